Context: an optimization exercise on an open-source flow, tuned for small area and a short achievable clock period. The choices shown serve that exercise and are no tape-out recipe. Only simulation tests tie the RTL to the original design; equivalence was not proved. Runs are listed by start time; runs that overlapped did not see each other's results, and the first one shown may already differ from the original design. Not every run is shown, and edits may drop behaviour that the tests do not exercise. Power is estimated from default activity; no workload was simulated.

==> flow/design.v <==
module Mux2 (
	input 			selector,
	input 	[31:0] 	input0,
	input 	[31:0] 	input1,
	output 	[31:0] 	data
);
assign data = (selector == 0 ? input0 : input1);
endmodule  
module Mux4 (
	input 	[1:0]	selector,
	input 	[31:0]	input0,
	input 	[31:0]	input1,
	input 	[31:0]	input2,
	input 	[31:0]	input3,
	output 	[31:0]	data
);
assign data = (selector[1] == 0)
				? (selector[0] == 0 ? input0 : input1)
				: (selector[0] == 0 ? input2 : input3);
endmodule  
module Adder (
	input 			[31:0]	dataa,
	input 			[31:0] 	datab,
	input 					add_or_sub,
	output 	reg 	[31:0] 	result,
	output 	reg 			CF,
	output 	reg 			OF,
	output 	reg 			ZF,
	output 	reg 			SF
);
reg [31:0] datab_xor, datab_xor_tmp;
reg carry_n, carry_n_1;
always @(*) begin
	datab_xor = {32{add_or_sub}} ^ datab[31:0];
	datab_xor_tmp = {32{add_or_sub}} ^ datab[31:0] + add_or_sub;
	{carry_n, result} = dataa[31:0] + datab_xor[31:0] + add_or_sub;
	CF = carry_n ^ add_or_sub;
	OF = (dataa[31] == datab_xor[31]) && (dataa[31] != result[31]);
	ZF = ~(|result[31:0]);
	SF = result[31];
end
endmodule  
module Shifter (
	input 			[31:0]	dataa,
	input 			[31:0] 	datab,
	input 					l_or_r,
	input 					a_or_h,
	output 	reg 	[31:0] 	result
);
always @(*) begin
	casex ({a_or_h, l_or_r})
		2'bx0: begin
			result = dataa << datab[4:0];
		end
		2'b01: begin
			result = (dataa >> datab[4:0]) | ({32{dataa[31]}} << (32 - datab[4:0]));
		end
		2'b11: begin
			result = dataa >> datab[4:0];
		end
		default: begin
			result = 32'bx;
		end	
	endcase
end
endmodule  
module ALU (
	input 		[31:0] 	dataa,
	input 		[31:0] 	datab,
	input 		[3:0]  	ALUctr,
	output 	reg			less,
	output 	reg			zero,
	output 	reg	[31:0] 	aluresult
);
wire [31:0] result_tmp[1:0];
wire CF, OF, ZF, SF;
Adder adder(
	.dataa(dataa),
	.datab(datab),
	.add_or_sub(ALUctr[1] | ALUctr[3]),  
	.result(result_tmp[0]),
	.CF(CF),
	.OF(OF),
	.ZF(ZF),
	.SF(SF)
);
Shifter shifter(
	.dataa(dataa),
	.datab(datab),
	.l_or_r(ALUctr[2]),  
	.a_or_h(~ALUctr[3]),  
	.result(result_tmp[1])
);
always @(*) begin
	casex (ALUctr)
		4'bx00x: begin
			aluresult = result_tmp[ALUctr[0]];
			zero = |aluresult;
			less = 1'b0;
		end
		4'b0010: begin
			zero = ZF;
			less = (SF ^ OF) & ~ZF;
			aluresult = less;
		end
		4'b1010: begin
			zero = ZF;
			less = CF & ~ZF;
			aluresult = less;
		end
		4'bx011: begin
			aluresult = datab;
			zero = |aluresult;
			less = 1'b0;
		end
		4'bx100: begin
			aluresult = dataa ^ datab;
			zero = |aluresult;
			less = 1'b0;
		end
		4'bx101: begin
			aluresult = result_tmp[ALUctr[0]];
			zero = |aluresult;
			less = 1'b0;
		end
		4'bx110: begin
			aluresult = dataa | datab;
			zero = |aluresult;
			less = 1'b0;
		end
		4'bx111: begin
			aluresult = dataa & datab;
			zero = |aluresult;
			less = 1'b0;
		end
		default: begin
			aluresult = 32'bx;
			zero = 1'bx;
			less = 1'bx;
		end
	endcase
end
endmodule  
module BranchCond (
	input 			[2:0] 	branch, 
	input 					zero, 
	input 					less, 
	output 	wire 			pcAsrc, 
	output 	wire 			pcBsrc
);
assign pcAsrc = (~branch[2] & (branch[1] ^ branch[0])) 
				| (branch[2] & ~branch[1] & (branch[0] ^ zero)) 
				| (branch[2] & branch[1] & (branch[0] ^ less));
assign pcBsrc = ~branch[2] & branch[1] & ~branch[0];
endmodule  
module ContrGen (
	input 			[6:0] 	op,
	input 			[2:0] 	func3,
	input 			[6:0] 	func7,
	output 	wire 	[2:0] 	extop,
	output 	wire 			regwr,
	output 	wire 			ALUAsrc,
	output 	wire 	[1:0] 	ALUBsrc,
	output 	wire 	[3:0] 	ALUctr,
	output 	wire 	[2:0] 	branch,
	output 	wire 			mem2reg,
	output 	wire 			memwr,
	output 	wire 	[2:0] 	memop
);
assign extop[2] = (&op[6:5]) & ~op[4] & (&op[3:2]);
assign extop[1] = op[5] & (&(~op[4:2]));
assign extop[0] = (~op[6] & op[4] & ~op[3] & op[2]) | ((&op[6:5]) & (&(~op[4:2])));
assign regwr = ~(op[5] & (&(~op[4:2])));
assign ALUAsrc = (~op[6] & ~op[5] & op[4] & ~op[3] & op[2]) | (op[6] & op[5] & ~op[4] & op[2]);
assign ALUBsrc[1] = op[6] & op[5] & ~op[4] & op[2];
assign ALUBsrc[0] = (~op[6] & (~op[5] | ~op[4]) & ~op[3] & ~op[2]) | (~op[6] & op[4] & ~op[3] & op[2]);
assign ALUctr = (op[4] & ~op[3] & op[2])
					? (op[5] ? 4'b0011 : 4'b0000)
					: ((~op[6] & ~op[5] & op[4] & ~op[3] & ~op[2])	
						? (~(|func3[2:0])
							? 4'b0000
							: ((~func3[2] & func3[1])
								? {func3[0], 3'b010}
								: {func7[5], func3[2:0]}))
						: ((~op[6] & op[5] & op[4] & ~op[3] & ~op[2])
							? ((~func3[2] & func3[1])
								? {func3[0], 3'b010}
								: {func7[5], func3[2:0]})
							: ((&op[6:5])
								? (op[2]
									? 4'b0000
									: {&func3[2:1], 3'b010})
								: 4'b0000)));						
assign branch[2] = op[6] & op[5] & (&(~op[4:2]));
assign branch[1] = op[6] & op[5] & ((~op[3] & op[2]) | ((&(~op[4:2])) & func3[2]));
assign branch[0] = op[6] & op[5] & (op[3] | func3[0]);
assign mem2reg = &(~op[6:2]);
assign memwr = ~op[6] & op[5] & ~op[4] & ~op[3] & ~op[2];
assign memop = func3[2:0];
endmodule  
module ImmGen (
	input 			[24:0] 	instr_31_7, 
	input 			[2:0] 	extop, 
	output 	wire 	[31:0] 	imm
);
wire [31:0] immI;
wire [31:0] immU;
wire [31:0] immS;
wire [31:0] immB;
wire [31:0] immJ;
assign immI = {{20{instr_31_7[24]}}, instr_31_7[24:13]};
assign immU = {instr_31_7[24:5], 12'b0};
assign immS = {{20{instr_31_7[24]}}, instr_31_7[24:18], instr_31_7[4:0]};
assign immB = {{20{instr_31_7[24]}}, instr_31_7[0], instr_31_7[23:18], instr_31_7[4:1], 1'b0};
assign immJ = {{12{instr_31_7[24]}}, instr_31_7[12:5], instr_31_7[13], instr_31_7[23:14], 1'b0};
assign imm = (extop == 3'b000)
				? immI
				: ((extop == 3'b001)
					? immU
					: ((extop == 3'b010)
						? immS
						: ((extop == 3'b011)
							? immB
							: immJ)));
endmodule  
module RegFile (
	input 					clk, 
	input 					regwr, 
	input 			[4:0] 	ra, 
	input 			[4:0] 	rb, 
	input 			[4:0] 	rw, 
	input 			[31:0] 	busW, 
	output 	wire 	[31:0] 	busA, 
	output 	wire 	[31:0] 	busB
);
reg [31:0] regs[31:0];
assign busA = regs[ra];
assign busB = regs[rb];
always @(posedge clk) begin
	regs[0] <= 0;
	if(regwr && rw != 0) begin
		regs[rw] <= busW;		
	end
end
endmodule  
module rv32is(
	input 			clock,
	input 			reset,
	output 	[31:0] 	imemaddr,
	input  	[31:0] 	imemdataout,
	output 	[31:0] 	dmemaddr,
	input  	[31:0] 	dmemdataout,
	output 	[31:0] 	dmemdatain,
	output 	[2:0]	dmemop,
	output			dmemwe,
	output 	[31:0] 	dbgdata
);
reg 	[31:0] 	pc;
wire 	[31:0]	pcA, pcB, nxtpc;
wire 	[31:0] 	instr;
wire 	[6:0] 	op;
wire 	[2:0] 	func3;
wire 	[6:0] 	func7;
wire 	[4:0] 	ra, rb, rw;
wire 	[31:0] 	busW, busA, busB;
wire 	[2:0] 	extop;
wire 			regwr;
wire 			ALUAsrc;
wire 	[1:0] 	ALUBsrc;
wire 	[3:0] 	ALUctr;
wire 	[2:0] 	branch;
wire 			mem2reg;
wire 			memwr;
wire 	[2:0] 	memop;
wire 			pcAsrc, pcBsrc;
wire 	[31:0] 	imm;
wire 	[31:0] 	alua, alub, aluresult;
wire 			less, zero;
assign instr = imemdataout;
assign op = instr[6:0];
assign func3 = instr[14:12];
assign func7 = instr[31:25];
assign ra = instr[19:15];
assign rb = instr[24:20];
assign rw = instr[11:7];
ImmGen immgen(
	.instr_31_7(instr[31:7]), 
	.extop(extop), 
	.imm(imm)
);
ContrGen contrgen(
	.op(op),
	.func3(func3),
	.func7(func7),
	.extop(extop),
	.regwr(regwr),
	.ALUAsrc(ALUAsrc),
	.ALUBsrc(ALUBsrc),
	.ALUctr(ALUctr),
	.branch(branch),
	.mem2reg(mem2reg),
	.memwr(memwr),
	.memop(memop)
);
RegFile myregfile(
	.clk(clock), 
	.regwr(regwr), 
	.ra(ra), 
	.rb(rb), 
	.rw(rw), 
	.busW(busW), 
	.busA(busA), 
	.busB(busB)
);
Mux2 mux2_ALUAsrc(
	.selector(ALUAsrc),
	.input0(busA),
	.input1(pc),
	.data(alua)
);
Mux4 mux4_ALUBsrc(
	.selector(ALUBsrc),
	.input0(busB),
	.input1(imm),
	.input2(32'd4),
	.input3(32'd0),
	.data(alub)
);
ALU alu(
	.dataa(alua),
	.datab(alub),
	.ALUctr(ALUctr),
	.less(less),
	.zero(zero),
	.aluresult(aluresult)
);
BranchCond branchcond(
	.branch(branch), 
	.zero(zero), 
	.less(less), 
	.pcAsrc(pcAsrc),
	.pcBsrc(pcBsrc)
);
Mux2 mux2_pcAsrc(
	.selector(pcAsrc),
	.input0(32'd4),
	.input1(imm),
	.data(pcA)
);
Mux2 mux2_pcBsrc(
	.selector(pcBsrc),
	.input0(pc),
	.input1(busA),
	.data(pcB)
);
assign nxtpc = reset ? 32'b0 : ((pcA + pcB) & {31'h7fffffff, ~pcBsrc});
assign imemaddr = nxtpc;
assign dmemaddr = aluresult;
assign dmemdatain = busB;
assign dmemop = memop;
assign dmemwe = memwr;
Mux2 mux2_regwr(
	.selector(mem2reg),
	.input0(aluresult),
	.input1(dmemdataout),
	.data(busW)
);
assign dbgdata = pc;
always @(posedge clock) begin
	if(reset) begin
		pc <= 0;
	end
	else begin
		pc <= nxtpc;
	end
end
endmodule  
==> flow/run.sh <==
#!/bin/bash
# synth_recipe.tcl (not shown) runs the flow's synth.tcl, then flattens the netlist and writes it again
# the make line also repeats each setting of config.mk as NAME=value (left out here)
make -C /OpenROAD-flow-scripts/flow DESIGN_CONFIG=/design/flow/config.mk WORK_HOME=/design/flow/orfs CLKGATE_MAP_FILE= SYNTH_SCRIPT=/design/flow/synth_recipe.tcl finish
==> flow/config.mk <==
export PLATFORM = sky130hd
export DESIGN_NAME = rv32is
export DESIGN_NICKNAME = rv32is
export VERILOG_FILES = /design/flow/design.v
export SDC_FILE = /design/flow/constraint.sdc
export NUM_CORES = 4
export LEC_CHECK = 0
export CAP_MARGIN = 20
export CORE_MARGIN = 2
export CORE_UTILIZATION = 40
export SETUP_SLACK_MARGIN = 0.5
export SLEW_MARGIN = 20
export SYNTH_MEMORY_MAX_BITS = 2048
==> flow/constraint.sdc <==
create_clock -name core_clock -period 17.0 [get_ports {clock}]
set_input_delay 3.4000 -clock core_clock [delete_from_list [all_inputs] [get_ports {clock}]]
set_output_delay 3.4000 -clock core_clock [all_outputs]
set_load 0.01 [all_outputs]
==> report_table.html, run 1 <==
<table>
<tr><th>Metric</th><th>Value</th></tr>
<tr><th colspan="2">Outcome</th></tr>
<tr><td>Run status</td><td>no timing/DRC/antenna violations</td></tr>
<tr><th colspan="2">Setup path</th></tr>
<tr><td>Most Frequent Cell on Critical Path</td><td>sky130_fd_sc_hd__buf_4</td></tr>
<tr><td>Critical path class</td><td>in -&gt; out</td></tr>
<tr><td>R2R depth</td><td>~50</td></tr>
<tr><td>Highest net fanout along the worst path</td><td>7</td></tr>
<tr><td>CP Data Required Time</td><td>13.60 ns</td></tr>
<tr><td>Slowest cell on the critical path</td><td>sky130_fd_sc_hd__mux4_2</td></tr>
<tr><td>Register-to-Register Setup Slack</td><td>6.66 ns</td></tr>
<tr><td>Delay of the slowest cell on the worst path</td><td>between 0.5 and 0.6 ns</td></tr>
<tr><td>Capturing element type of the critical path</td><td>output port</td></tr>
<tr><td>Critical Path Source Type</td><td>primary input</td></tr>
<tr><td>RR Startpoint</td><td>myregfile.regs[12][1]$_DFFE_PP_</td></tr>
<tr><td>Worst reg2reg path endpoint</td><td>pc[28]$_SDFF_PP0_</td></tr>
<tr><td>Arr. time, crit path</td><td>12.86 ns</td></tr>
<tr><th colspan="2">Placed design</th></tr>
<tr><td>DP HPWL</td><td>148,000 um</td></tr>
<tr><td>Count of buffers inserted at the top-level ports</td><td>195</td></tr>
<tr><td>Minimum setup slack after placement</td><td>-0.710 ns</td></tr>
<tr><td>Weighted congestion at the end of routability-driven global placement</td><td>0.986</td></tr>
<tr><th colspan="2">GRT</th></tr>
<tr><td>Number of global-route vias before repair</td><td>roughly 41,000</td></tr>
<tr><td>First-pass GRT wire length</td><td>approximately 300,000 um</td></tr>
<tr><td>Number of antenna violations at the first check in global routing</td><td>7</td></tr>
<tr><td>Overall routing resource usage</td><td>27.7%</td></tr>
<tr><td>Largest net degree at the start of global routing</td><td>59</td></tr>
<tr><td>Overflow after GRT</td><td>0</td></tr>
<tr><th colspan="2">Timing</th></tr>
<tr><td>Final-report max-slew violation count</td><td>0</td></tr>
<tr><td>Clock period minus final worst setup slack</td><td>around 16 ns</td></tr>
<tr><td>Total of endpoints with negative setup slack in the final report</td><td>0</td></tr>
<tr><td>Final worst setup slack</td><td>0.737 ns</td></tr>
<tr><td>Worst clock skew on the final layout</td><td>0.0466 ns</td></tr>
<tr><td>Highest achievable clock rate</td><td>61.5 MHz</td></tr>
<tr><td>Final critical-path share of the clock period</td><td>95.7%</td></tr>
<tr><td>Setup repair after global routing missed its margin</td><td>true</td></tr>
<tr><td>Setup TNS</td><td>0 ns</td></tr>
<tr><td>Worst Tran Pin Value</td><td>1.22 ns</td></tr>
<tr><td>Endpoints failing hold</td><td>0</td></tr>
<tr><td>Max transition margin</td><td>18.0%</td></tr>
<tr><th colspan="2">Clock network</th></tr>
<tr><td>Root Buffer</td><td>sky130_fd_sc_hd__clkbuf_16</td></tr>
<tr><td>Total number of clock tree sinks</td><td>1,056</td></tr>
<tr><td>Later-pin clock latency in the skew report</td><td>0.74 ns</td></tr>
<tr><td>TritonCTS buffer count</td><td>110</td></tr>
<tr><td>Buffer levels on the longest clock path</td><td>3</td></tr>
<tr><td>Clock-pin slew on the worst setup and hold paths</td><td>0.06 ns</td></tr>
<tr><td>Clock tree from TritonCTS</td><td>yes</td></tr>
<tr><td>Depth of the CTS H-tree</td><td>3</td></tr>
<tr><th colspan="2">Route</th></tr>
<tr><td>Number of search-and-repair iterations in the first detailed-routing pass</td><td>6</td></tr>
<tr><td>Via count normalized by instance count</td><td>approximately 6.3</td></tr>
<tr><td>Detailed Route Iter0 Violations</td><td>between 4,000 and 5,000</td></tr>
<tr><td>Drt total wl</td><td>214,000 um</td></tr>
<tr><td>Routed wire per std cell</td><td>32.1 um</td></tr>
<tr><td>DRC violation count after routing</td><td>0</td></tr>
<tr><td>Overall via count from detail_route</td><td>41,900</td></tr>
<tr><td>Number of antenna-violating nets in the routed design</td><td>0</td></tr>
<tr><th colspan="2">Logic synthesis</th></tr>
<tr><td>Post-synthesis cell count</td><td>3,894</td></tr>
<tr><td>Top post-synthesis cells by area</td><td>sky130_fd_sc_hd__edfxtp_1, sky130_fd_sc_hd__mux4_2, sky130_fd_sc_hd__mux2i_1, sky130_fd_sc_hd__ha_1, sky130_fd_sc_hd__dfxtp_1</td></tr>
<tr><td>Number of flops mapped to enable cells by yosys</td><td>a little under 1,000</td></tr>
<tr><td>Largest area contributor in the netlist</td><td>sky130_fd_sc_hd__edfxtp_1</td></tr>
<tr><td>Async set or reset register ratio after synthesis</td><td>0%</td></tr>
<tr><td>Number of unique standard cell types used by synthesis</td><td>107</td></tr>
<tr><td>Count of synthesis-stage warnings from yosys</td><td>5</td></tr>
<tr><td>Fraction of post-synthesis cell area in the top cell type by area</td><td>49.9%</td></tr>
<tr><td>Total standard cell area after synthesis</td><td>59,800 um2</td></tr>
<tr><td>Avg Cell Area, Syn</td><td>15.3 um2</td></tr>
<tr><td>Flip-flop and latch count after synthesis</td><td>1,056</td></tr>
<tr><td>Prevailing post-synth register cell</td><td>sky130_fd_sc_hd__edfxtp_1</td></tr>
<tr><td>Sequential cell area fraction in the yosys report</td><td>52.0%</td></tr>
<tr><th colspan="2">Min path</th></tr>
<tr><td>Class of the most critical hold timing path</td><td>reg -&gt; reg</td></tr>
<tr><td>Worst Hold Launch</td><td>pc[1]$_SDFF_PP0_</td></tr>
<tr><td>Hold depth</td><td>3</td></tr>
<tr><td>Terminating pin of the worst hold path</td><td>pc[1]$_SDFF_PP0_</td></tr>
<tr><th colspan="2">Final layout</th></tr>
<tr><td>Count of filler cells inserted in the layout</td><td>~12,000</td></tr>
<tr><td>Total Nets Final</td><td>4,843</td></tr>
<tr><td>Area growth, synth to finish</td><td>23.6%</td></tr>
<tr><td>Fraction of layout cells with a size suffix above 1</td><td>a little under two fifths</td></tr>
<tr><th colspan="2">Die</th></tr>
<tr><td>Floorplan core area</td><td>between 100,000 and 150,000 um2</td></tr>
<tr><td>Area enclosed by the die boundary</td><td>152,000 um2</td></tr>
<tr><td>Site row count</td><td>141</td></tr>
<tr><td>Number of top-level pins</td><td>198</td></tr>
<tr><td>Die width</td><td>just under 400 um</td></tr>
<tr><td>Floorplan die height</td><td>between 300 and 400 um</td></tr>
<tr><td>Initial standard-cell utilization of the core</td><td>roughly 40%</td></tr>
<tr><th colspan="2">Power</th></tr>
<tr><td>Power per cell area</td><td>118 nW/um2</td></tr>
<tr><td>Static leakage</td><td>26.4 nW</td></tr>
<tr><td>Peak supply drop</td><td>0.0000771 V</td></tr>
<tr><th colspan="2">Run</th></tr>
<tr><td>Max Cap Violations</td><td>0</td></tr>
</table>
==> power breakdown <==
group	total (W)	switching (W)	internal (W)
Clock	0.00252	0.00105	0.00147
Combinational	0.00281	0.00170	0.00112
Sequential	0.00335	0.0000422	0.00330
Total	0.00868	0.00279	0.00589
==> registers in the layout, summed over array words and instances, names as in the netlist <==
signal          cells
pc                 32
myregfile.regs   1024
==> per-layer routing <==
metal | track usage, % | vias up | part of all wire (%) | routed length [um]
li1 | - | 17500 | - | -
met1 | 38.6 | 21800 | 40 | 85800
met2 | 42.9 | 2210 | 46 | 97700
met3 | 5.62 | 392 | 10 | 21600
met4 | 10.5 | 16 | 4.3 | 9180
met5 | 0 | - | 0.050 | 108
==> Yosys cell counts (all sizes together) (8+ instances only) <==
cell type and count:
edfxtp 992, mux4 620, nor2 274, a21oi 195
mux2i 181, buf 158, o21ai 155, inv 130
ha 128, nand2 124, clkbuf 123, mux2 112
dfxtp 64, xnor2 45, nor3 44, nand3 38
a221oi 35, o211ai 33, xor2 32, a211oi 28
a21o 25, nand2b 25, a31oi 21, nor2b 21
o22ai 21, a22oi 19, and2 17, o21a 17
or3 16, a211o 14, o21bai 14, nand4 13
o31ai 12, a22o 10, and3 10, o221ai 10
nor4 9, or2 9, a21boi 8
==> per-stage QoR <==
stage | power [W] | area [um2] | util (%) | hold slack (ns) | instances
3_5_place_dp | 0.00606 | 68300 | 46.1 | 0.885 | 6368
6_report | 0.00868 | 73900 | 49.9 | 0.926 | 6673
2_1_floorplan | 0.00478 | 60000 | - | 0.855 | 3925
4_1_cts | 0.00860 | 72700 | 49.1 | 0.898 | 6599
5_1_grt | 0.00899 | 73900 | 49.9 | 0.974 | 6671
3_3_place_gp | 0.00603 | 68300 | 46.1 | 0.870 | 6366
==> area by class of cell <==
| cell class | instances | area (um2) | share of cell area [%] |
|---|---|---|---|
| Antenna cell | 2 | 5.00 | 0.00678 |
| Clock buffer | 132 | 2920 | 3.95 |
| Clock inverter | 74 | 846 | 1.15 |
| Inverter | 131 | 493 | 0.667 |
| Multi-Input combinational cell | 2457 | 28000 | 37.9 |
| Sequential cell | 1056 | 31100 | 42.1 |
| Tap cell | 1930 | 2410 | 3.27 |
| Timing Repair Buffer | 891 | 8120 | 11.0 |
==> layout by cell type (no fill, tap or decap), types with 19 or more instances in the layout <==
cell type                           n
sky130_fd_sc_hd__clkinv_2          25
sky130_fd_sc_hd__a21oi_2           23
sky130_fd_sc_hd__a211oi_1          21
sky130_fd_sc_hd__buf_6             19
sky130_fd_sc_hd__nor2b_1           21
sky130_fd_sc_hd__o21ai_1           39
sky130_fd_sc_hd__o211ai_1          31
sky130_fd_sc_hd__clkdlybuf4s50_1  168
sky130_fd_sc_hd__nor2_4            34
sky130_fd_sc_hd__mux2i_1          162
sky130_fd_sc_hd__buf_4            622
sky130_fd_sc_hd__a221oi_1          33
sky130_fd_sc_hd__conb_1            32
sky130_fd_sc_hd__a21o_1            25
sky130_fd_sc_hd__o22ai_1           19
sky130_fd_sc_hd__xnor2_1           40
sky130_fd_sc_hd__buf_12            36
sky130_fd_sc_hd__inv_1            121
sky130_fd_sc_hd__dfxtp_1           64
sky130_fd_sc_hd__clkbuf_16        117
sky130_fd_sc_hd__mux2_2            92
sky130_fd_sc_hd__mux4_2           620
sky130_fd_sc_hd__xor2_1            30
sky130_fd_sc_hd__a21oi_1          167
sky130_fd_sc_hd__ha_1             121
sky130_fd_sc_hd__nor3_1            32
sky130_fd_sc_hd__nand2b_1          24
sky130_fd_sc_hd__a31oi_1           20
sky130_fd_sc_hd__nor2_1           233
sky130_fd_sc_hd__nand3_1           38
sky130_fd_sc_hd__o21ai_0          110
sky130_fd_sc_hd__edfxtp_1         992
sky130_fd_sc_hd__nand2_1          122
==> kinds of logic after synthesis <==
family,after synthesis,share of synthesized area (%)
DFF,1056,52.0
muxes,913,28.7
AOI/OAI and AO/OA,675,7.39
and+or+nand+nor,630,4.94
buffers and inverters,412,3.12
adders and majority gates,130,2.75
xor gates and xnor gates,77,1.14
other,1,0.00628
==> worst max path at each step <==
stage                         endpoint             from  slack [ns]  cells after the start
after floorplan           imemaddr[30]  imemdataout[23]        0.51                     41
after global placement    imemaddr[31]  imemdataout[20]       -0.73                     46
after detailed placement  imemaddr[31]  imemdataout[20]       -0.71                     45
after CTS                 imemaddr[31]  imemdataout[15]        0.43                     47
after global routing      imemaddr[28]  imemdataout[20]        0.28                     48
final                     imemaddr[30]  imemdataout[20]        0.74                     47
==> critical path, delay by kind of cell <==
kind            cells  cell delay [ns]
compound gates     21             4.04
simple gates        8             1.25
xor+xnor            2             0.29
mux                 4             1.57
buf+inv            10             1.65
fa+ha+maj           2             0.61
==> what timing repair did <==
action                     4_1_cts  5_1_grt
pin swaps                       18       60
cloned                           3        6
buffers inserted                22       65
hold buffers                     0        0
resized for setup               84      137
setup endpoints to repair       21       20
hold endpoints to repair         0        0
==> run 2: changes to the inputs <==
==> flow/design.v (replaced) <==
module Mux2 (
	input 			selector,
	input 	[31:0] 	input0,
	input 	[31:0] 	input1,
	output 	[31:0] 	data
);
assign data = (selector == 0 ? input0 : input1);
endmodule  
module Mux4 (
	input 	[1:0]	selector,
	input 	[31:0]	input0,
	input 	[31:0]	input1,
	input 	[31:0]	input2,
	input 	[31:0]	input3,
	output 	[31:0]	data
);
assign data = (selector[1] == 0)
				? (selector[0] == 0 ? input0 : input1)
				: (selector[0] == 0 ? input2 : input3);
endmodule  
module Adder (
	input 			[31:0]	dataa,
	input 			[31:0] 	datab,
	input 					sub,
	output 	wire 	[31:0] 	result
);
assign result = dataa + (datab ^ {32{sub}}) + {31'b0, sub};
endmodule  
module Shifter (
	input 			[31:0]	dataa,
	input 			[4:0] 	shamt,
	input 					left,
	input 					arith,
	output 	wire 	[31:0] 	result
);
function [31:0] rev32(input [31:0] x);
	integer k;
	for (k = 0; k < 32; k = k + 1) rev32[k] = x[31 - k];
endfunction
wire [31:0] src = left ? rev32(dataa) : dataa;
wire 		fill = arith & dataa[31];
wire [31:0] s0 = shamt[0] ? {{ 1{fill}}, src[31:1]}  : src;
wire [31:0] s1 = shamt[1] ? {{ 2{fill}}, s0[31:2]}  : s0;
wire [31:0] s2 = shamt[2] ? {{ 4{fill}}, s1[31:4]}  : s1;
wire [31:0] s3 = shamt[3] ? {{ 8{fill}}, s2[31:8]}  : s2;
wire [31:0] s4 = shamt[4] ? {{16{fill}}, s3[31:16]} : s3;
assign result = left ? rev32(s4) : s4;
endmodule  
module ALU (
	input 		[31:0] 	dataa,
	input 		[31:0] 	datab,
	input 		[2:0]  	func3,
	input 				sub,
	input 				arith,
	output 	wire [31:0] sum,
	output 	reg  [31:0] aluresult
);
wire [31:0] shres;
Adder adder(
	.dataa(dataa),
	.datab(datab),
	.sub(sub),
	.result(sum)
);
Shifter shifter(
	.dataa(dataa),
	.shamt(datab[4:0]),
	.left(~func3[2]),
	.arith(arith),
	.result(shres)
);
wire 	diffsign = dataa[31] ^ datab[31];
wire 	lts = diffsign ? dataa[31] : sum[31];
wire 	ltu = diffsign ? datab[31] : sum[31];
always @(*) begin
	case (func3)
		3'b000: aluresult = sum;
		3'b001: aluresult = shres;
		3'b010: aluresult = {31'b0, lts};
		3'b011: aluresult = {31'b0, ltu};
		3'b100: aluresult = dataa ^ datab;
		3'b101: aluresult = shres;
		3'b110: aluresult = dataa | datab;
		default: aluresult = dataa & datab;
	endcase
end
endmodule  
module BranchCond (
	input 			[31:0] 	rs1,
	input 			[31:0] 	rs2,
	input 			[2:0] 	func3,
	output 	wire 			taken
);
wire eq  = (rs1 == rs2);
wire ltu = (rs1 < rs2);
wire lt  = (rs1[31] ^ rs2[31]) ? rs1[31] : ltu;
reg c;
always @(*) begin
	case (func3[2:1])
		2'b00: c = eq;
		2'b10: c = lt;
		default: c = ltu;
	endcase
end
assign taken = c ^ func3[0];
endmodule  
module ContrGen (
	input 			[6:0] 	op,
	input 			[2:0] 	func3,
	input 					f7b5,
	output 	wire 			regwr,
	output 	wire 			memwr,
	output 	wire 			mem2reg,
	output 	wire 			jump,
	output 	wire 			jal,
	output 	wire 			jalr,
	output 	wire 			branch,
	output 	wire 			lui,
	output 	wire 			auipc,
	output 	wire 			bsrc_reg,
	output 	wire 			imm_s,
	output 	wire 			sub,
	output 	wire 			arith,
	output 	wire 	[2:0] 	alufunc
);
assign memwr    = ~op[6] & op[5] & ~op[4];
assign mem2reg  = ~op[6] & ~op[5] & ~op[4];
assign regwr    = ~(op[5] & ~op[4] & ~op[2]);
assign jump     = op[6] & op[2];
assign jal      = op[3];
assign jalr     = op[6] & op[2] & ~op[3];
assign branch   = op[6] & ~op[2];
assign lui      = op[4] & op[2] & op[5];
assign auipc    = op[4] & op[2] & ~op[5];
assign bsrc_reg = op[5] & op[4];
assign imm_s    = op[5] & ~op[6];
wire   aluop    = op[4] & ~op[2];
assign alufunc  = aluop ? func3 : 3'b000;
assign sub      = aluop & ((func3 == 3'b000 & op[5] & f7b5) | (func3[2:1] == 2'b01));
assign arith    = f7b5;
endmodule  
module ImmGen (
	input 			[31:7] 	instr,
	input 					imm_s,
	input 					jal,
	input 					upper,
	output 	wire 	[31:0] 	immIS,
	output 	wire 	[31:0] 	immU,
	output 	wire 	[31:0] 	immPC
);
wire [31:0] immB = {{20{instr[31]}}, instr[7], instr[30:25], instr[11:8], 1'b0};
wire [31:0] immJ = {{12{instr[31]}}, instr[19:12], instr[20], instr[30:21], 1'b0};
assign immIS = {{20{instr[31]}}, instr[31:25], imm_s ? instr[11:7] : instr[24:20]};
assign immU  = {instr[31:12], 12'b0};
assign immPC = upper ? immU : (jal ? immJ : immB);
endmodule  
module RegRead (
	input 		[31:1] 	sela,
	input 		[31:1] 	selb,
	input 		[1023:32] regbits,
	output 	reg [31:0] 	busA,
	output 	reg [31:0] 	busB
);
integer i;
always @(*) begin
	busA = 32'b0;
	busB = 32'b0;
	for (i = 1; i < 32; i = i + 1) begin
		busA = busA | ({32{sela[i]}} & regbits[32*i +: 32]);
		busB = busB | ({32{selb[i]}} & regbits[32*i +: 32]);
	end
end
endmodule  
module RegFile (
	input 					clk,
	input 					regwr,
	input 			[4:0] 	ra,
	input 			[4:0] 	rb,
	input 			[4:0] 	rw,
	input 			[31:0] 	busW,
	output 	wire 	[31:0] 	busA,
	output 	wire 	[31:0] 	busB
);
reg  [31:0] regs [1:31];
wire [31:1] sela, selb;
wire [1023:32] regbits;
genvar g;
generate for (g = 1; g < 32; g = g + 1) begin : row
	assign sela[g] = (ra == g);
	assign selb[g] = (rb == g);
	assign regbits[32*g +: 32] = regs[g];
	always @(posedge clk)
		if (regwr && rw == g)
			regs[g] <= busW;
end endgenerate
RegRead rd(
	.sela(sela),
	.selb(selb),
	.regbits(regbits),
	.busA(busA),
	.busB(busB)
);
endmodule  
module rv32is(
	input 			clock,
	input 			reset,
	output 	[31:0] 	imemaddr,
	input  	[31:0] 	imemdataout,
	output 	[31:0] 	dmemaddr,
	input  	[31:0] 	dmemdataout,
	output 	[31:0] 	dmemdatain,
	output 	[2:0]	dmemop,
	output			dmemwe,
	output 	[31:0] 	dbgdata
);
reg 	[31:1] 	pc1;
wire 	[31:0] 	pc = {pc1, 1'b0};
wire 	[31:0] 	instr = imemdataout;
wire 	[2:0] 	func3 = instr[14:12];
wire regwr, memwr, mem2reg, jump, jal, jalr, branch, lui, auipc;
wire bsrc_reg, imm_s, sub, arith;
wire [2:0] alufunc;
ContrGen contrgen(
	.op(instr[6:0]),
	.func3(func3),
	.f7b5(instr[30]),
	.regwr(regwr),
	.memwr(memwr),
	.mem2reg(mem2reg),
	.jump(jump),
	.jal(jal),
	.jalr(jalr),
	.branch(branch),
	.lui(lui),
	.auipc(auipc),
	.bsrc_reg(bsrc_reg),
	.imm_s(imm_s),
	.sub(sub),
	.arith(arith),
	.alufunc(alufunc)
);
wire [31:0] immIS, immU, immPC;
ImmGen immgen(
	.instr(instr[31:7]),
	.imm_s(imm_s),
	.jal(jal),
	.upper(instr[4]),
	.immIS(immIS),
	.immU(immU),
	.immPC(immPC)
);
wire [31:0] busA, busB, busW;
RegFile myregfile(
	.clk(clock),
	.regwr(regwr),
	.ra(instr[19:15]),
	.rb(instr[24:20]),
	.rw(instr[11:7]),
	.busW(busW),
	.busA(busA),
	.busB(busB)
);
wire [31:0] alub;
Mux2 mux2_alub(
	.selector(bsrc_reg),
	.input0(immIS),
	.input1(busB),
	.data(alub)
);
wire [31:0] sum, aluresult;
ALU alu(
	.dataa(busA),
	.datab(alub),
	.func3(alufunc),
	.sub(sub),
	.arith(arith),
	.sum(sum),
	.aluresult(aluresult)
);
wire taken;
BranchCond branchcond(
	.rs1(busA),
	.rs2(busB),
	.func3(func3),
	.taken(taken)
);
wire [31:0] target = pc + immPC;
wire [31:0] pc4 = {pc[31:2] + 30'd1, pc[1:0]};
wire [31:0] wbsel;
Mux4 mux4_wb(
	.selector({lui | jump, auipc | jump}),
	.input0(aluresult),
	.input1(target),
	.input2(immU),
	.input3(pc4),
	.data(wbsel)
);
Mux2 mux2_regwr(
	.selector(mem2reg),
	.input0(wbsel),
	.input1(dmemdataout),
	.data(busW)
);
wire [31:0] seqtgt = (jal | (branch & taken)) ? target : pc4;
wire [31:0] nxtpc = reset ? 32'b0 : (jalr ? {sum[31:1], 1'b0} : seqtgt);
assign imemaddr = nxtpc;
assign dbgdata = pc;
assign dmemaddr = sum;
assign dmemdatain = busB;
assign dmemop = func3;
assign dmemwe = memwr;
always @(posedge clock)
	pc1 <= nxtpc[31:1];
endmodule  
--- a/flow/config.mk
+++ b/flow/config.mk
@@ -9,5 +9,7 @@
 export CORE_MARGIN = 2
-export CORE_UTILIZATION = 40
-export SETUP_SLACK_MARGIN = 0.5
+export CORE_UTILIZATION = 55
+export SETUP_SLACK_MARGIN = 4
 export SLEW_MARGIN = 20
+export SYNTH_HIERARCHICAL = 1
 export SYNTH_MEMORY_MAX_BITS = 2048
+export SYNTH_MINIMUM_KEEP_SIZE = 2000
==> run 2 against run 1 <==
- still clean
- cell count down 8.3%
- first-iteration DRC count up 41%
- clock-buffer cell count is 2 lower
- sequential cell count fell by 33
- worst hold slack got worse by 0.25 ns
- area after synthesis down 9.8%
- critical path depth shrank 25
- sequential share of layout area rose by 6.1 points
- worst setup slack improved by 3.2 ns
- critical path type unchanged
- highest routed layer unchanged
==> report_table.html, run 2 <==
<table>
<tr><th>Metric</th><th>Value</th></tr>
<tr><th colspan="2">Outcome</th></tr>
<tr><td>Run status</td><td>no timing/DRC/antenna violations (unchanged)</td></tr>
<tr><th colspan="2">GRT</th></tr>
<tr><td>Overall routing resource usage</td><td>42.9% (was 27.7%)</td></tr>
<tr><td>Overflow after GRT</td><td>0 (unchanged)</td></tr>
<tr><td>Number of antenna violations at the first check in global routing</td><td>20 (was 7)</td></tr>
<tr><td>Largest net degree at the start of global routing</td><td>45 (was 59)</td></tr>
<tr><td>First-pass GRT wire length</td><td>306,000 um (was 300,000 um)</td></tr>
<tr><td>Number of global-route vias before repair</td><td>42,300 (was 41,100)</td></tr>
<tr><th colspan="2">Route</th></tr>
<tr><td>Number of search-and-repair iterations in the first detailed-routing pass</td><td>9 (was 6)</td></tr>
<tr><td>Detailed Route Iter0 Violations</td><td>6,997 (was 4,966)</td></tr>
<tr><td>Number of antenna-violating nets in the routed design</td><td>0 (unchanged)</td></tr>
<tr><td>Routed wire per std cell</td><td>36.0 um (was 32.1 um)</td></tr>
<tr><td>Via count normalized by instance count</td><td>7.44 (was 6.28)</td></tr>
<tr><td>Overall via count from detail_route</td><td>45,600 (was 41,900)</td></tr>
<tr><td>DRC violation count after routing</td><td>0 (unchanged)</td></tr>
<tr><td>Drt total wl</td><td>220,000 um (was 214,000 um)</td></tr>
<tr><th colspan="2">Setup path</th></tr>
<tr><td>Slowest cell on the critical path</td><td>sky130_fd_sc_hd__or4_4 (was sky130_fd_sc_hd__mux4_2)</td></tr>
<tr><td>Worst reg2reg path endpoint</td><td>myregfile.regs[14][31]$_DFFE_PP_ (was pc[28]$_SDFF_PP0_)</td></tr>
<tr><td>Critical Path Source Type</td><td>primary input (unchanged)</td></tr>
<tr><td>Critical path class</td><td>in -&gt; out (unchanged)</td></tr>
<tr><td>R2R depth</td><td>20 (was 51)</td></tr>
<tr><td>RR Startpoint</td><td>myregfile.regs[6][4]$_DFFE_PP_ (was myregfile.regs[12][1]$_DFFE_PP_)</td></tr>
<tr><td>Arr. time, crit path</td><td>9.63 ns (was 12.86 ns)</td></tr>
<tr><td>CP Data Required Time</td><td>13.60 ns (about the same)</td></tr>
<tr><td>Delay of the slowest cell on the worst path</td><td>0.70 ns (was 0.51 ns)</td></tr>
<tr><td>Critical path cell sequence</td><td>clkdlybuf4s50_1, buf_12, buf_4, nand2_8, nor2_2, buf_12, a22oi_2, nand4_1, or4_4, a32o_1, a21o_1, xnor2_1, ha_2, nand4_1, a2111o_1, buf_4, nand3_1, a21oi_1, xnor2_1, o21ai_0, a31oi_1, clkdlybuf4s50_1</td></tr>
<tr><td>Highest net fanout along the worst path</td><td>31 (was 7)</td></tr>
<tr><td>Register-to-Register Setup Slack</td><td>10.74 ns (was 6.66 ns)</td></tr>
<tr><td>Capturing element type of the critical path</td><td>output port (unchanged)</td></tr>
<tr><th colspan="2">Clock network</th></tr>
<tr><td>Later-pin clock latency in the skew report</td><td>0.72 ns (was 0.74 ns)</td></tr>
<tr><td>TritonCTS buffer count</td><td>104 (was 110)</td></tr>
<tr><td>Clock-pin slew on the worst setup and hold paths</td><td>0.06 ns (about the same)</td></tr>
<tr><td>Clock tree from TritonCTS</td><td>yes (unchanged)</td></tr>
<tr><td>Buffer levels on the longest clock path</td><td>3 (unchanged)</td></tr>
<tr><td>Total number of clock tree sinks</td><td>1,023 (was 1,056)</td></tr>
<tr><td>Total of hold buffers inserted after clock tree synthesis</td><td>0 (unchanged)</td></tr>
<tr><td>Root Buffer</td><td>sky130_fd_sc_hd__clkbuf_16 (unchanged)</td></tr>
<tr><td>Depth of the CTS H-tree</td><td>3 (unchanged)</td></tr>
<tr><th colspan="2">Timing</th></tr>
<tr><td>Setup TNS</td><td>0 ns (unchanged)</td></tr>
<tr><td>Hold Slack</td><td>0.673 ns (was 0.926 ns)</td></tr>
<tr><td>Clock period minus final worst setup slack</td><td>13.03 ns (was 16.26 ns)</td></tr>
<tr><td>Total of endpoints with negative setup slack in the final report</td><td>0 (unchanged)</td></tr>
<tr><td>Endpoints failing hold</td><td>0 (unchanged)</td></tr>
<tr><td>Highest achievable clock rate</td><td>76.7 MHz (was 61.5 MHz)</td></tr>
<tr><td>Final-report max-slew violation count</td><td>0 (unchanged)</td></tr>
<tr><td>Worst Tran Pin Value</td><td>1.24 ns (was 1.22 ns)</td></tr>
<tr><td>Worst clock skew on the final layout</td><td>0.0590 ns (was 0.0466 ns)</td></tr>
<tr><td>Final critical-path share of the clock period</td><td>76.7% (was 95.7%)</td></tr>
<tr><td>Max transition margin</td><td>16.9% (was 18.0%)</td></tr>
<tr><td>Setup repair after global routing missed its margin</td><td>true (unchanged)</td></tr>
<tr><th colspan="2">Die</th></tr>
<tr><td>Die width</td><td>317 um (was 391 um)</td></tr>
<tr><td>Site row count</td><td>114 (was 141)</td></tr>
<tr><td>Number of top-level pins</td><td>198 (unchanged)</td></tr>
<tr><td>Area enclosed by the die boundary</td><td>101,000 um2 (was 152,000 um2)</td></tr>
<tr><td>Floorplan core area</td><td>96,900 um2 (was 148,000 um2)</td></tr>
<tr><td>Floorplan die height</td><td>317 um (was 391 um)</td></tr>
<tr><td>Initial standard-cell utilization of the core</td><td>55.7% (was 40.4%)</td></tr>
<tr><th colspan="2">Min path</th></tr>
<tr><td>Terminating pin of the worst hold path</td><td>pc1[1]$_DFF_P_ (was pc[1]$_SDFF_PP0_)</td></tr>
<tr><td>Worst Hold Launch</td><td>pc1[1]$_DFF_P_ (was pc[1]$_SDFF_PP0_)</td></tr>
<tr><td>Class of the most critical hold timing path</td><td>reg -&gt; reg (unchanged)</td></tr>
<tr><td>Hold depth</td><td>2 (was 3)</td></tr>
<tr><th colspan="2">Power</th></tr>
<tr><td>Static leakage</td><td>21.7 nW (was 26.4 nW)</td></tr>
<tr><td>Peak supply drop</td><td>0.000131 V (was 0.0000771 V)</td></tr>
<tr><td>Power per cell area</td><td>116 nW/um2 (was 118 nW/um2)</td></tr>
<tr><th colspan="2">Logic synthesis</th></tr>
<tr><td>Post-synthesis cell count</td><td>4,508 (was 3,894)</td></tr>
<tr><td>Total standard cell area after synthesis</td><td>53,900 um2 (was 59,800 um2)</td></tr>
<tr><td>Avg Cell Area, Syn</td><td>12.0 um2 (was 15.3 um2)</td></tr>
<tr><td>Count of synthesis-stage warnings from yosys</td><td>13 (was 5)</td></tr>
<tr><td>Largest area contributor in the netlist</td><td>sky130_fd_sc_hd__edfxtp_1 (unchanged)</td></tr>
<tr><td>Ranking of synthesized cells by instance count</td><td>sky130_fd_sc_hd__edfxtp_1, sky130_fd_sc_hd__a22oi_1, sky130_fd_sc_hd__clkbuf_1 (was sky130_fd_sc_hd__edfxtp_1, sky130_fd_sc_hd__mux4_2, sky130_fd_sc_hd__nor2_1)</td></tr>
<tr><td>Prevailing post-synth register cell</td><td>sky130_fd_sc_hd__edfxtp_1 (unchanged)</td></tr>
<tr><td>Async set or reset register ratio after synthesis</td><td>0% (unchanged)</td></tr>
<tr><td>Number of flops mapped to enable cells by yosys</td><td>992 (unchanged)</td></tr>
<tr><td>Fraction of post-synthesis cell area in the top cell type by area</td><td>55.3% (was 49.9%)</td></tr>
<tr><td>Number of unique standard cell types used by synthesis</td><td>93 (was 107)</td></tr>
<tr><td>Top post-synthesis cells by area</td><td>sky130_fd_sc_hd__edfxtp_1, sky130_fd_sc_hd__a22oi_1, sky130_fd_sc_hd__ha_1, sky130_fd_sc_hd__a21oi_1, sky130_fd_sc_hd__nand3_1 (was sky130_fd_sc_hd__edfxtp_1, sky130_fd_sc_hd__mux4_2, sky130_fd_sc_hd__mux2i_1, sky130_fd_sc_hd__ha_1, sky130_fd_sc_hd__dfxtp_1)</td></tr>
<tr><td>Sequential cell area fraction in the yosys report</td><td>56.4% (was 52.0%)</td></tr>
<tr><td>Most common cell in the netlist</td><td>sky130_fd_sc_hd__edfxtp_1 (unchanged)</td></tr>
<tr><td>Flip-flop and latch count after synthesis</td><td>1,023 (was 1,056)</td></tr>
<tr><th colspan="2">Final layout</th></tr>
<tr><td>Largest Register</td><td>myregfile.regs (unchanged)</td></tr>
<tr><td>Count of filler cells inserted in the layout</td><td>7,396 (was 12,400)</td></tr>
<tr><td>Largest registers</td><td>myregfile.regs (992), pc1 (31) (was myregfile.regs (1024), pc (32))</td></tr>
<tr><td>Largest register FFs</td><td>992 (was 1,024)</td></tr>
<tr><td>Area growth, synth to finish</td><td>17.2% (was 23.6%)</td></tr>
<tr><td>Most common library cell in the layout ignoring fill and taps</td><td>sky130_fd_sc_hd__edfxtp_1 (unchanged)</td></tr>
<tr><td>Commonest cells after routing, fill and taps aside</td><td>sky130_fd_sc_hd__edfxtp_1, sky130_fd_sc_hd__a22oi_1, sky130_fd_sc_hd__buf_4 (was sky130_fd_sc_hd__edfxtp_1, sky130_fd_sc_hd__buf_4, sky130_fd_sc_hd__mux4_2)</td></tr>
<tr><td>Total Nets Final</td><td>4,982 (was 4,843)</td></tr>
<tr><td>Fraction of layout cells with a size suffix above 1</td><td>16.3% (was 38.3%)</td></tr>
<tr><th colspan="2">Placed design</th></tr>
<tr><td>Count of buffers inserted at the top-level ports</td><td>193 (was 195)</td></tr>
<tr><td>Weighted congestion at the end of routability-driven global placement</td><td>1.07 (was 0.986)</td></tr>
<tr><td>DP HPWL</td><td>147,000 um (was 148,000 um)</td></tr>
<tr><th colspan="2">Run</th></tr>
<tr><td>Max Cap Violations</td><td>0 (unchanged)</td></tr>
</table>
[run 2: changes by cell type after synthesis, moves of 64 or more]
cell / change
sky130_fd_sc_hd__a222oi_1: +65
sky130_fd_sc_hd__a22oi_1: +752
sky130_fd_sc_hd__clkbuf_1: +126
sky130_fd_sc_hd__or4_1: +65
sky130_fd_sc_hd__a221oi_2: +64
sky130_fd_sc_hd__mux4_2: -620
sky130_fd_sc_hd__mux2i_1: -87
sky130_fd_sc_hd__nand4_1: +127
sky130_fd_sc_hd__nand3_1: +178
sky130_fd_sc_hd__mux2_2: -93
[run 2: logic make-up (layout without fill, tap and decap cells)]
group | after synthesis | after routing | synth area share (%)
compound gates | 1651 | 1651 | 23.2
xor+xnor | 114 | 114 | 1.87
fa+ha+maj | 159 | 159 | 3.72
buf+inv | 458 | 785 | 3.45
flops | 1023 | 1023 | 56.4
mux | 99 | 99 | 1.88
other cells | 1 | 9 | 0.00696
simple gates | 1003 | 1006 | 9.48
[run 2: how the worst max path moves through the flow]
stage / start / end / slack (ns) / cells after the start
2_1_floorplan: imemdataout[23] / imemaddr[21] / 4.60 / 26
3_3_place_gp: imemdataout[22] / imemaddr[21] / 1.81 / 22
3_5_place_dp: imemdataout[22] / imemaddr[21] / 1.83 / 21
4_1_cts: imemdataout[23] / imemaddr[28] / 3.99 / 23
5_1_grt: imemdataout[23] / imemaddr[15] / 3.88 / 23
6_report: imemdataout[23] / imemaddr[15] / 3.97 / 22
[run 2: cell type report]
class	instances	area (um2)	area share [%]
diodes	7	17.5	0.0277
clock buffers	130	2720	4.31
clock inverters	58	653	1.03
inverters	130	492	0.778
multi-input cells	3031	23100	36.6
flip-flops and latches	1023	30400	48.1
well taps	1276	1600	2.53
repair buffers	467	4160	6.58
[run 2: per-stage QoR]
step                      cell area (um2)  util, %  setup WS, ns  cells  power [W]
after floorplan                     53900        -          4.60   4509    0.00408
after global placement              58100     60.0          1.81   5834    0.00489
after detailed placement            58100     60.0          1.83   5835    0.00490
after CTS                           62500     64.5          3.99   6078    0.00723
after global routing                63200     65.2          3.88   6116    0.00755
final                               63200     65.2          3.97   6122    0.00736
[run 2: power by group]
| part | leakage, nW | total [W] | switching [W] | internal [W] |
|---|---|---|---|---|
| clock | 1.63 | 0.00230 | 0.000996 | 0.00130 |
| combinational | 10.8 | 0.00198 | 0.00130 | 0.000677 |
| sequential | 9.26 | 0.00308 | 0.0000493 | 0.00303 |
| total | 21.7 | 0.00736 | 0.00235 | 0.00501 |
[run 2: metal layers]
metal / track usage, % / vias to the layer above / part of all wire (%)
li1: - / 18900 / -
met1: 54.7 / 22400 / 35
met2: 63.8 / 3540 / 44
met3: 14.9 / 672 / 14
met4: 24.9 / 10 / 6.8
met5: 0 / - / 0.027
[run 2: modules after synthesis (local to each module, per instance)]
module / cells / flops+latches
rv32is: 3042 / 1023
RegRead: 1466 / 0
[run 2: critical path, delay by kind of cell]
kind,cells,cell delay (ns)
buffers and inverters,6,1.70
XOR/XNOR,2,0.67
AND/OR/NAND/NOR,6,1.74
AO/OA/AOI/OAI,7,1.70
adder cells (fa/ha/maj),1,0.39
[run 2: what timing repair did]
| action | CTS | global route |
|---|---|---|
| endpoints found under the setup margin | 58 | 39 |
| gates resized for setup | 158 | 88 |
| pin swaps | 36 | 36 |
| setup buffers | 51 | 35 |
| cloned | 4 | 1 |
==> run 3: changes to the inputs <==
==> flow/design.v (replaced) <==
module Aoi222 (
	input 		s0, d0, s1, d1, s2, d2,
	output 	wire 	y
);
assign y = ~((s0 & d0) | (s1 & d1) | (s2 & d2));
endmodule  
module RdBit (
	input 		[31:1] 	sel,
	input 		[31:1] 	d,
	output 	wire 		q
);
wire [10:0] n;
genvar k;
generate for (k = 0; k < 10; k = k + 1) begin : grp
	Aoi222 aoi(
		.s0(sel[3*k+1]), .d0(d[3*k+1]),
		.s1(sel[3*k+2]), .d1(d[3*k+2]),
		.s2(sel[3*k+3]), .d2(d[3*k+3]),
		.y(n[k])
	);
end endgenerate
assign n[10] = ~(sel[31] & d[31]);
assign q = ~&n;
endmodule  
module RegRead (
	input 		[31:1] 	sela,
	input 		[31:1] 	selb,
	input 		[1023:32] regbits,
	output 	wire [31:0] busA,
	output 	wire [31:0] busB
);
genvar b, r;
generate for (b = 0; b < 32; b = b + 1) begin : col
	wire [31:1] colbits;
	for (r = 1; r < 32; r = r + 1) begin : c
		assign colbits[r] = regbits[32*r + b];
	end
	RdBit rda(.sel(sela), .d(colbits), .q(busA[b]));
	RdBit rdb(.sel(selb), .d(colbits), .q(busB[b]));
end endgenerate
endmodule  
module Hold (
	input 		we, wen, d, q,
	output 	wire 	y
);
assign y = (we & d) | (wen & q);
endmodule  
module RegFile (
	input 					clk,
	input 					regwr,
	input 			[4:0] 	ra,
	input 			[4:0] 	rb,
	input 			[4:0] 	rw,
	input 			[31:0] 	busW,
	output 	wire 	[31:0] 	busA,
	output 	wire 	[31:0] 	busB
);
reg  [31:0] regs [1:31];
wire [31:1] sela, selb;
wire [1023:32] regbits;
genvar g, b;
generate for (g = 1; g < 32; g = g + 1) begin : row
	assign sela[g] = (ra == g);
	assign selb[g] = (rb == g);
	assign regbits[32*g +: 32] = regs[g];
	wire we = regwr & (rw == g);
	wire [31:0] nxt;
	for (b = 0; b < 32; b = b + 1) begin : bt
		Hold h(.we(we), .wen(~we), .d(busW[b]), .q(regs[g][b]), .y(nxt[b]));
	end
	always @(posedge clk)
		regs[g] <= nxt;
end endgenerate
RegRead rd(
	.sela(sela),
	.selb(selb),
	.regbits(regbits),
	.busA(busA),
	.busB(busB)
);
endmodule  
module rv32is(
	input 			clock,
	input 			reset,
	output 	[31:0] 	imemaddr,
	input  	[31:0] 	imemdataout,
	output 	[31:0] 	dmemaddr,
	input  	[31:0] 	dmemdataout,
	output 	[31:0] 	dmemdatain,
	output 	[2:0]	dmemop,
	output			dmemwe,
	output 	[31:0] 	dbgdata
);
function [31:0] rev32(input [31:0] x);
	integer k;
	for (k = 0; k < 32; k = k + 1) rev32[k] = x[31 - k];
endfunction
reg 	[31:1] 	pc1;
wire 	[31:0] 	pc = {pc1, 1'b0};
wire 	[31:0] 	instr = imemdataout;
wire 	[6:0] 	op = instr[6:0];
wire 	[2:0] 	func3 = instr[14:12];
wire memwr    = ~op[6] & op[5] & ~op[4];
wire mem2reg  = ~op[6] & ~op[5] & ~op[4];
wire regwr    = ~(op[5] & ~op[4] & ~op[2]);
wire jump     = op[6] & op[2];
wire jal      = op[3];
wire jalr     = op[6] & op[2] & ~op[3];
wire branch   = op[6] & ~op[2];
wire lui      = op[4] & op[2] & op[5];
wire auipc    = op[4] & op[2] & ~op[5];
wire bsrc_reg = op[5] & op[4];
wire imm_s    = op[5] & ~op[6];
wire aluop    = op[4] & ~op[2];
wire [2:0] alufunc = aluop ? func3 : 3'b000;
wire sub      = aluop & ((func3 == 3'b000 & op[5] & instr[30]) | (func3[2:1] == 2'b01));
wire arith    = instr[30];
wire [31:0] immIS = {{20{instr[31]}}, instr[31:25], imm_s ? instr[11:7] : instr[24:20]};
wire [31:0] immU  = {instr[31:12], 12'b0};
wire [31:0] immB  = {{20{instr[31]}}, instr[7], instr[30:25], instr[11:8], 1'b0};
wire [31:0] immJ  = {{12{instr[31]}}, instr[19:12], instr[20], instr[30:21], 1'b0};
wire [31:0] immPC = instr[4] ? immU : (jal ? immJ : immB);
wire [31:0] busA, busB, busW;
RegFile myregfile(
	.clk(clock),
	.regwr(regwr),
	.ra(instr[19:15]),
	.rb(instr[24:20]),
	.rw(instr[11:7]),
	.busW(busW),
	.busA(busA),
	.busB(busB)
);
wire [31:0] alub = bsrc_reg ? busB : immIS;
wire [31:0] sum  = busA + (alub ^ {32{sub}}) + {31'b0, sub};
wire        pcrel = op[6] ? ~op[2] | op[3] : op[2];    
wire [31:0] addr = (pcrel ? pc : busA) + (pcrel ? immPC : immIS);
wire diffsign = busA[31] ^ alub[31];
wire lts = diffsign ? busA[31] : sum[31];
wire ltu = diffsign ? alub[31] : sum[31];
wire [4:0]  shamt = alub[4:0];
wire [31:0] shsrc = ~func3[2] ? rev32(busA) : busA;
wire        fill  = arith & busA[31];
wire [31:0] s0 = shamt[0] ? {{ 1{fill}}, shsrc[31:1]} : shsrc;
wire [31:0] s1 = shamt[1] ? {{ 2{fill}}, s0[31:2]}  : s0;
wire [31:0] s2 = shamt[2] ? {{ 4{fill}}, s1[31:4]}  : s1;
wire [31:0] s3 = shamt[3] ? {{ 8{fill}}, s2[31:8]}  : s2;
wire [31:0] s4 = shamt[4] ? {{16{fill}}, s3[31:16]} : s3;
reg [31:0] aluresult;
always @(*) begin
	case (alufunc)
		3'b000: aluresult = sum;
		3'b001: aluresult = rev32(s4);
		3'b010: aluresult = {31'b0, lts};
		3'b011: aluresult = {31'b0, ltu};
		3'b100: aluresult = busA ^ alub;
		3'b101: aluresult = s4;
		3'b110: aluresult = busA | alub;
		default: aluresult = busA & alub;
	endcase
end
wire beq  = (busA == busB);
wire bltu = (busA < busB);
wire blt  = (busA[31] ^ busB[31]) ? busA[31] : bltu;
reg  bcond;
always @(*) begin
	case (func3[2:1])
		2'b00: bcond = beq;
		2'b10: bcond = blt;
		default: bcond = bltu;
	endcase
end
wire taken = bcond ^ func3[0];
wire [31:0] target = addr;
wire [31:0] pc4 = {pc[31:2] + 30'd1, pc[1:0]};
reg [31:0] wbsel;
always @(*) begin
	case ({lui | jump, auipc | jump})
		2'b00: wbsel = aluresult;
		2'b01: wbsel = target;
		2'b10: wbsel = immU;
		default: wbsel = pc4;
	endcase
end
assign busW = mem2reg ? dmemdataout : wbsel;
wire [31:0] seqtgt = (jal | (branch & taken)) ? target : pc4;
wire [31:0] nxtpc = reset ? 32'b0 : (jalr ? {addr[31:1], 1'b0} : seqtgt);
assign imemaddr = nxtpc;
assign dbgdata = pc;
assign dmemaddr = addr;
assign dmemdatain = busB;
assign dmemop = func3;
assign dmemwe = memwr;
always @(posedge clock)
	pc1 <= nxtpc[31:1];
endmodule  
--- a/flow/config.mk
+++ b/flow/config.mk
@@ -10,3 +10,3 @@
 export CORE_UTILIZATION = 55
-export SETUP_SLACK_MARGIN = 4
+export SETUP_SLACK_MARGIN = 5
 export SLEW_MARGIN = 20
@@ -14,2 +14 @@
 export SYNTH_MEMORY_MAX_BITS = 2048
-export SYNTH_MINIMUM_KEEP_SIZE = 2000
==> run 3 against run 2 <==
- still clean
- non-clock buffer count is 197 higher
- cell count up 12%
- synthesized cell count is 9.5% higher
- die area down 6.6%
- sequential power rose by about 30%
- combinational power up 96%
- critical path depth is 2 higher
- global-route usage is 11 points higher
- largest cell class is now multi-input combinational cells
- highest routed layer unchanged
==> report_table.html, run 3 <==
<table>
<tr><th>Metric</th><th>Value</th></tr>
<tr><th colspan="2">Outcome</th></tr>
<tr><td>Run status</td><td>no timing/DRC/antenna violations (unchanged)</td></tr>
<tr><th colspan="2">Final layout</th></tr>
<tr><td>Largest register FFs</td><td>992 (unchanged)</td></tr>
<tr><td>Most common library cell in the layout ignoring fill and taps</td><td>sky130_fd_sc_hd__dfxtp_1 (was sky130_fd_sc_hd__edfxtp_1)</td></tr>
<tr><td>Largest Register</td><td>myregfile.regs (unchanged)</td></tr>
<tr><td>Largest registers</td><td>myregfile.regs (992), pc1 (31) (unchanged)</td></tr>
<tr><td>Count of filler cells inserted in the layout</td><td>6,925 (was 7,396)</td></tr>
<tr><td>Area of the multi-input gates</td><td>30,500 um2 (was 23,100 um2)</td></tr>
<tr><td>Final Instance Area</td><td>63,000 um2 (was 63,200 um2)</td></tr>
<tr><td>Area growth, synth to finish</td><td>25.2% (was 17.2%)</td></tr>
<tr><td>Sequential cell area</td><td>20,500 um2 (was 30,400 um2)</td></tr>
<tr><td>Final Core Density</td><td>69.8% (was 65.2%)</td></tr>
<tr><td>Total Nets Final</td><td>5,808 (was 4,982)</td></tr>
<tr><td>Fraction of layout cells with a size suffix above 1</td><td>18.2% (was 16.3%)</td></tr>
<tr><td>Commonest cells after routing, fill and taps aside</td><td>sky130_fd_sc_hd__dfxtp_1, sky130_fd_sc_hd__a22o_1, sky130_fd_sc_hd__a222oi_1 (was sky130_fd_sc_hd__edfxtp_1, sky130_fd_sc_hd__a22oi_1, sky130_fd_sc_hd__buf_4)</td></tr>
<tr><th colspan="2">Setup path</th></tr>
<tr><td>Critical Path Source Type</td><td>primary input (unchanged)</td></tr>
<tr><td>Capturing element type of the critical path</td><td>output port (unchanged)</td></tr>
<tr><td>CP Data Required Time</td><td>13.60 ns (about the same)</td></tr>
<tr><td>Highest net fanout along the worst path</td><td>10 (was 31)</td></tr>
<tr><td>Arr. time, crit path</td><td>8.89 ns (was 9.63 ns)</td></tr>
<tr><td>Critical path class</td><td>in -&gt; out (unchanged)</td></tr>
<tr><th colspan="2">Min path</th></tr>
<tr><td>Class of the most critical hold timing path</td><td>reg -&gt; reg (unchanged)</td></tr>
<tr><th colspan="2">Clock network</th></tr>
<tr><td>Later-pin clock latency in the skew report</td><td>0.76 ns (was 0.72 ns)</td></tr>
<tr><td>Buffer levels on the longest clock path</td><td>3 (unchanged)</td></tr>
<tr><td>Root Buffer</td><td>sky130_fd_sc_hd__clkbuf_16 (unchanged)</td></tr>
<tr><td>TritonCTS buffer count</td><td>104 (unchanged)</td></tr>
<tr><td>Depth of the CTS H-tree</td><td>3 (unchanged)</td></tr>
<tr><td>Clock-pin slew on the worst setup and hold paths</td><td>0.06 ns (about the same)</td></tr>
<tr><td>Total of hold buffers inserted after clock tree synthesis</td><td>0 (unchanged)</td></tr>
<tr><td>Total number of clock tree sinks</td><td>1,023 (unchanged)</td></tr>
<tr><td>Clock tree from TritonCTS</td><td>yes (unchanged)</td></tr>
<tr><th colspan="2">Route</th></tr>
<tr><td>Detailed Route Iter0 Violations</td><td>13,700 (was 6,997)</td></tr>
<tr><td>Overall via count from detail_route</td><td>57,600 (was 45,600)</td></tr>
<tr><td>Via count normalized by instance count</td><td>8.40 (was 7.44)</td></tr>
<tr><td>DRC violation count after routing</td><td>0 (unchanged)</td></tr>
<tr><td>Routed wire per std cell</td><td>39.4 um (was 36.0 um)</td></tr>
<tr><td>Number of search-and-repair iterations in the first detailed-routing pass</td><td>13 (was 9)</td></tr>
<tr><td>Drt total wl</td><td>270,000 um (was 220,000 um)</td></tr>
<tr><td>Number of antenna-violating nets in the routed design</td><td>0 (unchanged)</td></tr>
<tr><th colspan="2">Die</th></tr>
<tr><td>Floorplan die height</td><td>306 um (was 317 um)</td></tr>
<tr><td>Floorplan core area</td><td>90,300 um2 (was 96,900 um2)</td></tr>
<tr><td>Initial standard-cell utilization of the core</td><td>55.7% (about the same)</td></tr>
<tr><td>Site row count</td><td>110 (was 114)</td></tr>
<tr><td>Number of top-level pins</td><td>198 (unchanged)</td></tr>
<tr><td>Area enclosed by the die boundary</td><td>93,900 um2 (was 101,000 um2)</td></tr>
<tr><td>Die width</td><td>306 um (was 317 um)</td></tr>
<tr><th colspan="2">Power</th></tr>
<tr><td>Proportion of power drawn by the clock network</td><td>23.6% (was 31.2%)</td></tr>
<tr><td>Share of total power consumed by net switching</td><td>38.9% (was 31.9%)</td></tr>
<tr><td>Peak supply drop</td><td>0.000109 V (was 0.000131 V)</td></tr>
<tr><td>Power after layout</td><td>0.0103 W (was 0.00736 W)</td></tr>
<tr><td>Static leakage</td><td>26.2 nW (was 21.7 nW)</td></tr>
<tr><td>Power per cell area</td><td>164 nW/um2 (was 116 nW/um2)</td></tr>
<tr><td>Switching Power</td><td>0.00401 W (was 0.00235 W)</td></tr>
<tr><td>Logic pwr share</td><td>37.6% (was 26.9%)</td></tr>
<tr><td>Proportion of power drawn by flip-flops and latches</td><td>38.8% (was 41.9%)</td></tr>
<tr><td>Internal Pwr Total</td><td>0.00629 W (was 0.00501 W)</td></tr>
<tr><th colspan="2">Logic synthesis</th></tr>
<tr><td>Arithmetic-cell share of the synthesized area counting full adders, half adders and majority gates</td><td>4.01% (was 3.72%)</td></tr>
<tr><td>Post-synthesis cell count</td><td>4,938 (was 4,508)</td></tr>
<tr><td>Avg Cell Area, Syn</td><td>10.2 um2 (was 12.0 um2)</td></tr>
<tr><td>Number of flops mapped to enable cells by yosys</td><td>0 (was 992)</td></tr>
<tr><td>Largest area contributor in the netlist</td><td>sky130_fd_sc_hd__dfxtp_1 (was sky130_fd_sc_hd__edfxtp_1)</td></tr>
<tr><td>Post-synthesis compound-gate area fraction</td><td>40.8% (was 23.2%)</td></tr>
<tr><td>Number of unique standard cell types used by synthesis</td><td>102 (was 93)</td></tr>
<tr><td>Dominant combinational cell family by area after synthesis</td><td>compound AO/OA/AOI/OAI gates (unchanged)</td></tr>
<tr><td>Count of synthesis-stage warnings from yosys</td><td>10 (was 13)</td></tr>
<tr><td>Flip-flop and latch count after synthesis</td><td>1,023 (unchanged)</td></tr>
<tr><td>Prevailing post-synth register cell</td><td>sky130_fd_sc_hd__dfxtp_1 (was sky130_fd_sc_hd__edfxtp_1)</td></tr>
<tr><td>Top post-synthesis cells by area</td><td>sky130_fd_sc_hd__dfxtp_1, sky130_fd_sc_hd__a22o_1, sky130_fd_sc_hd__a222oi_1, sky130_fd_sc_hd__ha_1, sky130_fd_sc_hd__nand2_1 (was sky130_fd_sc_hd__edfxtp_1, sky130_fd_sc_hd__a22oi_1, sky130_fd_sc_hd__ha_1, sky130_fd_sc_hd__a21oi_1, sky130_fd_sc_hd__nand3_1)</td></tr>
<tr><td>Ranking of synthesized cells by instance count</td><td>sky130_fd_sc_hd__dfxtp_1, sky130_fd_sc_hd__a22o_1, sky130_fd_sc_hd__a222oi_1 (was sky130_fd_sc_hd__edfxtp_1, sky130_fd_sc_hd__a22oi_1, sky130_fd_sc_hd__clkbuf_1)</td></tr>
<tr><td>Total standard cell area after synthesis</td><td>50,300 um2 (was 53,900 um2)</td></tr>
<tr><td>Sequential cell area fraction in the yosys report</td><td>40.7% (was 56.4%)</td></tr>
<tr><td>Fraction of the mapped netlist area in simple logic gates</td><td>8.61% (was 9.48%)</td></tr>
<tr><td>Fraction of synthesized area in multiplexers</td><td>1.74% (was 1.88%)</td></tr>
<tr><td>Post-Synth XOR/XNOR Area</td><td>2.04% (was 1.87%)</td></tr>
<tr><td>Most common cell in the netlist</td><td>sky130_fd_sc_hd__dfxtp_1 (was sky130_fd_sc_hd__edfxtp_1)</td></tr>
<tr><td>Async set or reset register ratio after synthesis</td><td>0% (unchanged)</td></tr>
<tr><td>Fraction of post-synthesis cell area in the top cell type by area</td><td>40.7% (was 55.3%)</td></tr>
<tr><th colspan="2">GRT</th></tr>
<tr><td>Largest net degree at the start of global routing</td><td>44 (was 45)</td></tr>
<tr><td>Global routing met2 resource utilization</td><td>72.4% (was 63.8%)</td></tr>
<tr><td>Number of antenna violations at the first check in global routing</td><td>33 (was 20)</td></tr>
<tr><td>GRT met1 Usage</td><td>65.4% (was 54.7%)</td></tr>
<tr><td>Number of global-route vias before repair</td><td>52,200 (was 42,300)</td></tr>
<tr><td>GR Layer Usage met3</td><td>26.9% (was 14.9%)</td></tr>
<tr><td>Overflow after GRT</td><td>0 (unchanged)</td></tr>
<tr><td>First-pass GRT wire length</td><td>373,000 um (was 306,000 um)</td></tr>
<tr><td>Overall routing resource usage</td><td>54.0% (was 42.9%)</td></tr>
<tr><td>Most used routing layer</td><td>met2 (unchanged)</td></tr>
<tr><th colspan="2">Placed design</th></tr>
<tr><td>Area of placed instances</td><td>55,600 um2 (was 58,100 um2)</td></tr>
<tr><td>Weighted congestion at the end of routability-driven global placement</td><td>1.06 (was 1.07)</td></tr>
<tr><td>DP HPWL</td><td>162,000 um (was 147,000 um)</td></tr>
<tr><td>Count of buffers inserted at the top-level ports</td><td>194 (was 193)</td></tr>
<tr><th colspan="2">Timing</th></tr>
<tr><td>Worst Tran Pin Value</td><td>1.26 ns (was 1.24 ns)</td></tr>
<tr><td>Final critical-path share of the clock period</td><td>72.3% (was 76.7%)</td></tr>
<tr><td>Total of endpoints with negative setup slack in the final report</td><td>0 (unchanged)</td></tr>
<tr><td>Endpoints failing hold</td><td>0 (unchanged)</td></tr>
<tr><td>Setup TNS</td><td>0 ns (unchanged)</td></tr>
<tr><td>Highest achievable clock rate</td><td>81.4 MHz (was 76.7 MHz)</td></tr>
<tr><td>Worst clock skew on the final layout</td><td>0.0416 ns (was 0.0590 ns)</td></tr>
<tr><td>Setup repair after global routing missed its margin</td><td>true (unchanged)</td></tr>
<tr><td>Max transition margin</td><td>15.8% (was 16.9%)</td></tr>
<tr><td>Clock period minus final worst setup slack</td><td>12.29 ns (was 13.03 ns)</td></tr>
<tr><td>Final-report max-slew violation count</td><td>0 (unchanged)</td></tr>
<tr><th colspan="2">Run</th></tr>
<tr><td>Max Cap Violations</td><td>0 (unchanged)</td></tr>
</table>
-- run 3: cell count changes in the layout (fill, tap and decap cells not counted), moves of 185 or more --
cell                       delta
sky130_fd_sc_hd__dfxtp_1    +992
sky130_fd_sc_hd__edfxtp_1   -992
sky130_fd_sc_hd__a22o_1     +936
sky130_fd_sc_hd__a22oi_1    -746
sky130_fd_sc_hd__a222oi_1   +580
sky130_fd_sc_hd__nand3_1    -185
-- run 3: Yosys stat by module (local to each module, per instance), excerpt --
module / flip-flops and latches / cells inside / copies in the design / area [um2]
Hold: 0 / 1 / 992 / 8.76
Aoi222: 0 / 1 / 640 / 10.0
RegFile: 992 / 1184 / 1 / 20800
RdBit: 0 / 4 / 64 / 27.5
rv32is: 31 / 1866 / 1 / 12600
-- run 3: cell families (layout without fill, tap and decap cells) --
family          count (synthesis)  count (layout)
compound gates               2412            2414
xor+xnor                      117             117
fa+ha+maj                     160             160
buf+inv                       261             982
flops                        1023            1023
mux                            67              67
other cells                     1               7
simple gates                  897             906
-- run 3: layout make-up --
cell class,instances,share of cell area (%)
inverter,124,0.781
antenna,6,0.0238
multi-input combinational,3665,48.4
timing repair buffer,664,10.2
sequential,1023,32.5
clock buffer,155,4.97
tap,1176,2.34
clock inverter,39,0.755
-- run 3: final timing paths --
path / cells after the start / end / slack [ns] / from
worst max-delay path: 24 / imemaddr[30] / 4.71 / imemdataout[17]
worst max register to register: 21 / myregfile.regs[23][30]$_DFF_P_ / 8.55 / myregfile.regs[22][4]$_DFF_P_
worst min-delay path: 1 / myregfile.regs[11][25]$_DFF_P_ / 0.50 / myregfile.regs[11][25]$_DFF_P_
worst min register to register: 1 / myregfile.regs[11][25]$_DFF_P_ / 0.50 / myregfile.regs[11][25]$_DFF_P_
-- run 3: critical path: stages --
cell                       delay (ns)
sky130_fd_sc_hd__buf_8           0.14
sky130_fd_sc_hd__or3b_4          0.27
sky130_fd_sc_hd__nor2_4          0.08
sky130_fd_sc_hd__buf_12          0.17
sky130_fd_sc_hd__a222oi_1        0.44
sky130_fd_sc_hd__nand4_1         0.45
sky130_fd_sc_hd__a2111o_1        0.59
sky130_fd_sc_hd__inv_4           0.16
sky130_fd_sc_hd__nor2_2          0.05
sky130_fd_sc_hd__ha_2            0.20
sky130_fd_sc_hd__fa_2            0.41
sky130_fd_sc_hd__a211oi_2        0.27
sky130_fd_sc_hd__o21ai_2         0.11
sky130_fd_sc_hd__o2111a_2        0.32
sky130_fd_sc_hd__o21ai_4         0.25
sky130_fd_sc_hd__nor3_4          0.07
sky130_fd_sc_hd__o311a_1         0.38
sky130_fd_sc_hd__buf_6           0.13
sky130_fd_sc_hd__a221oi_4        0.25
sky130_fd_sc_hd__xnor2_1         0.18
sky130_fd_sc_hd__buf_4           0.16
sky130_fd_sc_hd__nor2_1          0.05
sky130_fd_sc_hd__nor3_2          0.14
sky130_fd_sc_hd__buf_2           0.16
-- run 3: power groups by stage --
stage / Combinational, W / Clock (W) / Sequential (W)
final: 0.00388 / 0.00243 / 0.00399
after global routing: 0.00399 / 0.00251 / 0.00408
after CTS: 0.00350 / 0.00241 / 0.00394
after detailed placement: 0.00332 / 0 / 0.00397
after global placement: 0.00327 / 0 / 0.00394
after floorplan: 0.00203 / 0 / 0.00381
-- run 3: routing by layer --
metal	routed length, um	up-vias
met3	50200	1801
met5	486	-
li1	-	22700
met4	28200	56
met1	90000	27100
met2	101000	5982
-- run 3: through the flow --
| stage | hold WS (ns) | worst slack [ns] | std cells |
|---|---|---|---|
| after CTS | 0.496 | 4.92 | 6753 |
| after global routing | 0.506 | 4.75 | 6847 |
| after global placement | 0.472 | 2.21 | 6363 |
| after floorplan | 0.460 | 5.19 | 4938 |
| after detailed placement | 0.475 | 2.19 | 6368 |
| final | 0.496 | 4.71 | 6852 |
-- run 3: timing repair --
| action | in CTS | in global routing |
|---|---|---|
| endpoints found under the setup margin | 125 | 51 |
| gates resized for setup | 284 | 203 |
| cloned | 11 | 8 |
| pin swaps | 128 | 145 |
| setup buffers | 180 | 79 |
==> run 4: changes to the inputs <==
--- a/flow/config.mk
+++ b/flow/config.mk
@@ -9,3 +9,5 @@
 export CORE_MARGIN = 2
-export CORE_UTILIZATION = 55
+export CORE_UTILIZATION = 45
+export CTS_CLUSTER_DIAMETER = 100
+export CTS_CLUSTER_SIZE = 30
 export SETUP_SLACK_MARGIN = 5
==> run 4 against run 3 <==
- still clean on timing, DRC and antenna
- worst setup slack worse by 0.032 ns
- critical path depth stayed put
- sequential share of layout area grew 0.54 points
- sequential cell count unchanged
- fmax fell by 0.26%
- largest cell class unchanged
- largest power group is now combinational logic
==> report_table.html, run 4 <==
<table>
<tr><th>Metric</th><th>Value</th></tr>
<tr><th colspan="2">Logic synthesis</th></tr>
<tr><td>Post-Synth XOR/XNOR Area</td><td>2.04% (unchanged)</td></tr>
<tr><td>Fraction of the mapped netlist area in simple logic gates</td><td>8.61% (unchanged)</td></tr>
<tr><td>Count of synthesis-stage warnings from yosys</td><td>10 (unchanged)</td></tr>
<tr><td>Sequential cell area fraction in the yosys report</td><td>40.7% (unchanged)</td></tr>
<tr><td>Async set or reset register ratio after synthesis</td><td>0% (unchanged)</td></tr>
<tr><td>Most common cell in the netlist</td><td>sky130_fd_sc_hd__dfxtp_1 (unchanged)</td></tr>
<tr><td>Avg Cell Area, Syn</td><td>10.2 um2 (unchanged)</td></tr>
<tr><td>Fraction of synthesized area in multiplexers</td><td>1.74% (unchanged)</td></tr>
<tr><td>Flip-flop and latch count after synthesis</td><td>1,023 (unchanged)</td></tr>
<tr><td>Ranking of synthesized cells by instance count</td><td>sky130_fd_sc_hd__dfxtp_1, sky130_fd_sc_hd__a22o_1, sky130_fd_sc_hd__a222oi_1 (unchanged)</td></tr>
<tr><td>Number of unique standard cell types used by synthesis</td><td>102 (unchanged)</td></tr>
<tr><td>Number of flops mapped to enable cells by yosys</td><td>0 (unchanged)</td></tr>
<tr><td>Arithmetic-cell share of the synthesized area counting full adders, half adders and majority gates</td><td>4.01% (unchanged)</td></tr>
<tr><td>Total standard cell area after synthesis</td><td>50,300 um2 (unchanged)</td></tr>
<tr><td>Post-synthesis cell count</td><td>4,938 (unchanged)</td></tr>
<tr><td>Prevailing post-synth register cell</td><td>sky130_fd_sc_hd__dfxtp_1 (unchanged)</td></tr>
<tr><td>Fraction of post-synthesis cell area in the top cell type by area</td><td>40.7% (unchanged)</td></tr>
<tr><td>Dominant combinational cell family by area after synthesis</td><td>compound AO/OA/AOI/OAI gates (unchanged)</td></tr>
<tr><td>Post-synthesis compound-gate area fraction</td><td>40.8% (unchanged)</td></tr>
<tr><td>Largest area contributor in the netlist</td><td>sky130_fd_sc_hd__dfxtp_1 (unchanged)</td></tr>
<tr><td>Top post-synthesis cells by area</td><td>sky130_fd_sc_hd__dfxtp_1, sky130_fd_sc_hd__a22o_1, sky130_fd_sc_hd__a222oi_1, sky130_fd_sc_hd__ha_1, sky130_fd_sc_hd__nand2_1 (unchanged)</td></tr>
<tr><th colspan="2">Setup path</th></tr>
<tr><td>CP Data Required Time</td><td>13.60 ns (about the same)</td></tr>
<tr><td>Slowest cell on the critical path</td><td>sky130_fd_sc_hd__a2111o_2 (was sky130_fd_sc_hd__a2111o_1)</td></tr>
<tr><td>Delay of the slowest cell on the worst path</td><td>0.73 ns (was 0.59 ns)</td></tr>
<tr><td>Arr. time, crit path</td><td>8.92 ns (was 8.89 ns)</td></tr>
<tr><td>Critical path cell sequence</td><td>buf_6, nand2b_4, buf_4, nor2_4, buf_8, a222oi_1, nand4_1, a2111o_2, buf_4, buf_6, ha_1, nand2_1, nor2_2, nand4_1, a21oi_4, nor4_2, mux2_4, nor2_4, buf_12, buf_16, buf_8, nor2_1, nor3_4, buf_2 (was buf_8, or3b_4, nor2_4, buf_12, a222oi_1, nand4_1, a2111o_1, inv_4, nor2_2, ha_2, fa_2, a211oi_2, o21ai_2, o2111a_2, o21ai_4, nor3_4, o311a_1, buf_6, a221oi_4, xnor2_1, buf_4, nor2_1, nor3_2, buf_2)</td></tr>
<tr><td>Highest net fanout along the worst path</td><td>31 (was 10)</td></tr>
<tr><td>R2R depth</td><td>21 (unchanged)</td></tr>
<tr><td>Critical Path Source Type</td><td>primary input (unchanged)</td></tr>
<tr><td>Critical path class</td><td>in -&gt; out (unchanged)</td></tr>
<tr><td>Register-to-Register Setup Slack</td><td>9.27 ns (was 8.55 ns)</td></tr>
<tr><td>Capturing element type of the critical path</td><td>output port (unchanged)</td></tr>
<tr><th colspan="2">Route</th></tr>
<tr><td>Number of search-and-repair iterations in the first detailed-routing pass</td><td>14 (was 13)</td></tr>
<tr><td>Routed wire per std cell</td><td>39.8 um (was 39.4 um)</td></tr>
<tr><td>DRC violation count after routing</td><td>0 (unchanged)</td></tr>
<tr><td>Drt total wl</td><td>281,000 um (was 270,000 um)</td></tr>
<tr><td>Via count normalized by instance count</td><td>7.91 (was 8.40)</td></tr>
<tr><td>Overall via count from detail_route</td><td>55,900 (was 57,600)</td></tr>
<tr><td>Number of antenna-violating nets in the routed design</td><td>0 (unchanged)</td></tr>
<tr><td>Detailed Route Iter0 Violations</td><td>13,200 (was 13,700)</td></tr>
<tr><th colspan="2">Placed design</th></tr>
<tr><td>Area of placed instances</td><td>56,000 um2 (was 55,600 um2)</td></tr>
<tr><td>Placed cells</td><td>6,675 (was 6,368)</td></tr>
<tr><td>Weighted congestion at the end of routability-driven global placement</td><td>1.06 (about the same)</td></tr>
<tr><td>Count of buffers inserted at the top-level ports</td><td>194 (unchanged)</td></tr>
<tr><td>DP HPWL</td><td>171,000 um (was 162,000 um)</td></tr>
<tr><th colspan="2">Final layout</th></tr>
<tr><td>Commonest cells after routing, fill and taps aside</td><td>sky130_fd_sc_hd__dfxtp_1, sky130_fd_sc_hd__a22o_1, sky130_fd_sc_hd__a222oi_1 (unchanged)</td></tr>
<tr><td>Most common library cell in the layout ignoring fill and taps</td><td>sky130_fd_sc_hd__dfxtp_1 (unchanged)</td></tr>
<tr><td>Fraction of layout cells with a size suffix above 1</td><td>18.0% (was 18.2%)</td></tr>
<tr><td>Largest registers</td><td>myregfile.regs (992), pc1 (31) (unchanged)</td></tr>
<tr><td>Area growth, synth to finish</td><td>23.2% (was 25.2%)</td></tr>
<tr><td>Largest Register</td><td>myregfile.regs (unchanged)</td></tr>
<tr><td>Final Instance Area</td><td>62,000 um2 (was 63,000 um2)</td></tr>
<tr><td>Final cell count without fillers</td><td>7,063 (was 6,852)</td></tr>
<tr><td>Total Nets Final</td><td>5,780 (was 5,808)</td></tr>
<tr><td>Largest register FFs</td><td>992 (unchanged)</td></tr>
<tr><th colspan="2">Clock network</th></tr>
<tr><td>Clock-pin slew on the worst setup and hold paths</td><td>0.11 ns (was 0.06 ns)</td></tr>
<tr><td>Clock tree from TritonCTS</td><td>yes (unchanged)</td></tr>
<tr><td>Root Buffer</td><td>sky130_fd_sc_hd__clkbuf_16 (unchanged)</td></tr>
<tr><td>Later-pin clock latency in the skew report</td><td>0.72 ns (was 0.76 ns)</td></tr>
<tr><td>TritonCTS buffer count</td><td>42 (was 104)</td></tr>
<tr><td>Depth of the CTS H-tree</td><td>2 (was 3)</td></tr>
<tr><td>Buffer levels on the longest clock path</td><td>3 (unchanged)</td></tr>
<tr><td>Total number of clock tree sinks</td><td>1,023 (unchanged)</td></tr>
<tr><th colspan="2">Power</th></tr>
<tr><td>Peak supply drop</td><td>0.000132 V (was 0.000109 V)</td></tr>
<tr><td>Power per cell area</td><td>152 nW/um2 (was 164 nW/um2)</td></tr>
<tr><td>Static leakage</td><td>25.3 nW (was 26.2 nW)</td></tr>
<tr><th colspan="2">Timing</th></tr>
<tr><td>Setup TNS</td><td>0 ns (unchanged)</td></tr>
<tr><td>Worst clock skew on the final layout</td><td>0.0562 ns (was 0.0416 ns)</td></tr>
<tr><td>Endpoints failing hold</td><td>0 (unchanged)</td></tr>
<tr><td>Final critical-path share of the clock period</td><td>72.5% (was 72.3%)</td></tr>
<tr><td>Hold Slack</td><td>0.509 ns (was 0.496 ns)</td></tr>
<tr><td>Max transition margin</td><td>14.6% (was 15.8%)</td></tr>
<tr><td>Clock period minus final worst setup slack</td><td>12.32 ns (was 12.29 ns)</td></tr>
<tr><td>Worst Tran Pin Value</td><td>1.28 ns (was 1.26 ns)</td></tr>
<tr><td>Final-report max-slew violation count</td><td>0 (unchanged)</td></tr>
<tr><td>Total of endpoints with negative setup slack in the final report</td><td>0 (unchanged)</td></tr>
<tr><td>Highest achievable clock rate</td><td>81.1 MHz (was 81.4 MHz)</td></tr>
<tr><td>Setup repair after global routing missed its margin</td><td>true (unchanged)</td></tr>
<tr><th colspan="2">Die</th></tr>
<tr><td>Floorplan core area</td><td>111,000 um2 (was 90,300 um2)</td></tr>
<tr><td>Initial standard-cell utilization of the core</td><td>45.4% (was 55.7%)</td></tr>
<tr><td>Site row count</td><td>122 (was 110)</td></tr>
<tr><td>Number of top-level pins</td><td>198 (unchanged)</td></tr>
<tr><td>Area enclosed by the die boundary</td><td>114,000 um2 (was 93,900 um2)</td></tr>
<tr><td>Floorplan die height</td><td>338 um (was 306 um)</td></tr>
<tr><td>Die width</td><td>338 um (was 306 um)</td></tr>
<tr><th colspan="2">GRT</th></tr>
<tr><td>First-pass GRT wire length</td><td>385,000 um (was 373,000 um)</td></tr>
<tr><td>Number of global-route vias before repair</td><td>50,200 (was 52,200)</td></tr>
<tr><td>Largest net degree at the start of global routing</td><td>55 (was 44)</td></tr>
<tr><td>Overall routing resource usage</td><td>45.9% (was 54.0%)</td></tr>
<tr><td>Overflow after GRT</td><td>0 (unchanged)</td></tr>
<tr><td>Number of antenna violations at the first check in global routing</td><td>18 (was 33)</td></tr>
<tr><th colspan="2">Run</th></tr>
<tr><td>Max Cap Violations</td><td>0 (unchanged)</td></tr>
<tr><th colspan="2">Outcome</th></tr>
<tr><td>Run status</td><td>no timing/DRC/antenna violations (unchanged)</td></tr>
<tr><th colspan="2">Min path</th></tr>
<tr><td>Class of the most critical hold timing path</td><td>reg -&gt; reg (unchanged)</td></tr>
<tr><td>Hold depth</td><td>1 (unchanged)</td></tr>
</table>
==> run 4: cell counts after synthesis <==
No cell type changed its count.
==> run 4: worst max-delay path: cells and delay by family <==
kind	cells	cell delay, ns
and+or+nand+nor	10	1.90
AOI/OAI and AO/OA	3	1.58
buffers and inverters	9	1.41
muxes	1	0.34
adders and majority gates	1	0.26
==> run 4: cells by family (layout without fill, tap and decap cells) <==
kind of cell | count (synthesis) | after routing
AO/OA/AOI/OAI | 2412 | 2413
flip-flops | 1023 | 1023
AND/OR/NAND/NOR | 897 | 911
buffers and inverters | 261 | 875
adder cells (fa/ha/maj) | 160 | 160
XOR/XNOR | 117 | 117
multiplexers | 67 | 67
other | 1 | 9
==> run 4: worst paths after layout <==
check,endpoint,from
max,imemaddr[23],imemdataout[16]
max reg2reg,myregfile.regs[23][26]$_DFF_P_,myregfile.regs[22][4]$_DFF_P_
min reg2reg,myregfile.regs[23][18]$_DFF_P_,myregfile.regs[23][18]$_DFF_P_
min,myregfile.regs[23][18]$_DFF_P_,myregfile.regs[23][18]$_DFF_P_
==> run 4: cell type report <==
cell class / instances / area [um2]
well taps: 1488 / 1860
flip-flops and latches: 1023 / 20500
diodes: 8 / 20.0
fillers: 9786 / 48900
inverters: 124 / 494
clock buffers: 46 / 1090
clock inverters: 11 / 171
multi-input cells: 3669 / 31000
repair buffers: 694 / 6820
==> run 4: metal layers <==
layer	track usage (%)	up-vias	routed length, um
met1	57.3	26800	97100
li1	-	22500	-
met5	0.167	-	143
met3	15.2	1243	43900
met2	65.9	5308	113000
met4	33.4	16	26600
==> run 4: where the power goes <==
part           switching, W  total (W)  internal [W]
clock              0.000844    0.00133      0.000483
combinational       0.00242    0.00412       0.00171
sequential         0.000722    0.00399       0.00327
total               0.00398    0.00944       0.00546
==> run 4: per-module statistics from Yosys (local to each module, per instance), a selection <==
module | area [um2] | flip-flops and latches | cells | copies in the design
Aoi222 | 10.0 | 0 | 1 | 640
Hold | 8.76 | 0 | 1 | 992
RdBit | 27.5 | 0 | 4 | 64
RegFile | 20800 | 992 | 1184 | 1
rv32is | 12600 | 31 | 1866 | 1
==> run 4: through the flow <==
stage	util [%]	worst slack, ns	total power (W)
after floorplan	-	5.19	0.00584
after global placement	50.4	1.76	0.00738
after detailed placement	50.5	1.73	0.00744
after CTS	54.6	4.94	0.00902
after global routing	55.9	4.67	0.00970
final	55.9	4.68	0.00944
==> run 4: timing repair <==
item,4_1_cts,5_1_grt
cloned,18,5
setup buffers,213,69
hold buffers,0,0
setup endpoints to repair,192,52
pin swaps,187,155
gates resized for setup,412,206
==> run 5: changes to the inputs <==
--- a/flow/design.v
+++ b/flow/design.v
@@ -41,8 +41,2 @@
 endmodule  
-module Hold (
-	input 		we, wen, d, q,
-	output 	wire 	y
-);
-assign y = (we & d) | (wen & q);
-endmodule  
 module RegFile (
@@ -65,9 +59,5 @@
 	assign regbits[32*g +: 32] = regs[g];
-	wire we = regwr & (rw == g);
-	wire [31:0] nxt;
-	for (b = 0; b < 32; b = b + 1) begin : bt
-		Hold h(.we(we), .wen(~we), .d(busW[b]), .q(regs[g][b]), .y(nxt[b]));
-	end
 	always @(posedge clk)
-		regs[g] <= nxt;
+		if (regwr && rw == g)
+			regs[g] <= busW;
 end endgenerate
==> run 5 against run 4 <==
- largest cell class is now flip-flops and latches
- cell count decreased by 16%
- still clean on timing, DRC and antenna
- critical endpoint is now imemaddr[8]
- first-iteration DRC count decreased by 18%
- die area increased by 1.8%
==> report_table.html, run 5 <==
<table>
<tr><th>Metric</th><th>Value</th></tr>
<tr><th colspan="2">Timing</th></tr>
<tr><td>Clock period minus final worst setup slack</td><td>12.24 ns (was 12.32 ns)</td></tr>
<tr><td>Highest achievable clock rate</td><td>81.7 MHz (was 81.1 MHz)</td></tr>
<tr><td>Final-report max-slew violation count</td><td>0 (unchanged)</td></tr>
<tr><td>Endpoints failing hold</td><td>0 (unchanged)</td></tr>
<tr><td>Total of endpoints with negative setup slack in the final report</td><td>0 (unchanged)</td></tr>
<tr><td>Max transition margin</td><td>17.3% (was 14.6%)</td></tr>
<tr><td>Worst clock skew on the final layout</td><td>0.0438 ns (was 0.0562 ns)</td></tr>
<tr><td>Setup repair after global routing missed its margin</td><td>true (unchanged)</td></tr>
<tr><td>Setup TNS</td><td>0 ns (unchanged)</td></tr>
<tr><td>Worst Tran Pin Value</td><td>1.24 ns (was 1.28 ns)</td></tr>
<tr><td>Final critical-path share of the clock period</td><td>72.0% (was 72.5%)</td></tr>
<tr><th colspan="2">Final layout</th></tr>
<tr><td>Most common library cell in the layout ignoring fill and taps</td><td>sky130_fd_sc_hd__edfxtp_1 (was sky130_fd_sc_hd__dfxtp_1)</td></tr>
<tr><td>Area growth, synth to finish</td><td>20.9% (was 23.2%)</td></tr>
<tr><td>Final Core Density</td><td>55.0% (was 55.9%)</td></tr>
<tr><td>Largest register FFs</td><td>992 (unchanged)</td></tr>
<tr><td>Largest registers</td><td>myregfile.regs (992), pc1 (31) (unchanged)</td></tr>
<tr><td>Fraction of layout cells with a size suffix above 1</td><td>20.7% (was 18.0%)</td></tr>
<tr><td>Count of filler cells inserted in the layout</td><td>9,442 (was 9,786)</td></tr>
<tr><td>Commonest cells after routing, fill and taps aside</td><td>sky130_fd_sc_hd__edfxtp_1, sky130_fd_sc_hd__a222oi_1, sky130_fd_sc_hd__buf_4 (was sky130_fd_sc_hd__dfxtp_1, sky130_fd_sc_hd__a22o_1, sky130_fd_sc_hd__a222oi_1)</td></tr>
<tr><td>Total Nets Final</td><td>4,645 (was 5,780)</td></tr>
<tr><td>Largest Register</td><td>myregfile.regs (unchanged)</td></tr>
<tr><th colspan="2">GRT</th></tr>
<tr><td>First-pass GRT wire length</td><td>337,000 um (was 385,000 um)</td></tr>
<tr><td>Overall routing resource usage</td><td>41.4% (was 45.9%)</td></tr>
<tr><td>Largest net degree at the start of global routing</td><td>37 (was 55)</td></tr>
<tr><td>Overflow after GRT</td><td>0 (unchanged)</td></tr>
<tr><td>Number of antenna violations at the first check in global routing</td><td>12 (was 18)</td></tr>
<tr><td>Number of global-route vias before repair</td><td>42,100 (was 50,200)</td></tr>
<tr><th colspan="2">Setup path</th></tr>
<tr><td>Highest net fanout along the worst path</td><td>16 (was 31)</td></tr>
<tr><td>Capturing element type of the critical path</td><td>output port (unchanged)</td></tr>
<tr><td>Critical path class</td><td>in -&gt; out (unchanged)</td></tr>
<tr><td>CP Data Required Time</td><td>13.60 ns (about the same)</td></tr>
<tr><td>Arr. time, crit path</td><td>8.84 ns (was 8.92 ns)</td></tr>
<tr><td>Critical Path Source Type</td><td>primary input (unchanged)</td></tr>
<tr><th colspan="2">Clock network</th></tr>
<tr><td>Clock-pin slew on the worst setup and hold paths</td><td>0.08 ns (was 0.11 ns)</td></tr>
<tr><td>Total number of clock tree sinks</td><td>1,023 (unchanged)</td></tr>
<tr><td>TritonCTS buffer count</td><td>43 (was 42)</td></tr>
<tr><td>Depth of the CTS H-tree</td><td>2 (unchanged)</td></tr>
<tr><td>Buffer levels on the longest clock path</td><td>3 (unchanged)</td></tr>
<tr><td>Clock tree from TritonCTS</td><td>yes (unchanged)</td></tr>
<tr><td>Later-pin clock latency in the skew report</td><td>0.71 ns (was 0.72 ns)</td></tr>
<tr><td>Root Buffer</td><td>sky130_fd_sc_hd__clkbuf_16 (unchanged)</td></tr>
<tr><td>Total of hold buffers inserted after clock tree synthesis</td><td>0 (unchanged)</td></tr>
<tr><th colspan="2">Run</th></tr>
<tr><td>Max Cap Violations</td><td>0 (unchanged)</td></tr>
<tr><th colspan="2">Logic synthesis</th></tr>
<tr><td>Post-synthesis cell count</td><td>3,834 (was 4,938)</td></tr>
<tr><td>Prevailing post-synth register cell</td><td>sky130_fd_sc_hd__edfxtp_1 (was sky130_fd_sc_hd__dfxtp_1)</td></tr>
<tr><td>Ranking of synthesized cells by instance count</td><td>sky130_fd_sc_hd__edfxtp_1, sky130_fd_sc_hd__a222oi_1, sky130_fd_sc_hd__nand2_1 (was sky130_fd_sc_hd__dfxtp_1, sky130_fd_sc_hd__a22o_1, sky130_fd_sc_hd__a222oi_1)</td></tr>
<tr><td>Avg Cell Area, Syn</td><td>13.4 um2 (was 10.2 um2)</td></tr>
<tr><td>Sequential cell area fraction in the yosys report</td><td>59.4% (was 40.7%)</td></tr>
<tr><td>Largest area contributor in the netlist</td><td>sky130_fd_sc_hd__edfxtp_1 (was sky130_fd_sc_hd__dfxtp_1)</td></tr>
<tr><td>Count of synthesis-stage warnings from yosys</td><td>9 (was 10)</td></tr>
<tr><td>Flip-flop and latch count after synthesis</td><td>1,023 (unchanged)</td></tr>
<tr><td>Fraction of post-synthesis cell area in the top cell type by area</td><td>58.1% (was 40.7%)</td></tr>
<tr><td>Top post-synthesis cells by area</td><td>sky130_fd_sc_hd__edfxtp_1, sky130_fd_sc_hd__a222oi_1, sky130_fd_sc_hd__ha_1, sky130_fd_sc_hd__nand4_1, sky130_fd_sc_hd__a21oi_1 (was sky130_fd_sc_hd__dfxtp_1, sky130_fd_sc_hd__a22o_1, sky130_fd_sc_hd__a222oi_1, sky130_fd_sc_hd__ha_1, sky130_fd_sc_hd__nand2_1)</td></tr>
<tr><td>Number of flops mapped to enable cells by yosys</td><td>992 (was 0)</td></tr>
<tr><td>Most common cell in the netlist</td><td>sky130_fd_sc_hd__edfxtp_1 (was sky130_fd_sc_hd__dfxtp_1)</td></tr>
<tr><td>Total standard cell area after synthesis</td><td>51,200 um2 (was 50,300 um2)</td></tr>
<tr><td>Number of unique standard cell types used by synthesis</td><td>92 (was 102)</td></tr>
<tr><td>Async set or reset register ratio after synthesis</td><td>0% (unchanged)</td></tr>
<tr><th colspan="2">Route</th></tr>
<tr><td>Number of antenna-violating nets in the routed design</td><td>0 (unchanged)</td></tr>
<tr><td>Detailed Route Iter0 Violations</td><td>10,800 (was 13,200)</td></tr>
<tr><td>Number of search-and-repair iterations in the first detailed-routing pass</td><td>13 (was 14)</td></tr>
<tr><td>Drt total wl</td><td>251,000 um (was 281,000 um)</td></tr>
<tr><td>DRC violation count after routing</td><td>0 (unchanged)</td></tr>
<tr><td>Overall via count from detail_route</td><td>45,900 (was 55,900)</td></tr>
<tr><td>Via count normalized by instance count</td><td>7.74 (was 7.91)</td></tr>
<tr><td>Routed wire per std cell</td><td>42.3 um (was 39.8 um)</td></tr>
<tr><th colspan="2">Placed design</th></tr>
<tr><td>Count of buffers inserted at the top-level ports</td><td>194 (unchanged)</td></tr>
<tr><td>DP HPWL</td><td>156,000 um (was 171,000 um)</td></tr>
<tr><td>Weighted congestion at the end of routability-driven global placement</td><td>1.04 (was 1.06)</td></tr>
<tr><th colspan="2">Power</th></tr>
<tr><td>Power per cell area</td><td>108 nW/um2 (was 152 nW/um2)</td></tr>
<tr><td>Peak supply drop</td><td>0.0000869 V (was 0.000132 V)</td></tr>
<tr><td>Static leakage</td><td>21.3 nW (was 25.3 nW)</td></tr>
<tr><th colspan="2">Outcome</th></tr>
<tr><td>Run status</td><td>no timing/DRC/antenna violations (unchanged)</td></tr>
<tr><th colspan="2">Die</th></tr>
<tr><td>Number of top-level pins</td><td>198 (unchanged)</td></tr>
<tr><td>Initial standard-cell utilization of the core</td><td>45.5% (was 45.4%)</td></tr>
<tr><td>Floorplan die height</td><td>341 um (was 338 um)</td></tr>
<tr><td>Site row count</td><td>123 (was 122)</td></tr>
<tr><td>Floorplan core area</td><td>113,000 um2 (was 111,000 um2)</td></tr>
<tr><td>Die width</td><td>341 um (was 338 um)</td></tr>
<tr><td>Area enclosed by the die boundary</td><td>117,000 um2 (was 114,000 um2)</td></tr>
<tr><th colspan="2">Min path</th></tr>
<tr><td>Class of the most critical hold timing path</td><td>reg -&gt; reg (unchanged)</td></tr>
</table>
-- run 5: cell types whose count changed in the layout (fill, tap and decap cells not counted), sizes merged, moves of 13 or more --
cell	previous run	this run
a22o	1001	6
xor2	59	28
edfxtp	0	992
nand2	297	244
o21ai	175	160
buf	529	476
mux2i	42	67
nor3	53	37
a211oi	30	47
mux4	15	28
xnor2	58	87
dfxtp	1023	31
-- run 5: what timing repair did --
item                       in CTS  in global routing
pin swaps                     187                140
setup buffers                 190                 63
gates cloned                   20                  9
setup endpoints to repair     188                 52
gates resized for setup       384                148
-- run 5: final timing paths --
check / startpoint / endpoint / slack (ns) / cells past startpoint
setup / recovery: imemdataout[20] / imemaddr[8] / 4.76 / 23
hold / removal: pc1[1]$_DFF_P_ / pc1[1]$_DFF_P_ / 0.68 / 2
setup reg to reg: myregfile.regs[28][4]$_DFFE_PP_ / myregfile.regs[12][30]$_DFFE_PP_ / 9.18 / 19
hold reg to reg: pc1[1]$_DFF_P_ / pc1[1]$_DFF_P_ / 0.68 / 2
-- run 5: cell type report --
class | instances | area (um2) | area share (%)
flip-flops and latches | 1023 | 30400 | 49.1
multi-input cells | 2574 | 21400 | 34.6
repair buffers | 648 | 6380 | 10.3
well taps | 1500 | 1880 | 3.03
clock buffers | 43 | 1080 | 1.74
inverters | 129 | 542 | 0.875
clock inverters | 12 | 194 | 0.313
diodes | 8 | 20.0 | 0.0323
-- run 5: layer usage --
layer | vias to the layer above | part of all wire [%] | track usage (%)
li1 | 18100 | - | -
met1 | 22600 | 33 | 51.6
met2 | 4283 | 43 | 62.6
met3 | 951 | 15 | 10.6
met4 | 6 | 9.6 | 30.1
met5 | - | 0.015 | 0
-- run 5: per-module statistics from Yosys (local to each module, per instance), excerpt --
| module | flops+latches | times used | cells |
|---|---|---|---|
| RegFile | 992 | 1 | 1130 |
| rv32is | 31 | 1 | 1808 |
| RdBit | 0 | 64 | 4 |
| Aoi222 | 0 | 640 | 1 |
-- run 5: kinds of logic (layout without fill, tap and decap cells) --
kind of cell / count (synthesis) / count (layout) / synth area share (%)
and+or+nand+nor: 812 / 821 / 7.67
xor gates and xnor gates: 115 / 115 / 1.97
AOI/OAI and AO/OA: 1373 / 1373 / 22.3
muxes: 104 / 104 / 2.80
buffers and inverters: 246 / 832 / 1.94
adders and majority gates: 160 / 160 / 3.94
DFF: 1023 / 1023 / 59.4
other: 1 / 9 / 0.00732
-- run 5: critical path, cell delays in order --
cell                              delay, ns
sky130_fd_sc_hd__buf_12                0.11
sky130_fd_sc_hd__buf_12                0.14
sky130_fd_sc_hd__nand3b_1              0.15
sky130_fd_sc_hd__buf_6                 0.14
sky130_fd_sc_hd__buf_12                0.11
sky130_fd_sc_hd__nor2_4                0.07
sky130_fd_sc_hd__buf_16                0.19
sky130_fd_sc_hd__a222oi_1              0.32
sky130_fd_sc_hd__nand4_1               0.70
sky130_fd_sc_hd__a2111o_2              0.74
sky130_fd_sc_hd__inv_2                 0.08
sky130_fd_sc_hd__ha_4                  0.20
sky130_fd_sc_hd__a21oi_2               0.15
sky130_fd_sc_hd__o221ai_2              0.14
sky130_fd_sc_hd__a2111oi_4             0.42
sky130_fd_sc_hd__a31oi_4               0.16
sky130_fd_sc_hd__o22ai_4               0.21
sky130_fd_sc_hd__or4_4                 0.17
sky130_fd_sc_hd__o211ai_1              0.09
sky130_fd_sc_hd__buf_4                 0.20
sky130_fd_sc_hd__bufbuf_16             0.29
sky130_fd_sc_hd__a211oi_1              0.30
sky130_fd_sc_hd__clkdlybuf4s15_2       0.29
-- run 5: metrics by stage --
stage | cell area [um2] | power [W] | instances | hold slack (ns) | worst slack, ns
final | 61900 | 0.00671 | 5937 | 0.681 | 4.76
after global placement | 56700 | 0.00516 | 5592 | 0.653 | 2.30
after detailed placement | 56700 | 0.00517 | 5592 | 0.661 | 2.29
after global routing | 61900 | 0.00686 | 5929 | 0.720 | 4.72
after floorplan | 51200 | 0.00415 | 3834 | 0.621 | 5.36
after CTS | 60800 | 0.00654 | 5857 | 0.680 | 4.87
-- run 5: power breakdown --
part | leakage [nW] | internal, W | switching [W] | total [W]
clock network | 0.615 | 0.000482 | 0.000817 | 0.00130
logic | 11.4 | 0.000758 | 0.00153 | 0.00229
registers | 9.28 | 0.00306 | 0.0000658 | 0.00312

what the ideal ports hide:
No port has a modelled driver above. Below, the same layouts with a new extraction and two added sets of constraints. Step 1 assumes that a clkbuf_16 drives the clock port and a buf_2 every other input. Step 2 adds t to the input delays and takes it off the output delays; t is the mean of the earliest and latest rising clock arrival at the registers after step 1. Input paths then give back, and output paths get back, about the clock's delay inside the block. a / b / c = ideal ports / drivers / drivers and shift; a / b = the first two.
run	t, ns	setup WS [ns]	latest minus earliest clock arrival (ns)	worst slew at a driven data input, ns	pins driven straight from the clock port
run 1	0.794	0.737 / 0.583 / 0.583	0.046 / 0.046	0.15	1
run 2	0.768	3.966 / 3.941 / 3.941	0.059 / 0.059	0.11	1
run 3	0.817	4.709 / 4.667 / 4.489	0.041 / 0.042	0.10	1
run 4	0.773	4.677 / 4.593 / 4.593	0.056 / 0.056	0.16	1
run 5	0.768	4.756 / 4.642 / 4.642	0.043 / 0.044	0.24	1
After both steps every run listed still meets setup and hold. The setup slack of run 3, which loses most, moves by -0.042 ns with the drivers and by -0.220 ns with both steps.
